Context: an optimization exercise on an open-source flow, tuned for small area. The choices shown serve that exercise and are no tape-out recipe. RTL that was checked went through simulation tests only; none was proved equivalent to the original. Order is by start time. A run may have started before the one above it ended, and the first run may already hold edits. The series may have gaps, and a smaller design here may also do less where the tests do not look. For runs 1 to 3, only the layout was checked, not whether the RTL still works. The clock cells of runs 7 to 11 come from the design's own scripts or RTL, not from TritonCTS. The flow treats the clock pin as an ideal source. Dropping or thinning the clock tree relies on that and would not hold on a real chip. Power is estimated from default activity; no workload was simulated.

==> flow/design.v <==
`timescale 1ns / 1ps
module cathode_driver(
    input [1:0] ref_clk,
    output reg [3:0] cath
    );
    always @(*) begin
        case (ref_clk)
            2'b00: cath = 4'b0001;
            2'b01: cath = 4'b0010;
            2'b10: cath = 4'b0100;
            2'b11: cath = 4'b1000;
            default: cath = 4'b0000;
        endcase
    end
endmodule
`timescale 1ns / 1ps
module anode_driver(
    input [1:0] ref_clk,
    input [3:0] digit0,
    input [3:0] digit1,
    input [3:0] digit2,
    input [3:0] digit3,    
    output reg [7:0] anodes
    );
    always @(*) begin
        anodes = 8'b00000000;
        case (ref_clk)
            2'b11:
                if (digit3==0) anodes = 8'b00000000;  
                else case (digit3)
                    0: anodes = 8'b01111110;
                    1: anodes = 8'b01001000;
                    2: anodes = 8'b00111101;
                    3: anodes = 8'b01101101;
                    4: anodes = 8'b01001011;
                    5: anodes = 8'b01100111;
                    6: anodes = 8'b01110111;
                    7: anodes = 8'b01001100;
                    8: anodes = 8'b01111111;
                    9: anodes = 8'b01101111;
                endcase
            2'b10: 
                if (digit3==0 && digit2==0) anodes = 8'b00000000;  
                else case (digit2)
                    0: anodes = 8'b01111110;
                    1: anodes = 8'b01001000;
                    2: anodes = 8'b00111101;
                    3: anodes = 8'b01101101;
                    4: anodes = 8'b01001011;
                    5: anodes = 8'b01100111;
                    6: anodes = 8'b01110111;
                    7: anodes = 8'b01001100;
                    8: anodes = 8'b01111111;
                    9: anodes = 8'b01101111;
                endcase
            2'b01:
                if (digit3==0 && digit2==0 && digit1==0) anodes = 8'b00000000;  
                else case (digit1)
                    0: anodes = 8'b01111110;
                    1: anodes = 8'b01001000;
                    2: anodes = 8'b00111101;
                    3: anodes = 8'b01101101;
                    4: anodes = 8'b01001011;
                    5: anodes = 8'b01100111;
                    6: anodes = 8'b01110111;
                    7: anodes = 8'b01001100;
                    8: anodes = 8'b01111111;
                    9: anodes = 8'b01101111;
                endcase
            2'b00: case (digit0)
                    0: anodes = 8'b01111110;
                    1: anodes = 8'b01001000;
                    2: anodes = 8'b00111101;
                    3: anodes = 8'b01101101;
                    4: anodes = 8'b01001011;
                    5: anodes = 8'b01100111;
                    6: anodes = 8'b01110111;
                    7: anodes = 8'b01001100;
                    8: anodes = 8'b01111111;
                    9: anodes = 8'b01101111;
                endcase
        endcase
    end 
endmodule
`timescale 1ns / 1ps
module counter(
    input sysclk,
    input rst,
    output reg [3:0] digit0,
    output reg [3:0] digit1,
    output reg [3:0] digit2,
    output reg [3:0] digit3
    );
    parameter step_time = 600;
    reg [23:0] step_counter;
    reg [13:0] number;
    always @(posedge sysclk) begin
        if (rst) begin
            step_counter <= 0;
            number <= 0;
            digit0 <= 0;
            digit1 <= 0;
            digit2 <= 0;
            digit3 <= 0;
        end
        else if (step_counter == step_time) begin
            step_counter <= 0;
            if (number == 9999) number <= 0;
            else number <= number + 1;
            digit0 <= number%10;                          
            digit1 <= (number%100 - number%10) / 10;      
            digit2 <= (number%1000 - number%100) / 100;   
            digit3 <= (number%10000 - number%1000) / 1000;
        end
        else step_counter <= step_counter+1;
    end
endmodule
`timescale 1ns / 1ps
module refresh_clock(
    input sysclk,
    input rst,
    output reg [1:0] ref_clk,
    output reg blank
    );
    parameter clk_divide = 120;  
    parameter duty_cycle = 20;  
    wire [13:0] blank_release = 17 + (clk_divide-(duty_cycle*clk_divide/100));  
    reg [14:0] clk_counter;
    always @(posedge sysclk) begin
        if (rst) begin
            ref_clk <= 0;
            clk_counter <= 0;
            blank <= 1;
        end
        else begin
            if (clk_counter == clk_divide) begin
                ref_clk <= ref_clk + 1;
                clk_counter <= 0;
                blank <= 1;
            end
            else clk_counter <= clk_counter + 1;
            if (clk_counter == blank_release) blank <= 0;
        end
    end
endmodule
`timescale 1ns / 1ps
module display(
    input sysclk,
    input rst,
    input [7:0] anodes,
    output reg shift,
    output reg latch,
    output reg data
    );
    reg [4:0] step_count;
    reg [7:0] old_anodes;
    always @(posedge sysclk) begin
        if (rst) begin
            shift <= 0;
            latch <= 0;
            data <= 0;
            step_count <= 0;
            old_anodes <= 8'b11111111;
        end
        else if (anodes!=old_anodes) begin
            if (step_count == 16) begin
                shift <= 0;
                latch <= 1;
            end
            else if (step_count == 17) begin
                old_anodes <= anodes;
                latch <= 0;
            end
            else begin
                latch <= 0;
                case (step_count)
                    0: begin
                        data <= anodes[0];
                        shift <= 0;
                    end
                    2: begin
                        data <= anodes[1];
                        shift <= 0;
                    end
                    4: begin
                        data <= anodes[2];
                        shift <= 0;
                    end
                    6: begin
                        data <= anodes[3];
                        shift <= 0;
                    end
                    8: begin
                        data <= anodes[4];
                        shift <= 0;
                    end
                    10: begin
                        data <= anodes[5];
                        shift <= 0;
                    end
                    12: begin
                        data <= anodes[6];
                        shift <= 0;
                    end
                    14: begin
                        data <= anodes[7];
                        shift <= 0;
                    end
                    default: shift <= 1;
                endcase
            end
            step_count <= step_count + 1;
        end
        else begin 
            step_count <= 0;
        end
    end
endmodule
`timescale 1ns / 1ps
module seven_seg(
    input sysclk,
    input rst,
    output [3:0] cath,
    output shift,
    output data,
    output latch,
    output blank
    );
    wire [7:0] anodes;
    wire [1:0] ref_clk;
    wire [3:0] digit0;
    wire [3:0] digit1;
    wire [3:0] digit2;
    wire [3:0] digit3;
    refresh_clock rc(
        .sysclk(sysclk),
        .rst(rst),
        .ref_clk(ref_clk),
        .blank(blank)
    );
    cathode_driver cd(
        .ref_clk(ref_clk),
        .cath(cath)
    );
    anode_driver ad(
        .ref_clk(ref_clk),
        .digit0(digit0),
        .digit1(digit1),
        .digit2(digit2),
        .digit3(digit3),
        .anodes(anodes)
    );
    display disp(
        .sysclk(sysclk),
        .rst(rst),
        .anodes(anodes),
        .shift(shift),
        .latch(latch),
        .data(data)
    );
    counter c(
        .sysclk(sysclk),
        .rst(rst),
        .digit0(digit0),
        .digit1(digit1),
        .digit2(digit2),
        .digit3(digit3)
    );
endmodule
==> flow/run.sh <==
#!/bin/bash
# synth_recipe.tcl (not shown) runs the flow's synth.tcl, then flattens the netlist and writes it again
# the make line also repeats each setting of config.mk as NAME=value (left out here)
make -C /OpenROAD-flow-scripts/flow DESIGN_CONFIG=/design/flow/config.mk WORK_HOME=/design/flow/orfs CLKGATE_MAP_FILE= SYNTH_SCRIPT=/design/flow/synth_recipe.tcl finish
==> flow/config.mk <==
export PLATFORM = sky130hd
export DESIGN_NAME = seven_seg
export DESIGN_NICKNAME = seven_seg
export VERILOG_FILES = /design/flow/design.v
export SDC_FILE = /design/flow/constraint.sdc
export NUM_CORES = 4
export LEC_CHECK = 0
export CAP_MARGIN = 20
export CORE_MARGIN = 2
export CORE_UTILIZATION = 30
export SLEW_MARGIN = 20
==> flow/constraint.sdc <==
create_clock -name core_clock -period 40.0 [get_ports {sysclk}]
set_input_delay 8.0000 -clock core_clock [delete_from_list [all_inputs] [get_ports {sysclk}]]
set_output_delay 8.0000 -clock core_clock [all_outputs]
set_load 0.01 [all_outputs]
==> results.sh, run 1 <==
export IMPL_run_status="finished clean"
export IMPL_fp_dieH_um=341.4
export IMPL_layout_area_overhead_vs_synth_pct=4.764
export IMPL_ys_async_sr_fraction_pct=0
export IMPL_worst_ep_required_time_ns=40.35
export IMPL_clockBufferDepth=2
export IMPL_worst_slew_pin_slew_ns=1.108
export IMPL_worst_setup_path_startpoint="c.number[9]"
export IMPL_gr_usage_all_layers_pct=16.04
export IMPL_htreeDepth=4
export IMPL_initial_utilization_pct=30.31
export IMPL_final_max_slew_violation_count=0
export IMPL_clk_insertion_delay_late_ns=0.42
export IMPL_setup_repair_after_global_routing_missed_its_margin="no"
export IMPL_number_of_nets_in_the_finished_design=4826
export IMPL_detailed_placer_s_ending_hpwl_mm=76.06
export IMPL_fin_worst_skew_ns=0.008197
export IMPL_final_worst_path_period_share_pct=74.51
export IMPL_final_setup_tns_ns=0
export IMPL_route_vias_total=36981
export IMPL_buffer_ports_inserted=9
export IMPL_critical_path_arrival_ns=30.15
export IMPL_buffer_type_at_the_clock_tree_root="sky130_fd_sc_hd__clkbuf_16"
export IMPL_slowest_delay_ns=0.79
export IMPL_critical_path_class="reg2reg"
export IMPL_drt_initial_violations=3322
export IMPL_tritoncts="done"
export IMPL_yosys_warnings=5
export IMPL_cp_start_kind="flip-flop"
export IMPL_via_cell_ratio=5.962
export IMPL_cp_top_family="compound AO/OA/AOI/OAI gates"
export IMPL_wl_met3_mm=4.484
export IMPL_grt_first_pass_wirelength_mm=165.7
export IMPL_worstReg2RegStart="c.number[9]"
export IMPL_antenna_found_initial=0
export IMPL_synth_seq_area_share_pct=6.801
export IMPL_synth_seq_cells=116
export IMPL_placer_s_final_routability_congestion_estimate=0.9198
export IMPL_fin_hold_ws_ns=0.4655
export IMPL_number_of_global_route_vias_before_repair=33298
export IMPL_synth_top_cells_by_area="sky130_fd_sc_hd__dfxtp_1 6.8%, sky130_fd_sc_hd__xnor2_1 5.9%, sky130_fd_sc_hd__nor2_1 5.8%"
export IMPL_holdCritPathClass="reg2reg"
export IMPL_die_x_um=341.4
export IMPL_critical_path_buf_inv_count=6
export IMPL_drt_total_wl_mm=99.53
export IMPL_max_freq_ghz=0.03355
export IMPL_clk_transition_reported_paths_ns=0.06
export IMPL_floorplan_io_pins=10
export IMPL_cap_viol_max_count=0
export IMPL_slew_headroom_pct=25.83
export IMPL_drt_met1_wl_mm=47.99
export IMPL_timing_final_setup_violations=0
export IMPL_cts_resized=0
export IMPL_antenna_cell_count=0
export IMPL_top_ff_cell_synth="sky130_fd_sc_hd__dfxtp_1"
export IMPL_netlist_instances=4815
export IMPL_synth_avg_cell_area_um2=7.092
export IMPL_post_route_cells_drive_above_1_share_pct=10.82
export IMPL_cts_buffers_inserted=17
export IMPL_cts_hold_repair_buffers=0
export IMPL_tritoncts_num_sinks=116
export IMPL_gr_total_overflow=0
export IMPL_post_cts_repair_setup_buffers=0
export IMPL_first_pass_iteration_count_of_the_detailed_router=8
export IMPL_crit_path_top_delay_cell="sky130_fd_sc_hd__a21oi_1"
export IMPL_synth_edf_count=0
export IMPL_met2_wirelength_mm=45.67
export IMPL_maximum_number_of_pins_on_one_net_before_global_route_repair=51
export IMPL_n_fill_cell=12163
export IMPL_synth_unique_cells=183
export IMPL_synth_largest_area_cell="sky130_fd_sc_hd__dfxtp_1"
export IMPL_wl_per_cell_um=16.05
export IMPL_fin_crit_ns=29.80
export IMPL_highest_layer="met4"
export IMPL_core_um2=112700
export IMPL_post_route_drc_count=0
export IMPL_remaining_antenna_violation_count_after_routing=0
export IMPL_yosys_area_top_type_share_pct=6.801
export IMPL_hold_violations=0
export IMPL_syn_cell_area_um2=34150
export IMPL_placementRows=123
export IMPL_min_from="c.digit0[0]"
export IMPL_die_ar_um2=116500
export IMPL_crit_fanout=27
export IMPL_cp_end_kind="flip-flop"
kinds of logic (layout without fill, tap and decap cells):
kind of cell / count (synthesis) / after routing / share of synthesized area [%]
AO/OA/AOI/OAI: 1781 / 1781 / 40.06
XOR/XNOR: 353 / 353 / 9.384
adder cells (fa/ha/maj): 164 / 164 / 5.811
buffers and inverters: 369 / 231 / 5.628
flip-flops: 116 / 116 / 6.801
multiplexers: 124 / 124 / 4.067
other: 2 / 28 / 0.02199
AND/OR/NAND/NOR: 1906 / 1906 / 28.23
final cells by class:
| type | instances | area, µm² | share of cell area, % |
|---|---|---|---|
| Timing Repair Buffer | 52 | 407.9 | 1.140 |
| Inverter | 147 | 551.8 | 1.542 |
| Tap cell | 1500 | 1877 | 5.246 |
| Multi-Input combinational cell | 4356 | 30020 | 83.91 |
| Clock buffer | 18 | 439.2 | 1.228 |
| Sequential cell | 116 | 2322 | 6.492 |
| Clock inverter | 14 | 156.4 | 0.4372 |
placed cells by master (no fill, tap or decap), types with 43 or more instances in the layout:
master	instances
sky130_fd_sc_hd__nor4_1	49
sky130_fd_sc_hd__nor2_1	524
sky130_fd_sc_hd__o211ai_1	66
sky130_fd_sc_hd__o21a_1	64
sky130_fd_sc_hd__or3_1	46
sky130_fd_sc_hd__xnor2_1	230
sky130_fd_sc_hd__nand3_1	191
sky130_fd_sc_hd__nand4_1	73
sky130_fd_sc_hd__o21ai_0	246
sky130_fd_sc_hd__xor2_1	110
sky130_fd_sc_hd__o21ai_1	61
sky130_fd_sc_hd__o22ai_1	45
sky130_fd_sc_hd__nor3_1	177
sky130_fd_sc_hd__nand2_1	409
sky130_fd_sc_hd__and2_1	52
sky130_fd_sc_hd__buf_4	43
sky130_fd_sc_hd__a31oi_1	83
sky130_fd_sc_hd__dfxtp_1	116
sky130_fd_sc_hd__and3_1	63
sky130_fd_sc_hd__a21oi_1	293
sky130_fd_sc_hd__inv_1	138
sky130_fd_sc_hd__mux2i_1	73
sky130_fd_sc_hd__a21o_1	82
sky130_fd_sc_hd__a211oi_1	78
sky130_fd_sc_hd__ha_1	134
stage by stage:
| stage | setup WS [ns] | instance area (µm²) | util, % | std cells |
|---|---|---|---|---|
| floorplan | 15.85 | 34240 | - | 4841 |
| global placement | 10.92 | 35170 | 31.22 | 6171 |
| detailed placement | 10.80 | 35170 | 31.22 | 6171 |
| CTS | 10.64 | 35760 | 31.75 | 6203 |
| global route | 7.933 | 35770 | 31.76 | 6203 |
| finish | 10.20 | 35770 | 31.76 | 6203 |
synthesized netlist by cell type (all sizes together), types with 34 or more instances:
| master | number |
|---|---|
| nand4 | 74 |
| a21o | 95 |
| nor3 | 191 |
| mux2i | 82 |
| a211oi | 108 |
| inv | 145 |
| nand3 | 192 |
| and2 | 69 |
| a21oi | 308 |
| nor2 | 539 |
| o21a | 71 |
| xor2 | 111 |
| a211o | 52 |
| nand2b | 41 |
| a31oi | 89 |
| o21ai | 321 |
| or3 | 51 |
| a2111oi | 38 |
| and3 | 72 |
| o31ai | 51 |
| mux2 | 42 |
| nand2 | 414 |
| buf | 116 |
| nor2b | 38 |
| nor4 | 54 |
| ha | 134 |
| dfxtp | 116 |
| xnor2 | 242 |
| o211ai | 78 |
| or2 | 58 |
| o2111ai | 34 |
| o22ai | 49 |
| clkbuf | 102 |
metal layers:
layer,up-vias,GRT usage [%]
met1,17423,22.74
met3,111,0.9389
met5,-,0
met4,0,3.249
met2,1155,26.70
li1,18292,-
final timing paths:
path                       to  slack, ns  cells past startpoint
setup / recovery    flip-flop      10.20                     99
hold / removal    c.digit0[0]       0.47                      2
setup reg to reg    flip-flop      10.20                     99
hold reg to reg   c.digit0[0]       0.47                      2
worst reg2reg max path: cells and delay by family (launching register included):
kind            cells  cell delay (ns)
compound gates     56            17.36
xor+xnor            6             1.82
fa+ha+maj           5             1.80
buf+inv             6             1.09
flops               1             0.29
mux                 5             1.73
simple gates       21             5.60
Power of run 1 is left out: the tool's default activity adds up to more than one toggle a clock period on the data nets, which glitch-free logic cannot reach.
==> run 2, diff against run 1 <==
==> flow/design.v (replaced) <==
`timescale 1ns / 1ps
module seven_seg(
    input sysclk,
    input rst,
    output [3:0] cath,
    output shift,
    output data,
    output latch,
    output blank
    );
    reg [6:0] r;
    reg [1:0] dig;
    wire rwrap = r[6] & r[5] & r[4] & r[3];            
    always @(posedge sysclk) begin
        if (rst) begin
            r <= 0;
            dig <= 0;
        end else if (rwrap) begin
            r <= 0;
            dig <= dig + 1;
        end else
            r <= r + 1;
    end
    assign blank = ~(r[6] & r[5] & r[4] & (r[3] | r[2] | r[1]));
    assign cath = 4'b0001 << dig;
    reg [9:0] p;
    reg first;
    reg [3:0] d0, d1, d2, d3;
    wire pwrap = p[9] & p[6] & p[4] & p[3];            
    wire c0 = d0 == 9;
    wire c1 = c0 & (d1 == 9);
    wire c2 = c1 & (d2 == 9);
    always @(posedge sysclk) begin
        if (rst) begin
            p <= 0;
            first <= 1;
            d0 <= 0; d1 <= 0; d2 <= 0; d3 <= 0;
        end else if (pwrap) begin
            p <= 0;
            first <= 0;
            if (!first) begin
                d0 <= c0 ? 4'd0 : d0 + 4'd1;
                if (c0) d1 <= (d1 == 9) ? 4'd0 : d1 + 4'd1;
                if (c1) d2 <= (d2 == 9) ? 4'd0 : d2 + 4'd1;
                if (c2) d3 <= (d3 == 9) ? 4'd0 : d3 + 4'd1;
            end
        end else
            p <= p + 1;
    end
    reg [3:0] v;
    always @(*) begin
        case (dig)
            2'd0: v = d0;
            2'd1: v = d1;
            2'd2: v = d2;
            default: v = d3;
        endcase
    end
    wire z3 = d3 == 0;
    wire z32 = z3 & (d2 == 0);
    wire z321 = z32 & (d1 == 0);
    wire z = (dig == 3) ? z3 : (dig == 2) ? z32 : (dig == 1) ? z321 : 1'b0;
    wire [3:0] code = v | {z, 1'b0, z, 1'b0};
    reg [4:0] s;
    reg [3:0] old;                                     
    reg shift_r, latch_r, data_r;
    wire differ = code != old;
    reg [7:0] pat;
    always @(*) begin
        case (code)
            4'd0: pat = 8'b01111110;
            4'd1: pat = 8'b01001000;
            4'd2: pat = 8'b00111101;
            4'd3: pat = 8'b01101101;
            4'd4: pat = 8'b01001011;
            4'd5: pat = 8'b01100111;
            4'd6: pat = 8'b01110111;
            4'd7: pat = 8'b01001100;
            4'd8: pat = 8'b01111111;
            4'd9: pat = 8'b01101111;
            default: pat = 8'b00000000;
        endcase
    end
    always @(posedge sysclk) begin
        if (rst) begin
            s <= 0;
            old <= 4'hF;
            shift_r <= 0;
            latch_r <= 0;
            data_r <= 0;
        end else if (differ) begin
            s <= s + 1;
            if (s == 16) begin
                shift_r <= 0;
                latch_r <= 1;
            end else if (s == 17) begin
                old <= code;
                latch_r <= 0;
            end else begin
                latch_r <= 0;
                if (!s[4] && !s[0]) begin
                    data_r <= pat[s[3:1]];
                    shift_r <= 0;
                end else
                    shift_r <= 1;
            end
        end else
            s <= 0;
    end
    assign shift = shift_r;
    assign latch = latch_r;
    assign data = data_r;
endmodule
==> results.sh, run 2 <==
export IMPL_run_status="finished clean"
export IMPL_post_route_drc_count=0
export IMPL_timing_reg2reg_worst_path_depth=12
export IMPL_slew_headroom_pct=60.43
export IMPL_n_fill_cell=916
export IMPL_cp_start_kind="flip-flop"
export IMPL_drt_initial_violations=95
export IMPL_holdCritPathClass="reg2reg"
export IMPL_seq_power_share_pct=59.7
export IMPL_cts_resized=0
export IMPL_die_x_um=97.43
export IMPL_crit_fanout=5
export IMPL_top_ff_cell_synth="sky130_fd_sc_hd__dfxtp_1"
export IMPL_post_cts_repair_setup_buffers=0
export IMPL_cts_buffers_inserted=5
export IMPL_final_worst_path_period_share_pct=24.24
export IMPL_fp_dieH_um=97.43
export IMPL_worst_setup_path_startpoint="r[2]"
export IMPL_synth_avg_cell_area_um2=8.586
export IMPL_mostFrequentLayoutCells="48 x sky130_fd_sc_hd__dfxtp_1, 45 x sky130_fd_sc_hd__nor2_1, 17 x sky130_fd_sc_hd__inv_1, 17 x sky130_fd_sc_hd__nand2_1, 16 x sky130_fd_sc_hd__a21oi_1"
export IMPL_remaining_antenna_violation_count_after_routing=0
export IMPL_via_cell_ratio=4.974
export IMPL_sw_share_pct=24.45
export IMPL_synth_seq_cells=48
export IMPL_buffer_ports_inserted=9
export IMPL_critical_path_arrival_ns=1.70
export IMPL_grt_first_pass_wirelength_mm=9.397
export IMPL_number_of_nets_in_the_finished_design=332
export IMPL_multi_input_area_um2=1559
export IMPL_htreeDepth=2
export IMPL_synth_top_cells_by_area="sky130_fd_sc_hd__dfxtp_1 37%, sky130_fd_sc_hd__ha_1 7.2%, sky130_fd_sc_hd__nor2_1 6.5%"
export IMPL_synth_largest_area_cell="sky130_fd_sc_hd__dfxtp_1"
export IMPL_route_vias_total=2109
export IMPL_fin_crit_ns=9.696
export IMPL_powerDensity_nw_per_um2=28.76
export IMPL_clockBufferDepth=2
export IMPL_buffer_type_at_the_clock_tree_root="sky130_fd_sc_hd__clkbuf_8"
export IMPL_cp_end_kind="primary output"
export IMPL_timing_final_setup_violations=0
export IMPL_yosys_warnings=1
export IMPL_worst_slew_pin_slew_ns=0.5913
export IMPL_antenna_cell_count=0
export IMPL_cts_hold_repair_buffers=0
export IMPL_final_core_util_pct=33.81
export IMPL_first_pass_iteration_count_of_the_detailed_router=4
export IMPL_dpl_worst_slack_ns=30.62
export IMPL_power_internal_uw=63.13
export IMPL_power_clock_fraction_pct=35.1
export IMPL_largest_register_ff_count=10
export IMPL_number_of_global_route_vias_before_repair=2022
export IMPL_p_comb_share_pct=5.2
export IMPL_fin_worst_skew_ns=0.01228
export IMPL_synth_commonest_cells="48 x sky130_fd_sc_hd__dfxtp_1, 45 x sky130_fd_sc_hd__nor2_1, 17 x sky130_fd_sc_hd__inv_1, 17 x sky130_fd_sc_hd__nand2_1, 16 x sky130_fd_sc_hd__a21oi_1"
export IMPL_drt_total_wl_mm=5.192
export IMPL_tritoncts_num_sinks=48
export IMPL_synth_seq_area_share_pct=36.69
export IMPL_min_from="p[0]"
export IMPL_cap_viol_max_count=0
export IMPL_critical_path_class="reg2out"
export IMPL_final_max_slew_violation_count=0
export IMPL_wl_per_cell_um=12.25
export IMPL_maximum_number_of_pins_on_one_net_before_global_route_repair=31
export IMPL_setup_repair_after_global_routing_missed_its_margin="no"
export IMPL_ys_async_sr_fraction_pct=0
export IMPL_final_setup_tns_ns=0
export IMPL_synth_edf_count=0
export IMPL_initial_utilization_pct=30.47
export IMPL_hold_violations=0
export IMPL_core_um2=8593
export IMPL_clk_insertion_delay_late_ns=0.31
export IMPL_detailed_placer_s_ending_hpwl_mm=3.774
export IMPL_netlist_instances=305
export IMPL_die_ar_um2=9493
export IMPL_clk_transition_reported_paths_ns=0.09
export IMPL_syn_cell_area_um2=2619
export IMPL_crit_path_top_delay_cell="sky130_fd_sc_hd__clkdlybuf4s50_1"
export IMPL_ir_worst_vdd_mv=0.01439
export IMPL_hold_path_cell_count=1
export IMPL_worstReg2RegStart="dig[0]"
export IMPL_worst_ep_required_time_ns=32.00
export IMPL_tritoncts="done"
export IMPL_placementRows=34
export IMPL_synth_unique_cells=50
export IMPL_post_route_cells_drive_above_1_share_pct=6.962
export IMPL_largest_registers="p (10), r (7), s (5)"
export IMPL_regMostFlops="p"
export IMPL_leakage_power_of_the_design_nw=1.090
export IMPL_worstPathCellList="or3_1 -> nand4_1 -> clkdlybuf4s50_1"
export IMPL_slowest_delay_ns=0.54
export IMPL_layout_cells_most_common="sky130_fd_sc_hd__dfxtp_1"
export IMPL_yosys_cell_count_top_type="sky130_fd_sc_hd__dfxtp_1"
export IMPL_layout_setup_ws_ns=30.30
export IMPL_gr_total_overflow=0
export IMPL_yosys_area_top_type_share_pct=36.69
export IMPL_switching_power_uw=20.43
export IMPL_placer_s_final_routability_congestion_estimate=0.8246
export IMPL_layout_area_overhead_vs_synth_pct=10.94
export IMPL_max_freq_ghz=0.1031
export IMPL_register_area_um2=960.9
export IMPL_gr_usage_all_layers_pct=11.74
export IMPL_floorplan_io_pins=10
export IMPL_antenna_found_initial=0
-- run 2: cell types whose count changed after synthesis, moves of 78 or more --
cell | before | now
sky130_fd_sc_hd__a211oi_1 | 78 | 0
sky130_fd_sc_hd__a21oi_1 | 293 | 16
sky130_fd_sc_hd__a31oi_1 | 83 | 2
sky130_fd_sc_hd__clkbuf_1 | 87 | 5
sky130_fd_sc_hd__ha_1 | 134 | 15
sky130_fd_sc_hd__inv_1 | 138 | 17
sky130_fd_sc_hd__nand2_1 | 409 | 17
sky130_fd_sc_hd__nand3_1 | 191 | 10
sky130_fd_sc_hd__nor2_1 | 526 | 45
sky130_fd_sc_hd__nor3_1 | 177 | 7
sky130_fd_sc_hd__o21ai_0 | 246 | 14
sky130_fd_sc_hd__xnor2_1 | 231 | 11
sky130_fd_sc_hd__xor2_1 | 110 | 10
-- run 2: per-stage QoR --
stage | std cells | hold slack (ns) | instance area [µm²] | total power [mW]
2_1_floorplan | 305 | 0.4175 | 2619 | 0.05395
3_3_place_gp | 416 | 0.4351 | 2816 | 0.05525
3_5_place_dp | 416 | 0.4374 | 2816 | 0.05536
4_1_cts | 424 | 0.4628 | 2905 | 0.08492
5_1_grt | 424 | 0.4799 | 2905 | 0.08743
6_report | 424 | 0.4623 | 2905 | 0.08355
-- run 2: metal layers --
layer	vias to the layer above	wire [µm]	track usage, %
met5	-	0	0
met4	0	86	4.487
met3	6	158	2.446
met2	31	2250	18.89
met1	983	2697	15.47
li1	1089	-	-
-- run 2: critical path, delay by kind of cell (launching register included) --
family | cells | cell delay [ns]
buf+inv | 1 | 0.54
flops | 1 | 0.36
simple gates | 2 | 0.48
-- run 2: cell families after synthesis --
| logic type | after synthesis | synth area share, % |
|---|---|---|
| fa+ha+maj | 15 | 7.167 |
| mux | 3 | 1.147 |
| xor+xnor | 23 | 8.265 |
| flops | 48 | 36.69 |
| compound gates | 65 | 17.20 |
| buf+inv | 24 | 3.774 |
| simple gates | 127 | 25.75 |
-- run 2: final cells by class --
class                      count  share of cell area [%]
clock inverter                 2                  0.5599
multi-input combinational    233                   53.66
inverter                      17                   2.196
timing repair buffer          10                   3.359
clock buffer                   6                   2.498
sequential                    48                   33.07
tap                          108                   4.651
-- run 2: worst paths after layout --
path | slack [ns] | end
setup / recovery | 30.30 | blank
hold / removal | 0.46 | p[0]
setup reg to reg | 37.09 | data_r
hold reg to reg | 0.46 | p[0]
-- run 2: power groups by stage --
stage               clock (mW)  sequential [mW]  combinational [mW]
floorplan                    0           0.0506             0.00331
global placement             0           0.0510             0.00427
detailed placement           0           0.0510             0.00434
CTS                     0.0306           0.0499             0.00438
global route            0.0322           0.0501             0.00508
finish                  0.0293           0.0499             0.00431
==> run 3, diff against run 2 <==
--- a/flow/design.v
+++ b/flow/design.v
@@ -10,16 +10,15 @@
     );
-    reg [6:0] r;
+    reg [6:0] q;
     reg [1:0] dig;
-    wire rwrap = r[6] & r[5] & r[4] & r[3];            
+    reg blank_r;
+    wire endA = q[4] & q[3] & q[2] & q[1] & q[0];
+    wire endB = q[5];
+    wire qload = rst | (blank_r ? endA : endB);
     always @(posedge sysclk) begin
-        if (rst) begin
-            r <= 0;
-            dig <= 0;
-        end else if (rwrap) begin
-            r <= 0;
-            dig <= dig + 1;
-        end else
-            r <= r + 1;
+        q <= qload ? 7'd0 : {q[5:0], ~(q[6] ^ q[0])};
+        blank_r <= rst | (blank_r ? ~endA : endB);
+        if (rst) dig <= 0;
+        else if (!blank_r && endB) dig <= dig + 2'd1;
     end
-    assign blank = ~(r[6] & r[5] & r[4] & (r[3] | r[2] | r[1]));
+    assign blank = blank_r;
     assign cath = 4'b0001 << dig;
@@ -28,3 +27,4 @@
     reg [3:0] d0, d1, d2, d3;
-    wire pwrap = p[9] & p[6] & p[4] & p[3];            
+    wire pwrap = ~(p[8] | p[7] | p[4] | p[3] | p[1] | p[0]);
+    wire en0 = pwrap & ~first;
     wire c0 = d0 == 9;
@@ -33,17 +33,12 @@
     always @(posedge sysclk) begin
+        p <= (rst | pwrap) ? 10'd174 : {p[8:0], p[9] ^ p[2]};
+        first <= rst | (first & ~pwrap);
         if (rst) begin
-            p <= 0;
-            first <= 1;
             d0 <= 0; d1 <= 0; d2 <= 0; d3 <= 0;
-        end else if (pwrap) begin
-            p <= 0;
-            first <= 0;
-            if (!first) begin
-                d0 <= c0 ? 4'd0 : d0 + 4'd1;
-                if (c0) d1 <= (d1 == 9) ? 4'd0 : d1 + 4'd1;
-                if (c1) d2 <= (d2 == 9) ? 4'd0 : d2 + 4'd1;
-                if (c2) d3 <= (d3 == 9) ? 4'd0 : d3 + 4'd1;
-            end
-        end else
-            p <= p + 1;
+        end else if (en0) begin
+            d0 <= c0 ? 4'd0 : d0 + 4'd1;
+            if (c0) d1 <= (d1 == 9) ? 4'd0 : d1 + 4'd1;
+            if (c1) d2 <= (d2 == 9) ? 4'd0 : d2 + 4'd1;
+            if (c2) d3 <= (d3 == 9) ? 4'd0 : d3 + 4'd1;
+        end
     end
==> flow/flow/run.sh (new file) <==
#!/bin/bash
# Own flow: the standard flow, with an area-oriented ABC script and no
# half-adder extraction in synthesis, and buf_1 port buffers.
set -euo pipefail
rm -rf myscripts
cp -r "$FLOW_HOME/scripts" myscripts
cp flow/abc_area.script myscripts/abc_area.script
bash standard.sh SCRIPTS_DIR="$PWD/myscripts" ABC_AREA=1 ADDER_MAP_FILE= synth > synth.log 2>&1
bash standard.sh "BUFFER_PORTS_ARGS=-buffer_cell sky130_fd_sc_hd__buf_1" finish > finish.log 2>&1
==> flow/flow/abc_area.script (new file) <==
strash
dch
amap
==> flow/standard.sh (new file) <==
#!/bin/bash
# synth_recipe.tcl (not shown) runs the flow's synth.tcl, then flattens the netlist and writes it again
# the make line also repeats each setting of config.mk as NAME=value (left out here)
make -C /OpenROAD-flow-scripts/flow DESIGN_CONFIG=/design/flow/config.mk WORK_HOME=/design/flow/orfs CLKGATE_MAP_FILE= SYNTH_SCRIPT=/design/flow/synth_recipe.tcl "${@:-finish}"
removed: flow/run.sh
==> results.sh, run 3 <==
export IMPL_clk_transition_reported_paths_ns=0.09
export IMPL_ys_async_sr_fraction_pct=0
export IMPL_critical_path_class="reg2out"
export IMPL_detailed_placer_s_ending_hpwl_mm=2.946
export IMPL_fp_dieH_um=85.92
export IMPL_synth_avg_cell_area_um2=7.926
export IMPL_buffer_ports_inserted=9
export IMPL_remaining_antenna_violation_count_after_routing=0
export IMPL_yosys_cell_count_top_type="sky130_fd_sc_hd__nor2_1"
export IMPL_synth_unique_cells=29
export IMPL_placementRows=29
export IMPL_floorplan_io_pins=10
export IMPL_fin_crit_ns=9.406
export IMPL_tritoncts="done"
export IMPL_leakage_power_of_the_design_nw=0.7685
export IMPL_initial_utilization_pct=31.35
export IMPL_route_vias_total=1767
export IMPL_post_route_drc_count=0
export IMPL_post_cts_repair_setup_buffers=0
export IMPL_layout_setup_ws_ns=30.59
export IMPL_cts_hold_repair_buffers=0
export IMPL_die_x_um=85.92
export IMPL_synth_edf_count=0
export IMPL_synth_commonest_cells="52 x sky130_fd_sc_hd__nor2_1, 49 x sky130_fd_sc_hd__dfxtp_1, 39 x sky130_fd_sc_hd__clkinv_1, 17 x sky130_fd_sc_hd__nand2_1"
export IMPL_synth_largest_area_cell="sky130_fd_sc_hd__dfxtp_1"
export IMPL_final_worst_path_period_share_pct=23.51
export IMPL_netlist_instances=254
export IMPL_cp_start_kind="flip-flop"
export IMPL_number_of_global_route_vias_before_repair=1592
export IMPL_core_um2=6422
export IMPL_antenna_cell_count=0
export IMPL_largest_register_ff_count=10
export IMPL_yosys_area_top_type_share_pct=48.73
export IMPL_hold_violations=0
export IMPL_clk_insertion_delay_late_ns=0.30
export IMPL_cap_viol_max_count=0
export IMPL_setup_repair_after_global_routing_missed_its_margin="no"
export IMPL_critical_path_arrival_ns=1.41
export IMPL_top_ff_cell_synth="sky130_fd_sc_hd__dfxtp_1"
export IMPL_drt_initial_violations=66
export IMPL_layout_area_overhead_vs_synth_pct=11.50
export IMPL_maximum_number_of_pins_on_one_net_before_global_route_repair=20
export IMPL_cp_end_kind="primary output"
export IMPL_slew_headroom_pct=45.11
export IMPL_gr_total_overflow=0
export IMPL_fin_worst_skew_ns=0.008389
export IMPL_number_of_nets_in_the_finished_design=274
export IMPL_syn_cell_area_um2=2013
export IMPL_dpl_worst_slack_ns=30.77
export IMPL_run_status="finished clean"
export IMPL_timing_final_setup_violations=0
export IMPL_wl_per_cell_um=11.35
export IMPL_clockBufferDepth=2
export IMPL_holdCritPathClass="reg2reg"
export IMPL_total_power_uw=82.82
export IMPL_post_route_cells_drive_above_1_share_pct=3.297
export IMPL_gr_usage_all_layers_pct=11.60
export IMPL_cts_resized=0
export IMPL_worst_ep_required_time_ns=32.00
export IMPL_drt_total_wl_mm=3.973
export IMPL_yosys_warnings=1
export IMPL_antenna_found_initial=0
export IMPL_cts_buffers_inserted=5
export IMPL_regMostFlops="p"
export IMPL_mostFrequentLayoutCells="52 x sky130_fd_sc_hd__nor2_1, 49 x sky130_fd_sc_hd__dfxtp_1, 39 x sky130_fd_sc_hd__clkinv_1"
export IMPL_max_freq_ghz=0.1063
export IMPL_final_setup_tns_ns=0
export IMPL_first_pass_iteration_count_of_the_detailed_router=4
export IMPL_powerDensity_nw_per_um2=36.90
export IMPL_synth_top_cells_by_area="sky130_fd_sc_hd__dfxtp_1 49%, sky130_fd_sc_hd__nor2_1 9.7%, sky130_fd_sc_hd__clkinv_1 7.3%"
export IMPL_final_max_slew_violation_count=0
export IMPL_layout_cells_most_common="sky130_fd_sc_hd__nor2_1"
export IMPL_synth_seq_cells=49
export IMPL_buffer_type_at_the_clock_tree_root="sky130_fd_sc_hd__clkbuf_8"
export IMPL_largest_registers="p (10), q (7), s (5)"
export IMPL_tritoncts_num_sinks=49
export IMPL_placer_s_final_routability_congestion_estimate=0.8273
export IMPL_synth_seq_area_share_pct=48.73
export IMPL_die_ar_um2=7382
export IMPL_worst_slew_pin_slew_ns=0.8158
export IMPL_regToRegSetupSlack_ns=36.66
export IMPL_via_cell_ratio=5.049
export IMPL_ir_worst_vdd_mv=0.02304
export IMPL_htreeDepth=2
export IMPL_grt_first_pass_wirelength_mm=6.900
export IMPL_crit_fanout=7
run 3: changes by cell type after synthesis, sizes merged, moves of 7 or more:
cell,change
a211oi,+12
or3,-7
a21oi,-15
ha,-15
nand2b,-7
clkinv,+39
a21o,-7
or2,+7
xnor2,-13
nor2,+7
xor2,-10
inv,-17
run 3: metrics by stage:
step	utilization [%]	hold WS (ns)	area [µm²]	instances
floorplan	-	0.3940	2013	254
global placement	33.61	0.4182	2158	342
detailed placement	33.61	0.4205	2158	342
CTS	34.95	0.4359	2245	350
global route	34.95	0.4518	2245	350
finish	34.95	0.4301	2245	350
run 3: path summary, 6_finish.rpt:
| path | cells past startpoint | to | from |
|---|---|---|---|
| hold reg to reg | 2 | p[8] | p[7] |
| hold / removal | 2 | p[8] | p[7] |
| setup reg to reg | 11 | old[2] | dig[1] |
| setup / recovery | 3 | cath[3] | dig[1] |
run 3: critical path, stage by stage (launching register included):
cell and delay, ns:
sky130_fd_sc_hd__dfxtp_1 0.44, sky130_fd_sc_hd__clkinv_1 0.17, sky130_fd_sc_hd__nor2_1 0.30, sky130_fd_sc_hd__buf_1 0.20
run 3: logic make-up after synthesis:
| logic type | synth area share, % |
|---|---|
| AOI/OAI and AO/OA | 19.52 |
| buffers and inverters | 7.272 |
| DFF | 48.73 |
| and+or+nand+nor | 24.49 |
run 3: power by group:
| group | switching (mW) | total [mW] | internal (mW) | leakage [nW] |
|---|---|---|---|---|
| Sequential | 0.000732 | 0.0507 | 0.0500 | 0.400 |
| Clock | 0.0164 | 0.0288 | 0.0125 | 0.0456 |
| Combinational | 0.00204 | 0.00327 | 0.00123 | 0.323 |
| Total | 0.0191 | 0.0828 | 0.0637 | 0.768 |
run 3: cell type report:
type / instances / area (µm²)
fillers: 672 / 4178
flip-flops and latches: 49 / 980.9
multi-input cells: 166 / 885.9
inverters: 39 / 146.4
well taps: 77 / 96.34
clock buffers: 6 / 72.57
repair buffers: 11 / 48.80
clock inverters: 2 / 13.76
run 3: routing by layer:
layer / up-vias / GRT usage [%] / wire length [µm]
met1: 801 / 15.39 / 2022
li1: 930 / - / -
met4: 0 / 4.906 / 71
met5: - / 0 / 0
met3: 9 / 2.791 / 148
met2: 27 / 17.97 / 1731
==> run 4, diff against run 3 <==
--- a/flow/design.v
+++ b/flow/design.v
@@ -10,3 +10,4 @@
     );
-    reg [6:0] q;
+    reg [6:0] qs;
+    wire [6:0] q = qs ^ 7'b1010101;
     reg [1:0] dig;
@@ -17,3 +18,3 @@
     always @(posedge sysclk) begin
-        q <= qload ? 7'd0 : {q[5:0], ~(q[6] ^ q[0])};
+        qs <= (qload ? 7'd0 : {q[5:0], ~(q[6] ^ q[0])}) ^ 7'b1010101;
         blank_r <= rst | (blank_r ? ~endA : endB);
@@ -24,20 +25,31 @@
     assign cath = 4'b0001 << dig;
-    reg [9:0] p;
-    reg first;
+    function [3:0] inc10(input [3:0] d);
+        inc10 = {(d[3] & ~d[0]) | (d[2] & d[1] & d[0]),
+                 d[2] ^ (d[1] & d[0]),
+                 d[1] ^ (d[0] & ~d[3]),
+                 ~d[0]};
+    endfunction
+    function [3:0] inc10u(input [3:0] d);
+        inc10u = {(d[3] & ~d[1] & ~d[0]) | (d[2] & d[1] & d[0]),
+                  d[2] ^ (d[1] & d[0]),
+                  ~d[3] & (d[1] ^ d[0]),
+                  ~d[0] & ~(d[3] & d[1])};
+    endfunction
+    reg [9:0] ps;
+    wire [9:0] p = ps ^ 10'b1010101010;
     reg [3:0] d0, d1, d2, d3;
     wire pwrap = ~(p[8] | p[7] | p[4] | p[3] | p[1] | p[0]);
-    wire en0 = pwrap & ~first;
-    wire c0 = d0 == 9;
-    wire c1 = c0 & (d1 == 9);
-    wire c2 = c1 & (d2 == 9);
+    wire en0 = pwrap;
+    wire c0 = en0 & d0[3] & d0[0];
+    wire c1 = c0 & d1[3] & d1[0];
+    wire c2 = c1 & d2[3] & d2[0];
     always @(posedge sysclk) begin
-        p <= (rst | pwrap) ? 10'd174 : {p[8:0], p[9] ^ p[2]};
-        first <= rst | (first & ~pwrap);
+        ps <= ((rst | pwrap) ? 10'd174 : {p[8:0], p[9] ^ p[2]}) ^ 10'b1010101010;
         if (rst) begin
-            d0 <= 0; d1 <= 0; d2 <= 0; d3 <= 0;
-        end else if (en0) begin
-            d0 <= c0 ? 4'd0 : d0 + 4'd1;
-            if (c0) d1 <= (d1 == 9) ? 4'd0 : d1 + 4'd1;
-            if (c1) d2 <= (d2 == 9) ? 4'd0 : d2 + 4'd1;
-            if (c2) d3 <= (d3 == 9) ? 4'd0 : d3 + 4'd1;
+            d0 <= 4'b1010; d1 <= 0; d2 <= 0; d3 <= 0;
+        end else begin
+            if (en0) d0 <= inc10u(d0);
+            if (c0) d1 <= inc10(d1);
+            if (c1) d2 <= inc10(d2);
+            if (c2) d3 <= inc10(d3);
         end
@@ -47,3 +59,3 @@
         case (dig)
-            2'd0: v = d0;
+            2'd0: v = {d0[3] & ~d0[1], d0[2], d0[1] & ~d0[3], d0[0]};
             2'd1: v = d1;
==> flow/flow/run.sh (replaced) <==
#!/bin/bash
# Own flow: the standard flow (standard.sh) with three changes:
#  - after the standard synthesis, its combinational logic is mapped again by ABC
#    with area-oriented scripts (abc_*.abc); the registers are kept as they are
#    (same instances, names and cells). The smallest netlist that Yosys proves
#    equivalent to the standard one replaces it;
#  - port buffers are buf_1;
#  - the clock tree uses clkbuf_8 and no dummy loads; after CTS, tree buffers are
#    shrunk where the flip-flop clock-pin slew stays under 100 ps (cts_resize.tcl).
set -euo pipefail
export LIB="$FLOW_HOME/platforms/sky130hd/lib/sky130_fd_sc_hd__tt_025C_1v80.lib"
RES=orfs/results/sky130hd/seven_seg/base
bash standard.sh synth > synth.log 2>&1
cp "$RES/1_2_yosys.v" std_1_2_yosys.v

best=std_1_2_yosys.v
bestarea=1000000000
for s in flow/abc_*.abc; do
  n=$(basename "$s" .abc)
  ( IN=std_1_2_yosys.v OUT="remap_$n.v" ABCSCRIPT="$s" yosys -c flow/remap.tcl > "remap_$n.log" 2>&1 || true ) &
done
wait
for s in flow/abc_*.abc; do
  n=$(basename "$s" .abc)
  [[ -f "remap_$n.v.stat" ]] || continue
  a=$(awk '/Chip area/ {print $NF}' "remap_$n.v.stat")
  if GOLD=std_1_2_yosys.v GATE="remap_$n.v" yosys -c flow/equiv.tcl > "equiv_$n.log" 2>&1; then
    echo "$n area $a equivalent" >> remap_summary.log
    if awk -v a="$a" -v b="$bestarea" 'BEGIN {exit !(a < b)}'; then best="remap_$n.v"; bestarea=$a; fi
  else
    echo "$n area $a NOT equivalent" >> remap_summary.log
  fi
done
echo "using $best" >> remap_summary.log
if [[ "$best" != std_1_2_yosys.v ]]; then
  cp "$best" "$RES/1_2_yosys.v"
  rm -f "$RES/1_synth.odb" "$RES/1_synth.sdc"
fi

ARGS=("BUFFER_PORTS_ARGS=-buffer_cell sky130_fd_sc_hd__buf_1"
  "CTS_ARGS=-sink_clustering_enable -repair_clock_nets -dont_use_dummy_load -buf_list sky130_fd_sc_hd__clkbuf_8 -root_buf sky130_fd_sc_hd__clkbuf_8")
bash standard.sh "${ARGS[@]}" cts > cts.log 2>&1
PLATFORM_DIR="$FLOW_HOME/platforms/sky130hd" ODB="$RES/4_1_cts.odb" SDC="$RES/4_cts.sdc" LIMIT_PS=100 \
  ODB_OUT="$RES/4_1_cts.odb" openroad -no_init -exit flow/cts_resize.tcl > cts_resize.log 2>&1
bash standard.sh "${ARGS[@]}" finish > finish.log 2>&1
==> flow/flow/abc_1.abc (new file) <==
strash
dch
amap
==> flow/flow/abc_2.abc (new file) <==
strash
&get -n
&deepsyn -T 30
&put
dch
amap
==> flow/flow/abc_3.abc (new file) <==
strash
&get -n
&deepsyn -T 30 -S 3
&put
dch -f
amap
==> flow/flow/abc_4.abc (new file) <==
strash
&get -n
&deepsyn -T 30 -S 5
&put
dch
amap
==> flow/flow/abc_5.abc (new file) <==
strash
&get -n
&deepsyn -T 30 -S 17
&put
dch
amap
==> flow/flow/cts_resize.tcl (new file) <==
# Shrink clock-tree buffers where the flip-flop clock pins keep a slew below
# LIMIT_PS (estimated from placement): leaf buffers to clkbuf_4, then the
# root to clkbuf_4 / clkbuf_2 / clkbuf_1.  Reads and rewrites ODB.
read_lef $::env(PLATFORM_DIR)/lef/sky130_fd_sc_hd.tlef
read_lef $::env(PLATFORM_DIR)/lef/sky130_fd_sc_hd_merged.lef
read_liberty $::env(PLATFORM_DIR)/lib/sky130_fd_sc_hd__tt_025C_1v80.lib
read_db $::env(ODB)
read_sdc $::env(SDC)
source $::env(PLATFORM_DIR)/setRC.tcl
set_propagated_clock [all_clocks]
set limit $::env(LIMIT_PS)
proc max_clk_slew {} {
  estimate_parasitics -placement
  set mx 0
  foreach p [get_pins -of_objects [get_cells *] -filter "name == CLK"] {
    set s [expr {[get_property $p slew_max] * 1000.0}]
    if {$s > $mx} { set mx $s }
  }
  return $mx
}
proc try_cell {inst cell limit} {
  set old [get_property [get_cells $inst] ref_name]
  replace_cell [get_cells $inst] [get_lib_cells */$cell]
  set s [max_clk_slew]
  if {$s > $limit} {
    replace_cell [get_cells $inst] [get_lib_cells */$old]
    puts "keep $inst $old (with $cell: [format %.1f $s] ps)"
    return 0
  }
  puts "resized $inst $old -> $cell ([format %.1f $s] ps)"
  return 1
}
puts "start: [format %.1f [max_clk_slew]] ps"
set leaves {}
set root {}
foreach c [get_cells clkbuf_*] {
  set n [get_property $c name]
  if {[string match clkbuf_0_* $n]} { set root $n } else { lappend leaves $n }
}
foreach l $leaves { try_cell $l sky130_fd_sc_hd__clkbuf_4 $limit }
foreach l $leaves { if {[get_property [get_cells $l] ref_name] eq "sky130_fd_sc_hd__clkbuf_4"} { try_cell $l sky130_fd_sc_hd__clkbuf_2 $limit } }
if {$root ne ""} {
  if {[try_cell $root sky130_fd_sc_hd__clkbuf_4 $limit]} {
    if {[try_cell $root sky130_fd_sc_hd__clkbuf_2 $limit]} { try_cell $root sky130_fd_sc_hd__clkbuf_1 $limit }
  }
}
puts "end: [format %.1f [max_clk_slew]] ps"
detailed_placement
check_placement
write_db $::env(ODB_OUT)
==> flow/flow/equiv.tcl (new file) <==
yosys -import
set lib $::env(LIB)
read_liberty -ignore_miss_func -ignore_miss_dir -ignore_miss_data_latch $lib
read_verilog $::env(GOLD)
yosys rename seven_seg gold
read_verilog $::env(GATE)
yosys rename seven_seg gate
flatten
opt_clean
async2sync
equiv_make gold gate equiv
hierarchy -top equiv
equiv_simple -seq 5
equiv_induct -seq 5
equiv_status -assert
==> flow/flow/remap.tcl (new file) <==
# usage: yosys -c remap.tcl  (env: LIB, IN, OUT, ABCSCRIPT)
yosys -import
set lib $::env(LIB)
read_liberty -ignore_miss_func -ignore_miss_dir -ignore_miss_data_latch $lib
blackbox sky130_fd_sc_hd__dfxtp_1
read_verilog $::env(IN)
hierarchy -top seven_seg
flatten
opt_clean -purge
opt
abc -liberty $lib -script $::env(ABCSCRIPT)
opt_clean -purge
hilomap -singleton -hicell sky130_fd_sc_hd__conb_1 HI -locell sky130_fd_sc_hd__conb_1 LO
insbuf -buf sky130_fd_sc_hd__buf_1 A X
splitnets
opt_clean -purge
yosys rename -hide w:*.*
tee -q -o $::env(OUT).stat stat -liberty $lib
write_verilog -noattr -noexpr -nohex -nodec $::env(OUT)
--- a/flow/config.mk
+++ b/flow/config.mk
@@ -8,4 +8,5 @@
 export CAP_MARGIN = 20
-export CORE_MARGIN = 2
-export CORE_UTILIZATION = 30
+export CORE_AREA = 2.3 2.72 60.72 60.56
+export DIE_AREA = 0 0 63 63
+export PLACE_DENSITY = 0.8
 export SLEW_MARGIN = 20
removed: flow/flow/abc_area.script
==> results.sh, run 4 <==
export IMPL_run_status="finished clean"
export IMPL_n_fill_cell=320
export IMPL_leakage_power_of_the_design_nw=0.7318
export IMPL_crit_fanout=5
export IMPL_worst_ep_required_time_ns=32.00
export IMPL_fp_dieH_um=63
export IMPL_antenna_cell_count=0
export IMPL_tritoncts="done"
export IMPL_buffer_ports_inserted=9
export IMPL_route_vias_total=1596
export IMPL_max_freq_ghz=0.1050
export IMPL_cp_top_family="flip-flops"
export IMPL_post_route_drc_count=0
export IMPL_slowest_delay_ns=0.40
export IMPL_regMostFlops="ps"
export IMPL_multi_input_area_um2=802.0
export IMPL_clk_insertion_delay_late_ns=0.51
export IMPL_largest_register_ff_count=10
export IMPL_ir_worst_vdd_mv=0.02822
export IMPL_worstPathCellList="clkinv_1 -> nor2_1 -> buf_1"
export IMPL_hold_violations=0
export IMPL_buffer_type_at_the_clock_tree_root="sky130_fd_sc_hd__clkbuf_8"
export IMPL_final_setup_tns_ns=0
export IMPL_cap_viol_max_count=0
export IMPL_placed_cells=290
export IMPL_initial_utilization_pct=55.98
export IMPL_layout_cells_non_filler=295
export IMPL_detailed_placer_s_ending_hpwl_mm=2.512
export IMPL_holdCritPathClass="reg2reg"
export IMPL_cts_resized=0
export IMPL_fin_crit_ns=9.523
export IMPL_largest_registers="ps (10), qs (7), s (5)"
export IMPL_via_cell_ratio=5.410
export IMPL_slew_headroom_pct=51.05
export IMPL_cts_hold_repair_buffers=0
export IMPL_post_cts_repair_setup_buffers=0
export IMPL_die_ar_um2=3969
export IMPL_number_of_nets_in_the_finished_design=253
export IMPL_cp_start_kind="flip-flop"
export IMPL_maximum_number_of_pins_on_one_net_before_global_route_repair=18
export IMPL_gr_total_overflow=0
export IMPL_clk_transition_reported_paths_ns=0.08
export IMPL_grt_use_met2_pct=29.52
export IMPL_globalRouteMet1Util_pct=25.51
export IMPL_drt_total_wl_mm=3.295
export IMPL_floorplan_io_pins=10
export IMPL_synth_avg_cell_area_um2=7.949
export IMPL_fin_worst_skew_ns=0.007130
export IMPL_antenna_found_initial=0
export IMPL_grt_first_pass_wirelength_mm=6.113
export IMPL_critical_path_buf_inv_count=2
export IMPL_clockBufferDepth=2
export IMPL_final_max_slew_violation_count=0
export IMPL_worst_slew_pin_slew_ns=0.7343
export IMPL_placementRows=21
export IMPL_placer_s_final_routability_congestion_estimate=0.8136
export IMPL_core_um2=3337
export IMPL_crit_path_top_delay_cell="sky130_fd_sc_hd__dfxtp_1"
export IMPL_final_worst_path_period_share_pct=23.81
export IMPL_syn_cell_area_um2=1868
export IMPL_register_area_um2=960.9
export IMPL_remaining_antenna_violation_count_after_routing=0
export IMPL_critical_path_class="reg2out"
export IMPL_powerDensity_nw_per_um2=37.45
export IMPL_die_x_um=63
export IMPL_wl_per_cell_um=11.17
export IMPL_gr_usage_all_layers_pct=18.90
export IMPL_timing_final_setup_violations=0
export IMPL_groute_layer_met3_usage_pct=3.784
export IMPL_htreeDepth=2
export IMPL_number_of_global_route_vias_before_repair=1436
export IMPL_grt_max_usage_layer="met2"
export IMPL_setup_repair_after_global_routing_missed_its_margin="no"
export IMPL_layout_area_overhead_vs_synth_pct=8.038
export IMPL_first_pass_iteration_count_of_the_detailed_router=4
export IMPL_critical_path_arrival_ns=1.52
export IMPL_mostFrequentLayoutCells="48 x sky130_fd_sc_hd__dfxtp_1, 48 x sky130_fd_sc_hd__nor2_1, 34 x sky130_fd_sc_hd__nand2_1"
export IMPL_yosys_warnings=1
export IMPL_netlist_instances=235
export IMPL_cp_end_kind="primary output"
export IMPL_total_power_uw=75.57
export IMPL_cts_buffers_inserted=5
export IMPL_drt_initial_violations=167
export IMPL_post_route_cells_drive_above_1_share_pct=1.606
export IMPL_tritoncts_num_sinks=48
==> run 4: cell count changes in the layout (fill, tap and decap cells not counted), sizes merged, moves of 4 or more <==
cell and delta:
a211oi -6, clkinv -12, nand2 +17, nor2 -4
nor4 -5, o21ai +5, o221ai -5, o22a +4
or2 -7
==> run 4: area by class of cell <==
| class | instances | share of cell area [%] |
|---|---|---|
| sequential | 48 | 47.61 |
| multi-input combinational | 159 | 39.74 |
| inverter | 28 | 5.208 |
| clock buffer | 5 | 2.914 |
| tap | 46 | 2.852 |
| timing repair buffer | 9 | 1.674 |
==> run 4: worst register-to-register path, delay by kind of cell (launching register included) <==
| kind | cells | cell delay, ns |
|---|---|---|
| AO/OA/AOI/OAI | 4 | 1.04 |
| buffers and inverters | 3 | 0.31 |
| flip-flops | 1 | 0.40 |
| AND/OR/NAND/NOR | 9 | 1.20 |
==> run 4: final timing paths <==
| path | to | depth (start not counted) | startpoint | slack, ns |
|---|---|---|---|---|
| max reg2reg | data_r | 16 | dig[0] | 36.95 |
| max | cath[3] | 3 | dig[0] | 30.48 |
| min reg2reg | ps[6] | 1 | ps[5] | 0.38 |
| min | ps[6] | 1 | ps[5] | 0.38 |
==> run 4: metrics by stage <==
stage | hold WS, ns | worst slack [ns] | utilization [%] | cell area [µm²]
floorplan | 0.3531 | 31.17 | - | 1868
global placement | 0.3689 | 30.39 | 58.72 | 1959
detailed placement | 0.3685 | 30.35 | 58.72 | 1959
CTS | 0.3841 | 30.64 | 60.78 | 2028
global route | 0.3990 | 30.33 | 60.48 | 2018
finish | 0.3823 | 30.48 | 60.48 | 2018
==> run 4: power by group <==
group,internal [mW],switching (mW),leakage (nW)
registers,0.0491,0.000803,0.392
logic,0.00113,0.00209,0.310
clock network,0.00917,0.0133,0.0299
total,0.0594,0.0162,0.732
==> run 4: metal layers <==
metal	share of wire, %	vias up	routed length (µm)
li1	-	835	-
met1	50	727	1659
met2	45	28	1489
met3	3.5	6	116
met4	0.91	0	30
met5	0	-	0
==> run 5, diff against run 4 <==
--- a/flow/design.v
+++ b/flow/design.v
@@ -21,6 +21,7 @@
         if (rst) dig <= 0;
-        else if (!blank_r && endB) dig <= dig + 2'd1;
+        else if (!blank_r && endB) dig <= {dig[0], ~dig[1]};
     end
     assign blank = blank_r;
-    assign cath = 4'b0001 << dig;
+    wire [1:0] di = {dig[1], dig[1] ^ dig[0]};
+    assign cath = 4'b0001 << di;
     function [3:0] inc10(input [3:0] d);
@@ -58,3 +59,3 @@
     always @(*) begin
-        case (dig)
+        case (di)
             2'd0: v = {d0[3] & ~d0[1], d0[2], d0[1] & ~d0[3], d0[0]};
@@ -68,3 +69,3 @@
     wire z321 = z32 & (d1 == 0);
-    wire z = (dig == 3) ? z3 : (dig == 2) ? z32 : (dig == 1) ? z321 : 1'b0;
+    wire z = (di == 3) ? z3 : (di == 2) ? z32 : (di == 1) ? z321 : 1'b0;
     wire [3:0] code = v | {z, 1'b0, z, 1'b0};
@@ -93,3 +94,3 @@
             s <= 0;
-            old <= 4'hF;
+            old[3:2] <= 2'b11;
             shift_r <= 0;
==> flow/flow/abc_S11.abc (new file) <==
strash
&get -n
&deepsyn -T 30 -S 11
&put
dch -f
amap
==> flow/flow/abc_S19.abc (new file) <==
strash
&get -n
&deepsyn -T 30 -S 19
&put
dch -f
amap
==> flow/flow/abc_S7.abc (new file) <==
strash
&get -n
&deepsyn -T 30 -S 7
&put
dch -f
amap
==> results.sh, run 5 <==
export IMPL_run_status="finished clean"
export IMPL_buffer_type_at_the_clock_tree_root="sky130_fd_sc_hd__clkbuf_8"
export IMPL_top_ff_cell_synth="sky130_fd_sc_hd__dfxtp_1"
export IMPL_compound_cell_area_share_of_the_yosys_netlist_pct=11.75
export IMPL_clk_transition_reported_paths_ns=0.09
export IMPL_number_of_nets_in_the_finished_design=276
export IMPL_fp_dieH_um=63
export IMPL_synth_fa_ha_area_share_pct=5.291
export IMPL_worstPathCellList="and2_1 -> buf_1"
export IMPL_setup_repair_after_global_routing_missed_its_margin="no"
export IMPL_buffer_ports_inserted=9
export IMPL_ir_worst_vdd_mv=0.02519
export IMPL_yosys_warnings=1
export IMPL_critical_path_arrival_ns=1.73
export IMPL_max_freq_ghz=0.1027
export IMPL_fin_crit_ns=9.733
export IMPL_cts_resized=0
export IMPL_synth_unique_cells=58
export IMPL_crit_fanout=19
export IMPL_cts_hold_repair_buffers=0
export IMPL_fin_worst_skew_ns=0.02580
export IMPL_cp_end_kind="primary output"
export IMPL_largest_register_ff_count=10
export IMPL_drt_total_wl_mm=4.229
export IMPL_critical_path_buf_inv_count=1
export IMPL_switching_power_uw=16.91
export IMPL_synth_commonest_cells="46 x sky130_fd_sc_hd__dfxtp_1, 42 x sky130_fd_sc_hd__nor2_1, 17 x sky130_fd_sc_hd__nand2_1, 10 x sky130_fd_sc_hd__ha_1"
export IMPL_sw_share_pct=22.23
export IMPL_route_vias_total=1731
export IMPL_holdCritPathClass="reg2reg"
export IMPL_worst_slew_pin_slew_ns=0.8817
export IMPL_cp_top_family="flip-flops"
export IMPL_seq_power_share_pct=66.5
export IMPL_synth_largest_area_cell="sky130_fd_sc_hd__dfxtp_1"
export IMPL_mostFrequentLayoutCells="46 x sky130_fd_sc_hd__dfxtp_1, 42 x sky130_fd_sc_hd__nor2_1, 17 x sky130_fd_sc_hd__nand2_1"
export IMPL_regMostFlops="ps"
export IMPL_tritoncts="done"
export IMPL_cap_viol_max_count=0
export IMPL_die_ar_um2=3969
export IMPL_cts_buffers_inserted=5
export IMPL_layout_cells_most_common="sky130_fd_sc_hd__dfxtp_1"
export IMPL_die_x_um=63
export IMPL_hold_violations=0
export IMPL_placementRows=21
export IMPL_yosys_cell_count_top_type="sky130_fd_sc_hd__dfxtp_1"
export IMPL_post_route_cells_drive_above_1_share_pct=6.107
export IMPL_p_comb_share_pct=4.9
export IMPL_antenna_found_initial=0
export IMPL_largest_registers="ps (10), qs (7), s (5)"
export IMPL_synth_top_family_by_area="simple AND/OR/NAND/NOR gates"
export IMPL_antenna_cell_count=0
export IMPL_ys_async_sr_fraction_pct=0
export IMPL_tritoncts_num_sinks=48
export IMPL_final_worst_path_period_share_pct=24.33
export IMPL_slew_headroom_pct=40.60
export IMPL_gr_total_overflow=0
export IMPL_netlist_instances=257
export IMPL_detailed_placer_s_ending_hpwl_mm=2.929
export IMPL_placer_s_final_routability_congestion_estimate=0.9111
export IMPL_mux_share_of_post_synthesis_cell_area_pct=6.878
export IMPL_grt_first_pass_wirelength_mm=7.341
export IMPL_synth_seq_cells=48
export IMPL_synth_seq_area_share_pct=41.48
export IMPL_wl_per_cell_um=13.73
export IMPL_final_max_slew_violation_count=0
export IMPL_gr_usage_all_layers_pct=23.43
export IMPL_number_of_global_route_vias_before_repair=1580
export IMPL_clk_insertion_delay_late_ns=0.56
export IMPL_placedInstanceArea_um2=2412
export IMPL_fraction_of_the_mapped_netlist_area_in_simple_logic_gates_pct=25.08
export IMPL_post_cts_repair_setup_buffers=0
export IMPL_regToRegSetupSlack_ns=36.46
export IMPL_yosys_area_top_type_share_pct=38.94
export IMPL_power_internal_uw=59.16
export IMPL_core_um2=3337
export IMPL_syn_cell_area_um2=2365
export IMPL_synth_avg_cell_area_um2=9.201
export IMPL_critical_path_class="reg2out"
export IMPL_initial_utilization_pct=70.87
export IMPL_synth_top_cells_by_area="sky130_fd_sc_hd__dfxtp_1 39%, sky130_fd_sc_hd__nor2_1 6.7%, sky130_fd_sc_hd__ha_1 5.3%"
export IMPL_power_clock_fraction_pct=28.6
export IMPL_clockBufferDepth=2
export IMPL_first_pass_iteration_count_of_the_detailed_router=4
export IMPL_crit_path_top_delay_cell="sky130_fd_sc_hd__dfxtp_1"
export IMPL_worst_ep_required_time_ns=32.00
export IMPL_remaining_antenna_violation_count_after_routing=0
export IMPL_via_cell_ratio=5.620
export IMPL_htreeDepth=2
export IMPL_layout_area_overhead_vs_synth_pct=4.233
export IMPL_fin_area_um2=2465
export IMPL_powerDensity_nw_per_um2=30.86
export IMPL_leakage_power_of_the_design_nw=0.9348
export IMPL_drt_initial_violations=132
export IMPL_timing_final_setup_violations=0
export IMPL_slowest_delay_ns=0.79
export IMPL_final_setup_tns_ns=0
export IMPL_synth_edf_count=2
export IMPL_maximum_number_of_pins_on_one_net_before_global_route_repair=33
export IMPL_synth_xor_area_share_pct=5.926
export IMPL_cp_start_kind="flip-flop"
export IMPL_floorplan_io_pins=10
export IMPL_post_route_drc_count=0
export IMPL_n_fill_cell=275
[run 5: cell families (layout without fill, tap and decap cells)]
kind of cell,count (synthesis),after routing
buf+inv,19,24
simple gates,114,114
fa+ha+maj,10,10
flops,48,48
xor+xnor,16,16
compound gates,37,37
mux,13,13
[run 5: cell type report]
cell class              instances  area, µm²  area share [%]
repair buffers                 10      41.29           1.675
multi-input cells             190       1299           52.69
flip-flops and latches         48      980.9           39.80
well taps                      46      57.56           2.335
clock buffers                   5      52.55           2.132
inverters                       9      33.78           1.371
[run 5: path summary, 6_finish.rpt]
check / start / to / depth (start not counted)
min: qs[1] / qs[2] / 1
max reg2reg: d2[0] / data_r / 10
max: dig[0] / cath[2] / 2
min reg2reg: qs[1] / qs[2] / 1
[run 5: per-stage QoR]
stage | std cells | util (%) | power [mW] | hold WS (ns) | setup slack [ns]
5_1_grt | 308 | 73.87 | 0.07893 | 0.4017 | 30.17
6_report | 308 | 73.87 | 0.07607 | 0.3778 | 30.27
3_5_place_dp | 303 | 72.29 | 0.05542 | 0.3679 | 30.85
4_1_cts | 308 | 74.35 | 0.08025 | 0.3802 | 30.53
3_3_place_gp | 303 | 72.29 | 0.05528 | 0.3612 | 30.91
2_1_floorplan | 257 | - | 0.05427 | 0.3531 | 31.15
[run 5: power groups by stage]
stage / clock [mW] / combinational, mW / sequential, mW
finish: 0.0218 / 0.00374 / 0.0506
global route: 0.0238 / 0.00436 / 0.0508
CTS: 0.0259 / 0.00377 / 0.0506
detailed placement: 0 / 0.00377 / 0.0517
global placement: 0 / 0.00366 / 0.0516
floorplan: 0 / 0.00298 / 0.0513
[run 5: routing by layer]
layer,track usage [%],up-vias,part of all wire [%]
met1,33.14,781,49
met5,0,-,0
met4,9.167,0,1.4
li1,-,898,-
met3,4.324,7,5.2
met2,35.37,45,44
[run 5: worst register-to-register path, delay by kind of cell, from the launching register on]
| kind | cells | cell delay [ns] |
|---|---|---|
| compound gates | 5 | 1.97 |
| simple gates | 3 | 0.59 |
| flops | 1 | 0.38 |
| fa+ha+maj | 1 | 0.27 |
| buf+inv | 1 | 0.21 |
==> run 6, diff against run 5 <==
==> flow/design.v (replaced) <==
`timescale 1ns / 1ps
module seven_seg(
    input sysclk,
    input rst,
    output [3:0] cath,
    output shift,
    output data,
    output latch,
    output blank
    );
    reg [6:0] qs;
    wire [6:0] q = qs ^ 7'b1010101;
    reg [1:0] dig;
    reg blank_r;
    wire endA = q[4] & q[3] & q[2] & q[1] & q[0];
    wire endB = q[5];
    wire qload = rst | (blank_r ? endA : endB);
    always @(posedge sysclk) begin
        qs <= (qload ? 7'd0 : {q[5:0], ~(q[6] ^ q[0])}) ^ 7'b1010101;
        blank_r <= rst | (blank_r ? ~endA : endB);
        if (rst) dig <= 0;
        else if (!blank_r && endB) dig <= dig + 2'd1;
    end
    assign blank = blank_r;
    assign cath = 4'b0001 << dig;
    function [3:0] inc10(input [3:0] d);
        inc10 = {(d[2]),
                 (d[1]),
                 (d[0]),
                 (~d[2] & ~d[3]) | (d[0] & ~d[1]) | (d[1] & d[2] & d[3])};
    endfunction
    function is9(input [3:0] d);
        is9 = (~d[1] & ~d[2] & d[3]);
    endfunction
    function is0(input [3:0] d);
        is0 = (~d[0] & ~d[2] & ~d[3]);
    endfunction
    reg [9:0] ps;
    wire [9:0] p = ps ^ 10'b1010101010;
    reg first;
    reg [3:0] d0, d1, d2, d3;
    wire pwrap = ~(p[8] | p[7] | p[4] | p[3] | p[1] | p[0]);
    wire en0 = pwrap & ~first;
    wire c0 = en0 & is9(d0);
    wire c1 = c0 & is9(d1);
    wire c2 = c1 & is9(d2);
    always @(posedge sysclk) begin
        ps <= ((rst | pwrap) ? 10'd174 : {p[8:0], p[9] ^ p[2]}) ^ 10'b1010101010;
        first <= rst | (first & ~pwrap);
        if (rst) begin
            d0 <= 0; d1 <= 0; d2 <= 0; d3 <= 0;
        end else begin
            if (en0) d0 <= inc10(d0);
            if (c0) d1 <= inc10(d1);
            if (c1) d2 <= inc10(d2);
            if (c2) d3 <= inc10(d3);
        end
    end
    reg [3:0] v;
    always @(*) begin
        case (dig)
            2'd0: v = d0;
            2'd1: v = d1;
            2'd2: v = d2;
            default: v = d3;
        endcase
    end
    wire z3 = is0(d3);
    wire z32 = z3 & is0(d2);
    wire z321 = z32 & is0(d1);
    wire z = (dig == 3) ? z3 : (dig == 2) ? z32 : (dig == 1) ? z321 : 1'b0;
    wire [3:0] code = v | (4'b0010 & {4{z}});
    reg [4:0] s;
    reg [3:0] old;                                     
    reg shift_r, latch_r, data_r;
    wire differ = code != old;
    wire [7:0] pat = {1'b0, (~code[1]) | (code[3]) | (code[2]),
                      (~code[0] & ~code[1]) | (code[0] & code[1]) | (code[0] & code[2]),
                      (~code[0] & ~code[1] & ~code[3]) | (code[0] & code[1] & ~code[2]) | (~code[0] & ~code[1] & code[2]),
                      (code[0] & ~code[3]) | (~code[0] & code[2]) | (~code[1] & ~code[2]),
                      (~code[0] & ~code[1]) | (code[0] & code[1]) | (code[2] & ~code[3]) | (~code[1] & code[2]),
                      (~code[0] & ~code[1]) | (code[3]),
                      (code[0] & code[1]) | (code[3])};
    always @(posedge sysclk) begin
        if (rst) begin
            s <= 0;
            old <= 4'd15;
            shift_r <= 0;
            latch_r <= 0;
            data_r <= 0;
        end else if (differ) begin
            s <= s + 1;
            if (s == 16) begin
                shift_r <= 0;
                latch_r <= 1;
            end else if (s == 17) begin
                old <= code;
                latch_r <= 0;
            end else begin
                latch_r <= 0;
                if (!s[4] && !s[0]) begin
                    data_r <= pat[s[3:1]];
                    shift_r <= 0;
                end else
                    shift_r <= 1;
            end
        end else
            s <= 0;
    end
    assign shift = shift_r;
    assign latch = latch_r;
    assign data = data_r;
endmodule
--- a/flow/flow/run.sh
+++ b/flow/flow/run.sh
@@ -5,3 +5,3 @@
 #    (same instances, names and cells). The smallest netlist that Yosys proves
-#    equivalent to the standard one replaces it;
+#    equivalent to the standard one (equiv.tcl) replaces it;
 #  - port buffers are buf_1;
@@ -14,2 +14,10 @@
 cp "$RES/1_2_yosys.v" std_1_2_yosys.v
+python3 flow/prep_equiv.py std_1_2_yosys.v eq_gold.v g > prep_equiv.log 2>&1
+
+remap() {
+  n=$(basename "$1" .abc)
+  IN=std_1_2_yosys.v OUT="remap_$n.v" ABCSCRIPT="$1" timeout 600 yosys -c flow/remap.tcl > "remap_$n.log" 2>&1 || true
+}
+export -f remap
+ls flow/abc_*.abc | xargs -P 4 -I{} bash -c 'remap {}'
 
@@ -19,10 +27,9 @@
   n=$(basename "$s" .abc)
-  ( IN=std_1_2_yosys.v OUT="remap_$n.v" ABCSCRIPT="$s" yosys -c flow/remap.tcl > "remap_$n.log" 2>&1 || true ) &
-done
-wait
-for s in flow/abc_*.abc; do
-  n=$(basename "$s" .abc)
-  [[ -f "remap_$n.v.stat" ]] || continue
+  [[ -f "remap_$n.v.stat" && -f "remap_$n.v" ]] || { echo "$n failed" >> remap_summary.log; continue; }
   a=$(awk '/Chip area/ {print $NF}' "remap_$n.v.stat")
-  if GOLD=std_1_2_yosys.v GATE="remap_$n.v" yosys -c flow/equiv.tcl > "equiv_$n.log" 2>&1; then
+  if grep -q "sky130_fd_sc_hd__lpflow\|sky130_fd_sc_hd__probe" "remap_$n.v"; then
+    echo "$n uses a don't-use cell" >> remap_summary.log; continue
+  fi
+  python3 flow/prep_equiv.py "remap_$n.v" "eq_gate_$n.v" t >> prep_equiv.log 2>&1
+  if GOLD=eq_gold.v GATE="eq_gate_$n.v" timeout 600 yosys -c flow/equiv.tcl > "equiv_$n.log" 2>&1; then
     echo "$n area $a equivalent" >> remap_summary.log
==> flow/flow/abc_plain.abc (new file) <==
strash
dch
amap
==> flow/flow/abc_s0.abc (new file) <==
strash
&get -n
&deepsyn -T 30 -S 0
&put
dch
amap
strash
dch
amap
==> flow/flow/abc_s11.abc (new file) <==
strash
&get -n
&deepsyn -T 30 -S 11
&put
dch
amap
strash
dch
amap
==> flow/flow/abc_s17.abc (new file) <==
strash
&get -n
&deepsyn -T 30 -S 17
&put
dch
amap
strash
dch
amap
==> flow/flow/abc_s19.abc (new file) <==
strash
&get -n
&deepsyn -T 30 -S 19
&put
dch
amap
strash
dch
amap
==> flow/flow/abc_s23.abc (new file) <==
strash
&get -n
&deepsyn -T 30 -S 23
&put
dch
amap
strash
dch
amap
==> flow/flow/abc_s29.abc (new file) <==
strash
&get -n
&deepsyn -T 30 -S 29
&put
dch
amap
strash
dch
amap
==> flow/flow/abc_s3.abc (new file) <==
strash
&get -n
&deepsyn -T 30 -S 3
&put
dch
amap
strash
dch
amap
==> flow/flow/abc_s5.abc (new file) <==
strash
&get -n
&deepsyn -T 30 -S 5
&put
dch
amap
strash
dch
amap
==> flow/flow/abc_s7.abc (new file) <==
strash
&get -n
&deepsyn -T 30 -S 7
&put
dch
amap
strash
dch
amap
--- a/flow/flow/equiv.tcl
+++ b/flow/flow/equiv.tcl
@@ -9,7 +9,5 @@
 opt_clean
-async2sync
 equiv_make gold gate equiv
 hierarchy -top equiv
-equiv_simple -seq 5
-equiv_induct -seq 5
+equiv_simple -seq 2
 equiv_status -assert
==> flow/flow/prep_equiv.py (new file) <==
#!/usr/bin/env python3
"""Rename nets of a flat cell netlist for equivalence checking:
every flip-flop's Q net becomes q__<instance>, and every other net named
like _123_ gets a per-netlist prefix, so that equiv_make pairs only ports
and flip-flop outputs between two netlists.
usage: prep_equiv.py IN OUT PREFIX"""
import re, sys
src, dst, pre = sys.argv[1:4]
t = open(src).read()
ren = {}
for m in re.finditer(r'(sky130_fd_sc_hd__\w*df\w*)\s+(\\\S+\s|\S+)\s*\((.*?)\);', t, re.S):
    inst = m.group(2).strip().lstrip('\\')
    q = re.search(r'\.Q\(\s*(\\\S+\s|[^)\s]+)\s*\)', m.group(3))
    if q:
        net = q.group(1).strip()
        key = net.rstrip()
        clean = re.sub(r'[^A-Za-z0-9_]', '_', inst)
        ren[key] = 'q__' + clean
def sub_tok(tok):
    k = tok.strip()
    if k in ren: return ren[k] + ' '
    m = re.fullmatch(r'_(\d+)_', k)
    if m: return '%s_%s ' % (pre, m.group(1))
    return None
# tokens: escaped identifiers (\... followed by space) or plain identifiers
def repl(m):
    tok = m.group(0)
    r = sub_tok(tok)
    if r is None: return tok
    return r if tok.endswith(' ') else r.rstrip()
out = re.sub(r'\\\S+ |\b_\d+_\b|\b[A-Za-z_][A-Za-z0-9_$]*\b', repl, t)
open(dst, 'w').write(out)
print(len(ren), "flops")
--- a/flow/flow/remap.tcl
+++ b/flow/flow/remap.tcl
@@ -4,3 +4,3 @@
 read_liberty -ignore_miss_func -ignore_miss_dir -ignore_miss_data_latch $lib
-blackbox sky130_fd_sc_hd__dfxtp_1
+blackbox sky130_fd_sc_hd__*df* sky130_fd_sc_hd__*dl*
 read_verilog $::env(IN)
@@ -10,3 +10,6 @@
 opt
-abc -liberty $lib -script $::env(ABCSCRIPT)
+# the platform's don't-use cells (DONT_USE_CELLS in its config.mk)
+set dont_use {}
+foreach c {sky130_fd_sc_hd__probe_p_8 sky130_fd_sc_hd__probec_p_8 sky130_fd_sc_hd__lpflow_bleeder_1 sky130_fd_sc_hd__lpflow_clkbufkapwr_1 sky130_fd_sc_hd__lpflow_clkbufkapwr_16 sky130_fd_sc_hd__lpflow_clkbufkapwr_2 sky130_fd_sc_hd__lpflow_clkbufkapwr_4 sky130_fd_sc_hd__lpflow_clkbufkapwr_8 sky130_fd_sc_hd__lpflow_clkinvkapwr_1 sky130_fd_sc_hd__lpflow_clkinvkapwr_16 sky130_fd_sc_hd__lpflow_clkinvkapwr_2 sky130_fd_sc_hd__lpflow_clkinvkapwr_4 sky130_fd_sc_hd__lpflow_clkinvkapwr_8 sky130_fd_sc_hd__lpflow_decapkapwr_12 sky130_fd_sc_hd__lpflow_decapkapwr_3 sky130_fd_sc_hd__lpflow_decapkapwr_4 sky130_fd_sc_hd__lpflow_decapkapwr_6 sky130_fd_sc_hd__lpflow_decapkapwr_8 sky130_fd_sc_hd__lpflow_inputiso0n_1 sky130_fd_sc_hd__lpflow_inputiso0p_1 sky130_fd_sc_hd__lpflow_inputiso1n_1 sky130_fd_sc_hd__lpflow_inputiso1p_1 sky130_fd_sc_hd__lpflow_inputisolatch_1 sky130_fd_sc_hd__lpflow_isobufsrc_1 sky130_fd_sc_hd__lpflow_isobufsrc_16 sky130_fd_sc_hd__lpflow_isobufsrc_2 sky130_fd_sc_hd__lpflow_isobufsrc_4 sky130_fd_sc_hd__lpflow_isobufsrc_8 sky130_fd_sc_hd__lpflow_isobufsrckapwr_16 sky130_fd_sc_hd__lpflow_lsbuf_lh_hl_isowell_tap_1 sky130_fd_sc_hd__lpflow_lsbuf_lh_hl_isowell_tap_2 sky130_fd_sc_hd__lpflow_lsbuf_lh_hl_isowell_tap_4 sky130_fd_sc_hd__lpflow_lsbuf_lh_isowell_4 sky130_fd_sc_hd__lpflow_lsbuf_lh_isowell_tap_1 sky130_fd_sc_hd__lpflow_lsbuf_lh_isowell_tap_2 sky130_fd_sc_hd__lpflow_lsbuf_lh_isowell_tap_4} { lappend dont_use -dont_use $c }
+abc -liberty $lib {*}$dont_use -script $::env(ABCSCRIPT)
 opt_clean -purge
removed: flow/flow/abc_1.abc
removed: flow/flow/abc_2.abc
removed: flow/flow/abc_3.abc
removed: flow/flow/abc_4.abc
removed: flow/flow/abc_5.abc
removed: flow/flow/abc_S11.abc
removed: flow/flow/abc_S19.abc
removed: flow/flow/abc_S7.abc
==> results.sh, run 6 <==
export IMPL_leakage_power_of_the_design_nw=0.6817
export IMPL_clk_transition_reported_paths_ns=0.08
export IMPL_mostFrequentLayoutCells="49 x sky130_fd_sc_hd__dfxtp_1, 34 x sky130_fd_sc_hd__nor2_1, 32 x sky130_fd_sc_hd__clkinv_1"
export IMPL_max_freq_ghz=0.09815
export IMPL_regMostFlops="ps"
export IMPL_endpoint_of_the_worst_slack_reg_to_reg_timing_path="d3[1]"
export IMPL_n_fill_cell=302
export IMPL_cts_hold_repair_buffers=0
export IMPL_run_status="finished clean"
export IMPL_fp_dieH_um=63
export IMPL_die_ar_um2=3969
export IMPL_largest_register_ff_count=10
export IMPL_slew_headroom_pct=37.93
export IMPL_dpl_worst_slack_ns=29.30
export IMPL_crit_fanout=10
export IMPL_gr_total_overflow=0
export IMPL_fin_crit_ns=10.19
export IMPL_clk_insertion_delay_late_ns=0.53
export IMPL_die_x_um=63
export IMPL_layout_setup_ws_ns=29.81
export IMPL_hold_path_cell_count=1
export IMPL_grt_first_pass_wirelength_mm=6.078
export IMPL_worstReg2RegStart="ps[3]"
export IMPL_remaining_antenna_violation_count_after_routing=0
export IMPL_critical_path_arrival_ns=10.61
export IMPL_synth_avg_cell_area_um2=8.505
export IMPL_placementRows=21
export IMPL_placer_s_final_routability_congestion_estimate=0.8492
export IMPL_cp_end_kind="flip-flop"
export IMPL_tritoncts="done"
export IMPL_antenna_cell_count=0
export IMPL_powerDensity_nw_per_um2=38.49
export IMPL_timing_reg2reg_worst_path_depth=11
export IMPL_post_route_drc_count=0
export IMPL_yosys_warnings=1
export IMPL_total_power_uw=76.81
export IMPL_wl_per_cell_um=12.29
export IMPL_number_of_nets_in_the_finished_design=235
export IMPL_timing_final_setup_violations=0
export IMPL_floorplan_io_pins=10
export IMPL_gr_usage_all_layers_pct=19.35
export IMPL_cap_viol_max_count=0
export IMPL_route_vias_total=1535
export IMPL_drt_initial_violations=69
export IMPL_largest_registers="ps (10), qs (7), s (5)"
export IMPL_holdCritPathClass="reg2reg"
export IMPL_final_max_slew_violation_count=0
export IMPL_final_setup_tns_ns=0
export IMPL_final_core_util_pct=59.81
export IMPL_final_worst_path_period_share_pct=25.47
export IMPL_min_to="qs[2]"
export IMPL_syn_cell_area_um2=1846
export IMPL_detailed_placer_s_ending_hpwl_mm=2.524
export IMPL_via_cell_ratio=5.542
export IMPL_fin_area_um2=1996
export IMPL_worst_ep_required_time_ns=40.42
export IMPL_ir_worst_vdd_mv=0.02589
export IMPL_cp_start_kind="primary input"
export IMPL_tritoncts_num_sinks=49
export IMPL_first_pass_iteration_count_of_the_detailed_router=4
export IMPL_core_um2=3337
export IMPL_regToRegSetupSlack_ns=36.73
export IMPL_drt_total_wl_mm=3.404
export IMPL_post_cts_repair_setup_buffers=0
export IMPL_cts_buffers_inserted=5
export IMPL_setup_repair_after_global_routing_missed_its_margin="no"
export IMPL_placedInstanceArea_um2=1937
export IMPL_number_of_global_route_vias_before_repair=1439
export IMPL_cts_resized=0
export IMPL_htreeDepth=2
export IMPL_antenna_found_initial=0
export IMPL_hold_violations=0
export IMPL_layout_cells_most_common="sky130_fd_sc_hd__dfxtp_1"
export IMPL_buffer_ports_inserted=9
export IMPL_placed_cells=272
export IMPL_layout_cells_non_filler=277
export IMPL_clockBufferDepth=2
export IMPL_buffer_type_at_the_clock_tree_root="sky130_fd_sc_hd__clkbuf_8"
export IMPL_post_route_cells_drive_above_1_share_pct=1.732
export IMPL_initial_utilization_pct=55.31
export IMPL_min_from="qs[1]"
export IMPL_fin_worst_skew_ns=0.01103
export IMPL_fin_hold_ws_ns=0.3859
export IMPL_maximum_number_of_pins_on_one_net_before_global_route_repair=16
export IMPL_worst_slew_pin_slew_ns=0.9311
export IMPL_layout_area_overhead_vs_synth_pct=8.135
export IMPL_netlist_instances=217
export IMPL_critical_path_class="in2reg"
[run 6: cell count changes in the layout (fill, tap and decap cells not counted), moves of 6 or more]
cell and delta:
sky130_fd_sc_hd__and2_1 -7, sky130_fd_sc_hd__nor2b_1 -7, sky130_fd_sc_hd__inv_1 -9, sky130_fd_sc_hd__xor2_1 -6, sky130_fd_sc_hd__mux2i_1 -8, sky130_fd_sc_hd__clkinv_1 +32, sky130_fd_sc_hd__nor2_1 -8, sky130_fd_sc_hd__o22ai_1 +16
sky130_fd_sc_hd__ha_1 -10, sky130_fd_sc_hd__xnor2_1 -9
[run 6: metal layers]
metal  global-route usage (%)  vias up  routed length (µm)
met3                    5.045        6                 130
met1                    23.52      690                1625
li1                         -      815                   -
met2                    31.52       24                1605
met4                    9.722        0                  43
met5                        0        -                   0
[run 6: worst max-delay path by stage]
stage,from,end,slack (ns),depth (start not counted)
after global placement,rst,d3[3],29.38,9
final,rst,d3[1],29.81,9
after global routing,rst,d3[3],29.66,9
after floorplan,rst,d3[1],29.78,8
after CTS,rst,d3[3],29.62,9
after detailed placement,rst,d3[3],29.30,9
[run 6: critical path: stages]
cell	delay [ns]
sky130_fd_sc_hd__buf_1	0.21
sky130_fd_sc_hd__or3_1	0.45
sky130_fd_sc_hd__or3_1	0.47
sky130_fd_sc_hd__nand2_1	0.15
sky130_fd_sc_hd__o22ai_1	0.10
sky130_fd_sc_hd__or3_1	0.44
sky130_fd_sc_hd__or4_1	0.54
sky130_fd_sc_hd__nand2_1	0.16
sky130_fd_sc_hd__o22ai_1	0.08
[run 6: cell type report]
type                            count  area [µm²]  area share [%]
Sequential cell                    49       980.9           49.15
Multi-Input combinational cell    136       744.5           37.30
Inverter                           32       120.1           6.019
Clock buffer                        5       58.81           2.947
Tap cell                           46       57.56           2.884
Timing Repair Buffer                9       33.78           1.693
[run 6: where the power goes]
part / switching, mW / internal, mW / leakage, nW / total (mW)
registers: 0.000786 / 0.0500 / 0.400 / 0.0508
clock network: 0.0141 / 0.00919 / 0.0299 / 0.0232
logic: 0.00181 / 0.000949 / 0.252 / 0.00276
==> run 7, diff against run 6 <==
--- a/flow/flow/run.sh
+++ b/flow/flow/run.sh
@@ -7,4 +7,6 @@
 #  - port buffers are buf_1;
-#  - the clock tree uses clkbuf_8 and no dummy loads; after CTS, tree buffers are
-#    shrunk where the flip-flop clock-pin slew stays under 100 ps (cts_resize.tcl).
+#  - the clock tree is a clkbuf_1 root and 3 or 4 clkbuf_8 leaves, one per cluster
+#    of flip-flops (manual_cts.tcl), if its estimated clock-pin slew is at most
+#    105 ps; otherwise TritonCTS's tree with clkbuf_8 and no dummy loads, its
+#    buffers shrunk where the slew stays under 100 ps (cts_resize.tcl).
 set -euo pipefail
@@ -49,4 +51,22 @@
 bash standard.sh "${ARGS[@]}" cts > cts.log 2>&1
-PLATFORM_DIR="$FLOW_HOME/platforms/sky130hd" ODB="$RES/4_1_cts.odb" SDC="$RES/4_cts.sdc" LIMIT_PS=100 \
-  ODB_OUT="$RES/4_1_cts.odb" openroad -no_init -exit flow/cts_resize.tcl > cts_resize.log 2>&1
+# Replace TritonCTS's tree by a smaller one if it keeps the clock-pin slew low:
+# root clkbuf_1 and K clkbuf_8 leaves over K clusters of flip-flops.
+manual=0
+for K in 3 4; do
+  if PLATFORM_DIR="$FLOW_HOME/platforms/sky130hd" MANUAL_CTS_TCL=flow/manual_cts.tcl ODB="$RES/3_place.odb" \
+     SDC="$RES/3_place.sdc" K=$K CB=sky130_fd_sc_hd__clkbuf_8 RB=sky130_fd_sc_hd__clkbuf_1 ODB_OUT="manual_cts_$K.odb" \
+     openroad -no_init -exit flow/manual_cts_one.tcl > "manual_cts_$K.log" 2>&1; then
+    sl=$(awk '/MAXCLKSLEW/ {print $2}' "manual_cts_$K.log")
+    if [[ -n "$sl" ]] && awk -v a="$sl" 'BEGIN {exit !(a <= 105)}'; then
+      cp "manual_cts_$K.odb" "$RES/4_1_cts.odb"; manual=1
+      echo "manual clock tree with $K leaves, $sl ps" > clock_tree.log
+      break
+    fi
+  fi
+done
+if [[ $manual == 0 ]]; then
+  echo "TritonCTS tree, resized" > clock_tree.log
+  PLATFORM_DIR="$FLOW_HOME/platforms/sky130hd" ODB="$RES/4_1_cts.odb" SDC="$RES/4_cts.sdc" LIMIT_PS=100 \
+    ODB_OUT="$RES/4_1_cts.odb" openroad -no_init -exit flow/cts_resize.tcl > cts_resize.log 2>&1
+fi
 bash standard.sh "${ARGS[@]}" finish > finish.log 2>&1
==> flow/flow/manual_cts.tcl (new file) <==
# Drive the clock sinks through K buffers of type CB, one per cluster of sinks
# (clusters by k-means on sink positions); each buffer sits at its cluster's centre.
proc manual_cts {cb k {rootcb ""}} {
  set block [ord::get_db_block]
  set clk [$block findNet sysclk]
  set master [[ord::get_db] findMaster $cb]
  set its {}
  foreach it [$clk getITerms] { lappend its $it }
  set n [llength $its]
  set xs {}; set ys {}
  foreach it $its { set b [[$it getInst] getBBox]; lappend xs [expr ([$b xMin]+[$b xMax])/2]; lappend ys [expr ([$b yMin]+[$b yMax])/2] }
  # k-means, initial centres spread along x order
  set order [lsort -integer -indices $xs]
  set cx {}; set cy {}
  for {set j 0} {$j < $k} {incr j} { set i [lindex $order [expr {int(($j + 0.5) * $n / $k)}]]; lappend cx [lindex $xs $i]; lappend cy [lindex $ys $i] }
  for {set iter 0} {$iter < 50} {incr iter} {
    set asg {}
    for {set i 0} {$i < $n} {incr i} {
      set best 0; set bd 1e30
      for {set j 0} {$j < $k} {incr j} { set d [expr {abs([lindex $xs $i]-[lindex $cx $j]) + abs([lindex $ys $i]-[lindex $cy $j])}]; if {$d < $bd} {set bd $d; set best $j} }
      lappend asg $best
    }
    set ncx {}; set ncy {}
    for {set j 0} {$j < $k} {incr j} {
      set sx 0; set sy 0; set c 0
      for {set i 0} {$i < $n} {incr i} { if {[lindex $asg $i] == $j} { set sx [expr $sx + [lindex $xs $i]]; set sy [expr $sy + [lindex $ys $i]]; incr c } }
      if {$c > 0} { lappend ncx [expr $sx / $c]; lappend ncy [expr $sy / $c] } else { lappend ncx [lindex $cx $j]; lappend ncy [lindex $cy $j] }
    }
    set cx $ncx; set cy $ncy
  }
  set src $clk
  if {$rootcb ne ""} {
    set rinst [odb::dbInst_create $block [[ord::get_db] findMaster $rootcb] clkbuf_root]
    set rnet [odb::dbNet_create $block clknet_root]
    $rnet setSigType CLOCK
    [$rinst findITerm A] connect $clk
    [$rinst findITerm X] connect $rnet
    set sx 0; set sy 0
    for {set j 0} {$j < $k} {incr j} { set sx [expr $sx + [lindex $cx $j]]; set sy [expr $sy + [lindex $cy $j]] }
    $rinst setLocation [expr $sx / $k] [expr $sy / $k]
    $rinst setPlacementStatus PLACED
    set src $rnet
  }
  for {set j 0} {$j < $k} {incr j} {
    set inst [odb::dbInst_create $block $master clkbuf_m$j]
    set nn [odb::dbNet_create $block clknet_m$j]
    $nn setSigType CLOCK
    [$inst findITerm A] connect $src
    [$inst findITerm X] connect $nn
    $inst setLocation [lindex $cx $j] [lindex $cy $j]
    $inst setPlacementStatus PLACED
    for {set i 0} {$i < $n} {incr i} {
      if {[lindex $asg $i] == $j} { set it [lindex $its $i]; $it disconnect; $it connect $nn }
    }
  }
}
==> flow/flow/manual_cts_one.tcl (new file) <==
# Manual clock tree for one K: a root buffer RB fed by the clock port drives
# K leaf buffers CB, each driving one k-means cluster of flip-flops (clusters
# by position). Prints the estimated worst clock-pin slew; writes ODB_OUT.
read_lef $::env(PLATFORM_DIR)/lef/sky130_fd_sc_hd.tlef
read_lef $::env(PLATFORM_DIR)/lef/sky130_fd_sc_hd_merged.lef
read_liberty $::env(PLATFORM_DIR)/lib/sky130_fd_sc_hd__tt_025C_1v80.lib
read_db $::env(ODB)
read_sdc $::env(SDC)
source $::env(PLATFORM_DIR)/setRC.tcl
source $::env(MANUAL_CTS_TCL)
manual_cts $::env(CB) $::env(K) $::env(RB)
detailed_placement
check_placement
set_propagated_clock [all_clocks]
estimate_parasitics -placement
set mx 0
foreach p [get_pins -of_objects [get_cells *] -filter "name == CLK"] {
  set s [expr {[get_property $p slew_max] * 1000.0}]
  if {$s > $mx} { set mx $s }
}
puts "MAXCLKSLEW [format %.1f $mx]"
report_clock_skew
write_db $::env(ODB_OUT)
==> results.sh, run 7 <==
export IMPL_critical_path_class="in2reg"
export IMPL_final_setup_tns_ns=0
export IMPL_fin_worst_skew_ns=0.01482
export IMPL_timing_reg2reg_worst_path_depth=11
export IMPL_min_from="qs[3]"
export IMPL_first_pass_iteration_count_of_the_detailed_router=4
export IMPL_layout_area_overhead_vs_synth_pct=8.135
export IMPL_layout_cells_most_common="sky130_fd_sc_hd__dfxtp_1"
export IMPL_grt_first_pass_wirelength_mm=6.258
export IMPL_floorplan_io_pins=10
export IMPL_hold_violations=0
export IMPL_crit_path_top_delay_cell="sky130_fd_sc_hd__or4_1"
export IMPL_endpoint_of_the_worst_slack_reg_to_reg_timing_path="d3[1]"
export IMPL_ir_worst_vdd_mv=0.03077
export IMPL_final_worst_path_period_share_pct=25.51
export IMPL_drt_total_wl_mm=3.448
export IMPL_post_route_drc_count=0
export IMPL_maximum_number_of_pins_on_one_net_before_global_route_repair=16
export IMPL_critical_path_top_cell_by_count="sky130_fd_sc_hd__or3_1"
export IMPL_worst_ep_required_time_ns=40.40
export IMPL_tritoncts_num_sinks=49
export IMPL_cp_start_kind="primary input"
export IMPL_worstPathCellList="buf_1 -> or3_1 -> or3_1 -> nand2_1 -> o22ai_1 -> or3_1 -> or4_1 -> nand2_1 -> o22ai_1"
export IMPL_gr_usage_all_layers_pct=18.55
export IMPL_placementRows=21
export IMPL_placed_cells=272
export IMPL_fp_dieH_um=63
export IMPL_number_of_global_route_vias_before_repair=1481
export IMPL_leakage_power_of_the_design_nw=0.6817
export IMPL_die_ar_um2=3969
export IMPL_clk_transition_reported_paths_ns=0.08
export IMPL_mostFrequentLayoutCells="49 x sky130_fd_sc_hd__dfxtp_1, 34 x sky130_fd_sc_hd__nor2_1, 32 x sky130_fd_sc_hd__clkinv_1"
export IMPL_antenna_cell_count=0
export IMPL_layout_cells_non_filler=277
export IMPL_placer_s_final_routability_congestion_estimate=0.8492
export IMPL_cts_hold_repair_buffers=0
export IMPL_crit_fanout=10
export IMPL_initial_utilization_pct=55.31
export IMPL_timing_final_setup_violations=0
export IMPL_fin_crit_ns=10.20
export IMPL_route_vias_total=1562
export IMPL_fin_area_um2=1996
export IMPL_hold_path_cell_count=1
export IMPL_core_um2=3337
export IMPL_total_power_uw=76.69
export IMPL_dpl_worst_slack_ns=29.30
export IMPL_remaining_antenna_violation_count_after_routing=0
export IMPL_powerDensity_nw_per_um2=38.43
export IMPL_n_fill_cell=306
export IMPL_largest_registers="ps (10), qs (7), s (5)"
export IMPL_final_max_slew_violation_count=0
export IMPL_critical_path_buf_inv_count=1
export IMPL_drt_initial_violations=64
export IMPL_setup_repair_after_global_routing_missed_its_margin="no"
export IMPL_die_x_um=63
export IMPL_worstReg2RegStart="ps[3]"
export IMPL_final_core_util_pct=59.81
export IMPL_regToRegSetupSlack_ns=36.73
export IMPL_holdCritPathClass="reg2reg"
export IMPL_placedInstanceArea_um2=1937
export IMPL_yosys_warnings=1
export IMPL_synth_avg_cell_area_um2=8.505
export IMPL_post_cts_repair_setup_buffers=0
export IMPL_slew_headroom_pct=34.65
export IMPL_detailed_placer_s_ending_hpwl_mm=2.524
export IMPL_syn_cell_area_um2=1846
export IMPL_clk_insertion_delay_late_ns=0.52
export IMPL_wl_per_cell_um=12.45
export IMPL_number_of_nets_in_the_finished_design=235
export IMPL_cap_viol_max_count=0
export IMPL_buffer_ports_inserted=9
export IMPL_regMostFlops="ps"
export IMPL_fin_hold_ws_ns=0.3861
export IMPL_run_status="finished clean"
export IMPL_antenna_found_initial=0
export IMPL_cts_resized=0
export IMPL_min_to="qs[4]"
export IMPL_largest_register_ff_count=10
export IMPL_max_freq_ghz=0.09801
export IMPL_critical_path_arrival_ns=10.60
export IMPL_netlist_instances=217
export IMPL_via_cell_ratio=5.639
export IMPL_cp_top_family="simple AND/OR/NAND/NOR gates"
export IMPL_layout_setup_ws_ns=29.80
export IMPL_gr_total_overflow=0
export IMPL_post_route_cells_drive_above_1_share_pct=1.732
export IMPL_cp_end_kind="flip-flop"
export IMPL_worst_slew_pin_slew_ns=0.9802
export IMPL_slowest_delay_ns=0.54
==> run 7: worst register-to-register path: cells and delay by family, from the launching register on <==
family	cells	cell delay (ns)
simple gates	9	2.60
flops	1	0.36
compound gates	2	0.19
==> run 7: how the worst max path moves through the flow <==
stage                     start    end  slack, ns  cells after the start
after global placement      rst  d3[3]      29.38                      9
after CTS                   rst  d3[3]      29.62                      9
after detailed placement    rst  d3[3]      29.30                      9
after global routing        rst  d3[3]      29.64                      9
final                       rst  d3[1]      29.80                      9
after floorplan             rst  d3[1]      29.78                      8
==> run 7: cell type report <==
cell class              instances  area [µm²]  share of cell area, %
flip-flops and latches         49       980.9                  49.15
multi-input cells             136       744.5                  37.30
inverters                      32       120.1                  6.019
plain buffers                   5       58.81                  2.947
well taps                      46       57.56                  2.884
repair buffers                  9       33.78                  1.693
==> run 7: routing by layer <==
| layer | vias to the layer above | part of all wire [%] | GRT usage [%] | wire, µm |
|---|---|---|---|---|
| li1 | 818 | - | - | - |
| met1 | 706 | 46 | 23.97 | 1586 |
| met2 | 32 | 49 | 33.11 | 1689 |
| met3 | 6 | 3.8 | 1.802 | 132 |
| met4 | 0 | 1.2 | 4.444 | 40 |
| met5 | - | 0 | 0 | 0 |
==> run 7: report_power, final <==
| group | internal (mW) | switching, mW | total, mW |
|---|---|---|---|
| clock network | 0.00919 | 0.0139 | 0.0231 |
| logic | 0.000950 | 0.00182 | 0.00277 |
| registers | 0.0500 | 0.000768 | 0.0508 |
==> run 8, diff against run 7 <==
--- a/flow/flow/run.sh
+++ b/flow/flow/run.sh
@@ -9,3 +9,3 @@
 #    of flip-flops (manual_cts.tcl), if its estimated clock-pin slew is at most
-#    105 ps; otherwise TritonCTS's tree with clkbuf_8 and no dummy loads, its
+#    112 ps; otherwise TritonCTS's tree with clkbuf_8 and no dummy loads, its
 #    buffers shrunk where the slew stays under 100 ps (cts_resize.tcl).
@@ -59,3 +59,3 @@
     sl=$(awk '/MAXCLKSLEW/ {print $2}' "manual_cts_$K.log")
-    if [[ -n "$sl" ]] && awk -v a="$sl" 'BEGIN {exit !(a <= 105)}'; then
+    if [[ -n "$sl" ]] && awk -v a="$sl" 'BEGIN {exit !(a <= 112)}'; then
       cp "manual_cts_$K.odb" "$RES/4_1_cts.odb"; manual=1
==> results.sh, run 8 <==
export IMPL_largest_registers="ps (10), qs (7), s (5)"
export IMPL_leakage_power_of_the_design_nw=0.6746
export IMPL_final_worst_path_period_share_pct=25.60
export IMPL_gr_usage_all_layers_pct=17.71
export IMPL_drt_initial_violations=65
export IMPL_fin_worst_skew_ns=0.01181
export IMPL_total_power_uw=74.19
export IMPL_maximum_number_of_pins_on_one_net_before_global_route_repair=20
export IMPL_layout_area_overhead_vs_synth_pct=7.390
export IMPL_n_fill_cell=304
export IMPL_die_ar_um2=3969
export IMPL_holdCritPathClass="reg2reg"
export IMPL_antenna_cell_count=0
export IMPL_cp_end_kind="flip-flop"
export IMPL_final_core_util_pct=59.39
export IMPL_cts_resized=0
export IMPL_final_max_slew_violation_count=0
export IMPL_placedInstanceArea_um2=1937
export IMPL_floorplan_io_pins=10
export IMPL_mostFrequentLayoutCells="49 x sky130_fd_sc_hd__dfxtp_1, 34 x sky130_fd_sc_hd__nor2_1, 32 x sky130_fd_sc_hd__clkinv_1"
export IMPL_antenna_found_initial=0
export IMPL_first_pass_iteration_count_of_the_detailed_router=4
export IMPL_critical_path_class="in2reg"
export IMPL_drt_total_wl_mm=3.312
export IMPL_clk_transition_reported_paths_ns=0.10
export IMPL_fin_area_um2=1982
export IMPL_grt_first_pass_wirelength_mm=6.016
export IMPL_remaining_antenna_violation_count_after_routing=0
export IMPL_placementRows=21
export IMPL_final_setup_tns_ns=0
export IMPL_critical_path_arrival_ns=10.59
export IMPL_powerDensity_nw_per_um2=37.43
export IMPL_largest_register_ff_count=10
export IMPL_placer_s_final_routability_congestion_estimate=0.8492
export IMPL_worst_ep_required_time_ns=40.35
export IMPL_hold_violations=0
export IMPL_run_status="finished clean"
export IMPL_worst_slew_pin_slew_ns=0.9290
export IMPL_via_cell_ratio=5.580
export IMPL_yosys_warnings=1
export IMPL_buffer_ports_inserted=9
export IMPL_number_of_nets_in_the_finished_design=234
export IMPL_detailed_placer_s_ending_hpwl_mm=2.524
export IMPL_initial_utilization_pct=55.31
export IMPL_core_um2=3337
export IMPL_cp_start_kind="primary input"
export IMPL_clk_insertion_delay_late_ns=0.47
export IMPL_number_of_global_route_vias_before_repair=1431
export IMPL_fin_crit_ns=10.24
export IMPL_post_route_drc_count=0
export IMPL_netlist_instances=217
export IMPL_crit_fanout=10
export IMPL_route_vias_total=1540
export IMPL_post_cts_repair_setup_buffers=0
export IMPL_gr_total_overflow=0
export IMPL_setup_repair_after_global_routing_missed_its_margin="no"
export IMPL_slew_headroom_pct=38.07
export IMPL_timing_final_setup_violations=0
export IMPL_layout_cells_most_common="sky130_fd_sc_hd__dfxtp_1"
export IMPL_post_route_cells_drive_above_1_share_pct=1.304
export IMPL_tritoncts_num_sinks=49
export IMPL_synth_avg_cell_area_um2=8.505
export IMPL_fp_dieH_um=63
export IMPL_wl_per_cell_um=12.00
export IMPL_die_x_um=63
export IMPL_syn_cell_area_um2=1846
export IMPL_regMostFlops="ps"
export IMPL_ir_worst_vdd_mv=0.02442
export IMPL_max_freq_ghz=0.09767
export IMPL_cts_hold_repair_buffers=0
export IMPL_cap_viol_max_count=0
## run 8: report_power, final
group | switching [mW] | internal [mW]
combinational | 0.00181 | 0.000949
clock | 0.0136 | 0.00707
sequential | 0.000772 | 0.0500
total | 0.0161 | 0.0580
## run 8: area by class of cell
type	instances	area, µm²	area share, %
Buffer	4	45.04	2.273
Inverter	32	120.1	6.061
Multi-Input combinational cell	136	744.5	37.56
Sequential cell	49	980.9	49.49
Tap cell	46	57.56	2.904
Timing Repair Buffer	9	33.78	1.705
## run 8: path summary, 6_finish.rpt
check | slack, ns | cells after the start | startpoint | endpoint
worst max-delay path | 29.76 | 9 | rst | d3[1]
worst max register to register | 36.74 | 11 | ps[3] | d3[1]
worst min register to register | 0.38 | 1 | qs[1] | qs[2]
worst min-delay path | 0.38 | 1 | qs[1] | qs[2]
## run 8: metrics by stage
| step | hold WS, ns | setup WS [ns] | instances |
|---|---|---|---|
| finish | 0.3763 | 29.76 | 276 |
| global route | 0.3943 | 29.57 | 276 |
| CTS | 0.3890 | 29.62 | 277 |
| detailed placement | 0.3711 | 29.30 | 272 |
| global placement | 0.3661 | 29.38 | 272 |
| floorplan | 0.3580 | 29.78 | 217 |
## run 8: per-layer routing
| layer | vias to the layer above | GRT usage [%] | part of all wire [%] |
|---|---|---|---|
| li1 | 807 | - | - |
| met1 | 693 | 23.89 | 47 |
| met2 | 33 | 30.59 | 47 |
| met3 | 7 | 1.261 | 4.3 |
| met4 | 0 | 4.722 | 1.7 |
| met5 | - | 0 | 0 |
## run 8: critical path: stages
cell and delay, ns:
sky130_fd_sc_hd__buf_1 0.22, sky130_fd_sc_hd__or3_1 0.45, sky130_fd_sc_hd__or3_1 0.46, sky130_fd_sc_hd__nand2_1 0.15, sky130_fd_sc_hd__o22ai_1 0.11, sky130_fd_sc_hd__or3_1 0.42
sky130_fd_sc_hd__or4_1 0.54, sky130_fd_sc_hd__nand2_1 0.16, sky130_fd_sc_hd__o22ai_1 0.08
==> run 9, diff against run 8 <==
--- a/flow/design.v
+++ b/flow/design.v
@@ -31,2 +31,17 @@
     endfunction
+    function [3:0] inc10u(input [3:0] d);
+        inc10u = {(d[2] & d[3]) | (d[1] & d[2]),
+                  (d[1]),
+                  (d[0]),
+                  (~d[2] & ~d[3]) | (d[0] & ~d[1]) | (d[1] & d[2] & d[3])};
+    endfunction
+    function [3:0] show0(input [3:0] d);
+        show0 = {(d[3]),
+                 (d[2] & d[3]) | (d[1] & d[2]),
+                 (d[1]),
+                 (d[0])};
+    endfunction
+    function is9u(input [3:0] d);
+        is9u = (~d[1] & ~d[2] & d[3]);
+    endfunction
     function is9(input [3:0] d);
@@ -39,7 +54,6 @@
     wire [9:0] p = ps ^ 10'b1010101010;
-    reg first;
     reg [3:0] d0, d1, d2, d3;
     wire pwrap = ~(p[8] | p[7] | p[4] | p[3] | p[1] | p[0]);
-    wire en0 = pwrap & ~first;
-    wire c0 = en0 & is9(d0);
+    wire en0 = pwrap;
+    wire c0 = en0 & is9u(d0);
     wire c1 = c0 & is9(d1);
@@ -48,7 +62,6 @@
         ps <= ((rst | pwrap) ? 10'd174 : {p[8:0], p[9] ^ p[2]}) ^ 10'b1010101010;
-        first <= rst | (first & ~pwrap);
         if (rst) begin
-            d0 <= 0; d1 <= 0; d2 <= 0; d3 <= 0;
+            d0 <= 4'b0100; d1 <= 0; d2 <= 0; d3 <= 0;
         end else begin
-            if (en0) d0 <= inc10(d0);
+            if (en0) d0 <= inc10u(d0);
             if (c0) d1 <= inc10(d1);
@@ -61,3 +74,3 @@
         case (dig)
-            2'd0: v = d0;
+            2'd0: v = show0(d0);
             2'd1: v = d1;
==> results.sh, run 9 <==
export IMPL_buffer_ports_inserted=9
export IMPL_final_max_slew_violation_count=0
export IMPL_syn_cell_area_um2=1826
export IMPL_mostFrequentLayoutCells="48 x sky130_fd_sc_hd__dfxtp_1, 44 x sky130_fd_sc_hd__nor2_1, 34 x sky130_fd_sc_hd__clkinv_1"
export IMPL_initial_utilization_pct=54.71
export IMPL_max_freq_ghz=0.09860
export IMPL_timing_final_setup_violations=0
export IMPL_remaining_antenna_violation_count_after_routing=0
export IMPL_hold_violations=0
export IMPL_fp_dieH_um=63
export IMPL_placed_cells=275
export IMPL_run_status="finished clean"
export IMPL_slew_headroom_pct=41.37
export IMPL_clk_insertion_delay_late_ns=0.52
export IMPL_antenna_found_initial=0
export IMPL_synth_avg_cell_area_um2=8.298
export IMPL_gr_usage_all_layers_pct=17.47
export IMPL_fin_crit_ns=10.14
export IMPL_timing_reg2reg_worst_path_depth=13
export IMPL_via_cell_ratio=5.480
export IMPL_hold_path_cell_count=1
export IMPL_layout_cells_most_common="sky130_fd_sc_hd__dfxtp_1"
export IMPL_final_setup_tns_ns=0
export IMPL_core_um2=3337
export IMPL_drt_initial_violations=125
export IMPL_cts_resized=0
export IMPL_crit_path_top_delay_cell="sky130_fd_sc_hd__or4_1"
export IMPL_layout_cells_non_filler=279
export IMPL_fin_hold_ws_ns=0.3903
export IMPL_route_vias_total=1529
export IMPL_endpoint_of_the_worst_slack_reg_to_reg_timing_path="shift_r"
export IMPL_first_pass_iteration_count_of_the_detailed_router=4
export IMPL_crit_fanout=10
export IMPL_placementRows=21
export IMPL_holdCritPathClass="reg2reg"
export IMPL_wl_per_cell_um=12.06
export IMPL_gr_total_overflow=0
export IMPL_worstReg2RegStart="dig[1]"
export IMPL_layout_area_overhead_vs_synth_pct=7.471
export IMPL_cp_start_kind="primary input"
export IMPL_regMostFlops="ps"
export IMPL_worstPathCellList="buf_1 -> nor2_1 -> clkinv_1 -> or3_1 -> or4_1 -> or4_1 -> nor2_1 -> o32ai_1"
export IMPL_die_x_um=63
export IMPL_n_fill_cell=299
export IMPL_min_to="ps[6]"
export IMPL_largest_registers="ps (10), qs (7), s (5)"
export IMPL_slowest_delay_ns=0.68
export IMPL_final_worst_path_period_share_pct=25.36
export IMPL_post_cts_repair_setup_buffers=0
export IMPL_fin_worst_skew_ns=0.02457
export IMPL_drt_total_wl_mm=3.365
export IMPL_yosys_warnings=1
export IMPL_cp_end_kind="flip-flop"
export IMPL_maximum_number_of_pins_on_one_net_before_global_route_repair=20
export IMPL_floorplan_io_pins=10
export IMPL_regToRegSetupSlack_ns=36.65
export IMPL_post_route_drc_count=0
export IMPL_antenna_cell_count=0
export IMPL_post_route_cells_drive_above_1_share_pct=1.288
export IMPL_clk_transition_reported_paths_ns=0.11
export IMPL_ir_worst_vdd_mv=0.03378
export IMPL_grt_first_pass_wirelength_mm=5.947
export IMPL_setup_repair_after_global_routing_missed_its_margin="no"
export IMPL_worst_ep_required_time_ns=40.37
export IMPL_min_from="ps[5]"
export IMPL_detailed_placer_s_ending_hpwl_mm=2.526
export IMPL_critical_path_arrival_ns=10.51
export IMPL_worst_slew_pin_slew_ns=0.8794
export IMPL_number_of_global_route_vias_before_repair=1367
export IMPL_tritoncts_num_sinks=48
export IMPL_placer_s_final_routability_congestion_estimate=0.9473
export IMPL_leakage_power_of_the_design_nw=0.6512
export IMPL_cts_hold_repair_buffers=0
export IMPL_largest_register_ff_count=10
export IMPL_critical_path_class="in2reg"
export IMPL_cap_viol_max_count=0
export IMPL_netlist_instances=220
export IMPL_number_of_nets_in_the_finished_design=237
export IMPL_powerDensity_nw_per_um2=37.18
export IMPL_die_ar_um2=3969
-- run 9: worst max-delay path, delay by kind of cell --
kind / cells / cell delay, ns
and+or+nand+nor: 5 / 2.06
AOI/OAI and AO/OA: 1 / 0.08
buffers and inverters: 2 / 0.36
-- run 9: worst max path at each step --
stage,slack (ns),cells after the start,end,startpoint
floorplan,29.88,7,d3[0],rst
global placement,29.46,8,d3[0],rst
detailed placement,29.38,8,d3[0],rst
CTS,29.69,8,d3[0],rst
global route,29.69,8,d3[1],rst
finish,29.86,8,d3[0],rst
-- run 9: stage by stage --
stage / utilization [%] / worst slack, ns / power, mW / area [µm²]
2_1_floorplan: - / 29.88 / 0.05277 / 1826
3_3_place_gp: 57.44 / 29.46 / 0.05366 / 1917
3_5_place_dp: 57.44 / 29.38 / 0.05371 / 1917
4_1_cts: 59.51 / 29.69 / 0.07852 / 1986
5_1_grt: 58.79 / 29.69 / 0.07624 / 1962
6_report: 58.79 / 29.86 / 0.07295 / 1962
-- run 9: cell type report --
class	count	area (µm²)	area share, %
flip-flops and latches	48	960.9	48.98
multi-input cells	138	737.0	37.56
inverters	34	127.6	6.505
well taps	46	57.56	2.934
plain buffers	4	45.04	2.296
repair buffers	9	33.78	1.722
-- run 9: metal layers --
layer,up-vias,routed length [µm],global-route usage (%)
li1,807,-,-
met1,677,1664,24.80
met2,39,1472,29.12
met3,6,172,1.622
met4,0,56,3.333
met5,-,0,0
-- run 9: report_power, final --
group / total (mW) / internal (mW) / switching [mW] / leakage, nW
Sequential: 0.0497 / 0.0490 / 0.000678 / 0.392
Clock: 0.0204 / 0.00704 / 0.0134 / 0.0228
Combinational: 0.00284 / 0.000907 / 0.00193 / 0.237
Total: 0.0730 / 0.0570 / 0.0160 / 0.651
==> run 10, diff against run 9 <==
--- a/flow/flow/run.sh
+++ b/flow/flow/run.sh
@@ -7,4 +7,4 @@
 #  - port buffers are buf_1;
-#  - the clock tree is a clkbuf_1 root and 3 or 4 clkbuf_8 leaves, one per cluster
-#    of flip-flops (manual_cts.tcl), if its estimated clock-pin slew is at most
+#  - the clock tree is 3 or 4 clkbuf_8 buffers fed by the clock port, one per
+#    cluster of flip-flops (manual_cts.tcl), if its estimated clock-pin slew is at most
 #    112 ps; otherwise TritonCTS's tree with clkbuf_8 and no dummy loads, its
@@ -51,4 +51,2 @@
 bash standard.sh "${ARGS[@]}" cts > cts.log 2>&1
-# Replace TritonCTS's tree by a smaller one if it keeps the clock-pin slew low:
-# root clkbuf_1 and K clkbuf_8 leaves over K clusters of flip-flops.
 manual=0
@@ -56,3 +54,3 @@
   if PLATFORM_DIR="$FLOW_HOME/platforms/sky130hd" MANUAL_CTS_TCL=flow/manual_cts.tcl ODB="$RES/3_place.odb" \
-     SDC="$RES/3_place.sdc" K=$K CB=sky130_fd_sc_hd__clkbuf_8 RB=sky130_fd_sc_hd__clkbuf_1 ODB_OUT="manual_cts_$K.odb" \
+     SDC="$RES/3_place.sdc" K=$K CB=sky130_fd_sc_hd__clkbuf_8 RB=none ODB_OUT="manual_cts_$K.odb" \
      openroad -no_init -exit flow/manual_cts_one.tcl > "manual_cts_$K.log" 2>&1; then
--- a/flow/flow/manual_cts.tcl
+++ b/flow/flow/manual_cts.tcl
@@ -31,3 +31,3 @@
   set src $clk
-  if {$rootcb ne ""} {
+  if {$rootcb ne "" && $rootcb ne "none"} {
     set rinst [odb::dbInst_create $block [[ord::get_db] findMaster $rootcb] clkbuf_root]
==> results.sh, run 10 <==
export IMPL_holdCritPathClass="reg2reg"
export IMPL_layout_cells_most_common="sky130_fd_sc_hd__dfxtp_1"
export IMPL_setup_repair_after_global_routing_missed_its_margin="no"
export IMPL_wl_per_cell_um=12.13
export IMPL_powerDensity_nw_per_um2=36.17
export IMPL_via_cell_ratio=5.676
export IMPL_maximum_number_of_pins_on_one_net_before_global_route_repair=20
export IMPL_cts_hold_repair_buffers=0
export IMPL_number_of_nets_in_the_finished_design=239
export IMPL_final_core_util_pct=58.94
export IMPL_clk_insertion_delay_late_ns=0.16
export IMPL_gr_usage_all_layers_pct=17.84
export IMPL_final_max_slew_violation_count=0
export IMPL_mostFrequentLayoutCells="48 x sky130_fd_sc_hd__dfxtp_1, 42 x sky130_fd_sc_hd__nor2_1, 34 x sky130_fd_sc_hd__clkinv_1"
export IMPL_number_of_global_route_vias_before_repair=1470
export IMPL_fin_worst_skew_ns=0.01874
export IMPL_n_fill_cell=316
export IMPL_placer_s_final_routability_congestion_estimate=0.8801
export IMPL_die_x_um=63
export IMPL_slew_headroom_pct=36.03
export IMPL_hold_violations=0
export IMPL_largest_registers="ps (10), qs (7), s (5)"
export IMPL_placementRows=21
export IMPL_fin_hold_ws_ns=0.3889
export IMPL_gr_total_overflow=0
export IMPL_netlist_instances=223
export IMPL_cp_end_kind="flip-flop"
export IMPL_run_status="finished clean"
export IMPL_placed_cells=278
export IMPL_tritoncts_num_sinks=48
export IMPL_critical_path_class="in2reg"
export IMPL_timing_final_setup_violations=0
export IMPL_floorplan_io_pins=10
export IMPL_post_route_drc_count=0
export IMPL_core_um2=3337
export IMPL_largest_register_ff_count=10
export IMPL_placedInstanceArea_um2=1926
export IMPL_syn_cell_area_um2=1834
export IMPL_detailed_placer_s_ending_hpwl_mm=2.571
export IMPL_antenna_found_initial=0
export IMPL_initial_utilization_pct=54.97
export IMPL_worst_slew_pin_slew_ns=0.9538
export IMPL_final_setup_tns_ns=0
export IMPL_multi_input_area_um2=745.7
export IMPL_regMostFlops="ps"
export IMPL_critical_path_arrival_ns=10.64
export IMPL_drt_initial_violations=107
export IMPL_layout_cells_non_filler=281
export IMPL_cap_viol_max_count=0
export IMPL_post_route_cells_drive_above_1_share_pct=1.277
export IMPL_antenna_cell_count=0
export IMPL_drt_total_wl_mm=3.408
export IMPL_fin_crit_ns=10.60
export IMPL_post_cts_repair_setup_buffers=0
export IMPL_final_worst_path_period_share_pct=26.51
export IMPL_cts_resized=0
export IMPL_die_ar_um2=3969
export IMPL_crit_fanout=15
export IMPL_fp_dieH_um=63
export IMPL_buffer_ports_inserted=9
export IMPL_route_vias_total=1595
export IMPL_max_freq_ghz=0.09431
export IMPL_register_area_um2=960.9
export IMPL_remaining_antenna_violation_count_after_routing=0
export IMPL_worst_ep_required_time_ns=40.04
export IMPL_yosys_warnings=1
export IMPL_fin_area_um2=1967
export IMPL_leakage_power_of_the_design_nw=0.6720
export IMPL_clk_transition_reported_paths_ns=0.11
export IMPL_ir_worst_vdd_mv=0.02850
export IMPL_layout_area_overhead_vs_synth_pct=7.231
export IMPL_first_pass_iteration_count_of_the_detailed_router=4
export IMPL_synth_avg_cell_area_um2=8.225
export IMPL_grt_first_pass_wirelength_mm=6.161
export IMPL_cp_start_kind="primary input"
[run 10: area by class of cell]
class	instances	share of cell area [%]
timing repair buffer	9	1.718
tap	46	2.926
sequential	48	48.85
inverter	34	6.489
multi-input combinational	141	37.91
buffer	3	2.099
[run 10: worst max-delay path, stage by stage]
cell                       delay, ns
sky130_fd_sc_hd__buf_1          0.44
sky130_fd_sc_hd__clkinv_1       0.54
sky130_fd_sc_hd__nand2_1        0.24
sky130_fd_sc_hd__o22ai_1        0.11
sky130_fd_sc_hd__nor3_1         0.21
sky130_fd_sc_hd__clkinv_1       0.21
sky130_fd_sc_hd__nor3_1         0.35
sky130_fd_sc_hd__clkinv_1       0.24
sky130_fd_sc_hd__nor2_1         0.20
sky130_fd_sc_hd__o32ai_1        0.09
[run 10: per-stage QoR]
stage	worst slack [ns]	total power, mW
finish	29.40	0.07114
global route	29.02	0.07401
CTS	29.53	0.07846
detailed placement	29.21	0.05375
global placement	29.37	0.05367
floorplan	30.34	0.05277
[run 10: final timing paths]
path | from | end | cells past startpoint | slack [ns]
max | rst | d3[0] | 10 | 29.40
min | qs[3] | qs[4] | 1 | 0.39
max reg2reg | ps[3] | d3[0] | 14 | 36.93
min reg2reg | qs[3] | qs[4] | 1 | 0.39
[run 10: report_power, final]
part	switching (mW)	internal, mW
clock	0.0115	0.00695
combinational	0.00200	0.000904
sequential	0.000730	0.0490
total	0.0143	0.0569
[run 10: per-layer routing]
layer | GRT usage [%] | up-vias | wire length [µm] | part of all wire, %
li1 | - | 810 | - | -
met1 | 25.06 | 729 | 1639 | 48
met2 | 30.45 | 50 | 1548 | 45
met3 | 1.261 | 6 | 173 | 5.1
met4 | 3.056 | 0 | 46 | 1.3
met5 | 0 | - | 0 | 0
==> run 11, diff against run 10 <==
==> flow/flow/abc_s0.abc (replaced) <==
strash
&get -n
&deepsyn -T 60 -S 0
&put
dch
amap
strash
dch
amap
==> flow/flow/abc_s11.abc (replaced) <==
strash
&get -n
&deepsyn -T 60 -S 11
&put
dch
amap
strash
dch
amap
==> flow/flow/abc_s13.abc (new file) <==
strash
&get -n
&deepsyn -T 60 -S 13
&put
dch
amap
strash
dch
amap
==> flow/flow/abc_s17.abc (replaced) <==
strash
&get -n
&deepsyn -T 60 -S 17
&put
dch
amap
strash
dch
amap
==> flow/flow/abc_s19.abc (replaced) <==
strash
&get -n
&deepsyn -T 60 -S 19
&put
dch
amap
strash
dch
amap
==> flow/flow/abc_s23.abc (replaced) <==
strash
&get -n
&deepsyn -T 60 -S 23
&put
dch
amap
strash
dch
amap
==> flow/flow/abc_s29.abc (replaced) <==
strash
&get -n
&deepsyn -T 60 -S 29
&put
dch
amap
strash
dch
amap
==> flow/flow/abc_s3.abc (replaced) <==
strash
&get -n
&deepsyn -T 60 -S 3
&put
dch
amap
strash
dch
amap
==> flow/flow/abc_s5.abc (replaced) <==
strash
&get -n
&deepsyn -T 60 -S 5
&put
dch
amap
strash
dch
amap
==> flow/flow/abc_s7.abc (replaced) <==
strash
&get -n
&deepsyn -T 60 -S 7
&put
dch
amap
strash
dch
amap
==> results.sh, run 11 <==
export IMPL_gr_usage_all_layers_pct=17.83
export IMPL_clk_insertion_delay_late_ns=0.15
export IMPL_critical_path_class="in2reg"
export IMPL_post_route_drc_count=0
export IMPL_hold_violations=0
export IMPL_placer_s_final_routability_congestion_estimate=0.8326
export IMPL_antenna_cell_count=0
export IMPL_maximum_number_of_pins_on_one_net_before_global_route_repair=17
export IMPL_leakage_power_of_the_design_nw=0.6871
export IMPL_netlist_instances=227
export IMPL_worst_ep_required_time_ns=40.00
export IMPL_placementRows=21
export IMPL_cts_hold_repair_buffers=0
export IMPL_via_cell_ratio=5.521
export IMPL_worstPathCellList="buf_1 -> nor2_1 -> clkinv_1 -> or3_1 -> or4_1 -> or4_1 -> nor2_1 -> o32ai_1"
export IMPL_syn_cell_area_um2=1833
export IMPL_total_power_uw=73.12
export IMPL_wl_per_cell_um=11.69
export IMPL_fin_worst_skew_ns=0.02351
export IMPL_max_freq_ghz=0.09456
export IMPL_ir_worst_vdd_mv=0.02791
export IMPL_fin_crit_ns=10.57
export IMPL_dpl_worst_slack_ns=29.33
export IMPL_number_of_nets_in_the_finished_design=244
export IMPL_fin_hold_ws_ns=0.3700
export IMPL_largest_registers="ps (10), qs (7), s (5)"
export IMPL_cp_top_family="simple AND/OR/NAND/NOR gates"
export IMPL_drt_total_wl_mm=3.343
export IMPL_die_ar_um2=3969
export IMPL_crit_fanout=12
export IMPL_number_of_global_route_vias_before_repair=1435
export IMPL_fp_dieH_um=63
export IMPL_worst_slew_pin_slew_ns=0.9897
export IMPL_post_cts_repair_setup_buffers=0
export IMPL_route_vias_total=1579
export IMPL_cp_end_kind="flip-flop"
export IMPL_initial_utilization_pct=54.93
export IMPL_detailed_placer_s_ending_hpwl_mm=2.466
export IMPL_clk_transition_reported_paths_ns=0.07
export IMPL_buffer_ports_inserted=9
export IMPL_layout_setup_ws_ns=29.43
export IMPL_layout_cells_most_common="sky130_fd_sc_hd__dfxtp_1"
export IMPL_final_setup_tns_ns=0
export IMPL_crit_path_top_delay_cell="sky130_fd_sc_hd__or4_1"
export IMPL_remaining_antenna_violation_count_after_routing=0
export IMPL_die_x_um=63
export IMPL_mostFrequentLayoutCells="48 x sky130_fd_sc_hd__dfxtp_1, 44 x sky130_fd_sc_hd__nor2_1, 34 x sky130_fd_sc_hd__clkinv_1"
export IMPL_regMostFlops="ps"
export IMPL_first_pass_iteration_count_of_the_detailed_router=4
export IMPL_setup_repair_after_global_routing_missed_its_margin="no"
export IMPL_grt_first_pass_wirelength_mm=6.072
export IMPL_yosys_warnings=1
export IMPL_gr_total_overflow=0
export IMPL_cap_viol_max_count=0
export IMPL_cp_start_kind="primary input"
export IMPL_drt_initial_violations=68
export IMPL_timing_final_setup_violations=0
export IMPL_slew_headroom_pct=34.02
export IMPL_run_status="finished clean"
export IMPL_cts_resized=0
export IMPL_slowest_delay_ns=0.67
export IMPL_post_route_cells_drive_above_1_share_pct=1.667
export IMPL_critical_path_arrival_ns=10.57
export IMPL_layout_area_overhead_vs_synth_pct=7.986
export IMPL_tritoncts_num_sinks=48
export IMPL_floorplan_io_pins=10
export IMPL_antenna_found_initial=0
export IMPL_final_worst_path_period_share_pct=26.44
export IMPL_powerDensity_nw_per_um2=36.94
export IMPL_synth_avg_cell_area_um2=8.075
export IMPL_final_max_slew_violation_count=0
export IMPL_core_um2=3337
export IMPL_critical_path_buf_inv_count=2
export IMPL_holdCritPathClass="reg2reg"
export IMPL_largest_register_ff_count=10
[run 11: layout make-up]
cell class / instances / area [µm²]
Tap cell: 46 / 57.56
Inverter: 34 / 127.6
Buffer: 4 / 55.05
Multi-Input combinational cell: 145 / 744.5
Fill cell: 314 / 1358
Sequential cell: 48 / 960.9
Timing Repair Buffer: 9 / 33.78
[run 11: stage by stage]
| step | cells | area, µm² | utilization, % |
|---|---|---|---|
| floorplan | 227 | 1833 | - |
| global route | 286 | 1979 | 59.32 |
| global placement | 282 | 1924 | 57.67 |
| finish | 286 | 1979 | 59.32 |
| CTS | 287 | 1993 | 59.73 |
| detailed placement | 282 | 1924 | 57.67 |
[run 11: metal layers]
| metal | wire length [µm] | up-vias | global-route usage [%] |
|---|---|---|---|
| met4 | 59 | 0 | 2.778 |
| li1 | - | 817 | - |
| met3 | 131 | 7 | 1.441 |
| met2 | 1499 | 39 | 29.52 |
| met1 | 1652 | 716 | 25.83 |
| met5 | 0 | - | 0 |
[run 11: worst paths after layout]
path	slack [ns]	cells past startpoint	start	to
worst min register to register	0.37	1	ps[1]	ps[2]
worst min-delay path	0.37	1	ps[1]	ps[2]
worst max register to register	36.90	15	dig[0]	data_r
worst max-delay path	29.43	8	rst	d3[0]
[run 11: where the power goes]
part           total [mW]  switching [mW]  internal [mW]
sequential         0.0498        0.000736         0.0491
combinational     0.00318         0.00218        0.00100
clock              0.0201          0.0110        0.00913
total              0.0731          0.0139         0.0592

## what the ideal ports hide
No port has a modelled driver above. Below, the same layouts with a new extraction and two added sets of constraints.
Step 1 (the two cells are an assumption about what drives the block):
set clk [get_ports {sysclk}]
set_driving_cell -lib_cell sky130_fd_sc_hd__clkbuf_16 $clk
set_driving_cell -lib_cell sky130_fd_sc_hd__buf_2 [delete_from_list [all_inputs] $clk]
Step 2 also shifts input and output timing later by t, the mid clock arrival at the registers, as if the neighbouring blocks saw the same clock.
Slacks: ideal ports / drivers / drivers and shift; pairs: ideal ports / drivers.
run	t, ns	setup slack, ns	clock arrival spread, ns
run 1	0.459	10.195 / 10.195 / 10.195	0.009 / 0.009
run 2	0.330	30.304 / 30.275 / 30.605	0.012 / 0.012
run 3	0.324	30.594 / 30.568 / 30.807	0.009 / 0.008
run 4	0.530	30.477 / 30.456 / 30.342	0.007 / 0.008
run 5	0.571	30.267 / 30.244 / 30.815	0.027 / 0.026
run 6	0.550	29.812 / 29.815 / 29.265	0.011 / 0.011
run 7	0.534	29.797 / 29.800 / 29.266	0.015 / 0.015
run 8	0.484	29.761 / 29.764 / 29.280	0.012 / 0.012
run 9	0.532	29.858 / 29.861 / 29.329	0.025 / 0.024
run 10	0.198	29.396 / 29.416 / 29.219	0.019 / 0.019
run 11	0.190	29.425 / 29.458 / 29.268	0.024 / 0.024
After both steps every run listed still meets setup and hold. For run 6, which loses most, drivers alone change the setup slack by +0.003 ns; drivers and shift together by -0.547 ns.
